Source: an optimization exercise on an open RTL-to-GDS flow (aim: small area, a short achievable clock period and few clock cycles per item). Production flows keep margins and buffers that such runs may drop. Only simulation tests tie the RTL to the original design; equivalence was not proved. Runs are listed by start time; runs that overlapped did not see each other's results, and the first one shown may already differ from the original design. The series may have gaps, and a smaller design here may also do less where the tests do not look.

==> flow/design.v <==
module matrix_alu (
    input wire clk,
    input wire rst_n,
    input wire [2:0] op_code,
    input wire start,
    input wire [199:0] matrix_a_flat,
    input wire [2:0] m_a,
    input wire [2:0] n_a,
    input wire [199:0] matrix_b_flat,
    input wire [2:0] m_b,
    input wire [2:0] n_b,
    input wire [7:0] scalar,
    output reg [399:0] result_flat,
    output reg [2:0] result_m,
    output reg [2:0] result_n,
    output reg done,
    output reg valid,
    output reg busy
);
localparam OP_TRANSPOSE = 3'd0;
localparam OP_SCALAR    = 3'd1;
localparam OP_ADD       = 3'd2;
localparam OP_MULTIPLY  = 3'd3;
localparam IDLE    = 2'd0;
localparam COMPUTE = 2'd1;
localparam FINISH  = 2'd2;
reg [1:0] state;
reg [2:0] i, j;
reg [3:0] k;                 
reg [15:0] temp_sum;
reg [2:0] m_len, n_len;      
reg [2:0] mb_len;           
reg [2:0] nb_len;            
reg [15:0] mult_result_pipe1;
reg [15:0] sum_pipe2;
reg        valid_pipe1, valid_pipe2;
wire [7:0] a_elem, b_elem;
assign a_elem = matrix_a_flat[((i)*n_len+(j))*8 +: 8];
assign b_elem = matrix_b_flat[((i)*n_len+(j))*8 +: 8];
wire [7:0] a_ik, b_kj;
assign a_ik = (k[2:0] < n_len) ? matrix_a_flat[((i)*n_len+(k[2:0]))*8 +: 8] : 8'd0;
assign b_kj = (k[2:0] < mb_len) ? matrix_b_flat[((k[2:0])*nb_len+(j))*8 +: 8] : 8'd0;
wire [15:0] add_tmp, scalar_tmp, mul_tmp;
assign add_tmp = {8'd0, a_elem} + {8'd0, b_elem};
assign scalar_tmp = a_elem * scalar;
assign mul_tmp = a_ik * b_kj;
always @(posedge clk or negedge rst_n) begin
    if (!rst_n) begin
        state <= IDLE;
        done <= 1'b0;
        busy <= 1'b0;
        valid <= 1'b1;
        i <= 3'd0;
        j <= 3'd0;
        k <= 3'd0;
        temp_sum <= 16'd0;
        mb_len <= 3'd0;
        nb_len <= 3'd0;
        result_flat <= 400'd0;
        result_m <= 3'd0;
        result_n <= 3'd0;
        m_len <= 3'd0;
        n_len <= 3'd0;
        mult_result_pipe1 <= 16'd0;
        sum_pipe2 <= 16'd0;
        valid_pipe1 <= 1'b0;
        valid_pipe2 <= 1'b0;
    end else begin
        case (state)
            IDLE: begin
                done <= 1'b0;
                busy <= 1'b0;
                if (start) begin
                    case (op_code)
                        OP_TRANSPOSE: valid <= m_a >= 3'd1 && n_a >= 3'd1 && m_a <= 3'd5 && n_a <= 3'd5;
                        OP_ADD:       valid <= (m_a == m_b) && (n_a == n_b) && m_a >= 3'd1 && n_a >= 3'd1 && m_a <= 3'd5 && n_a <= 3'd5;
                        OP_SCALAR:    valid <= m_a >= 3'd1 && n_a >= 3'd1 && m_a <= 3'd5 && n_a <= 3'd5;
                        OP_MULTIPLY:  valid <= (n_a == m_b) && m_a >= 3'd1 && n_a >= 3'd1 && m_b >= 3'd1 && n_b >= 3'd1 &&
                                              m_a <= 3'd5 && n_a <= 3'd5 && m_b <= 3'd5 && n_b <= 3'd5;
                        default:      valid <= 1'b0;
                    endcase
                    busy <= 1'b1;
                    state <= COMPUTE;
                    i <= 3'd0;
                    j <= 3'd0;
                    k <= 4'd0;
                    temp_sum <= 16'd0;
                    m_len <= m_a;
                    n_len <= n_a;
                    mb_len <= m_b;
                    nb_len <= n_b;
                end
            end
            COMPUTE: begin
                if (!valid) begin
                    state <= FINISH;
                end else begin
                    case (op_code)
                        OP_TRANSPOSE: begin
                            result_flat[((j)*m_len+(i))*16 +: 16] <= {8'd0, a_elem};
                            if (j == n_len - 1) begin
                                j <= 3'd0;
                                if (i == m_len - 1) begin
                                    result_m <= n_len;
                                    result_n <= m_len;
                                    state <= FINISH;
                                end else begin
                                    i <= i + 1'b1;
                                end
                            end else begin
                                j <= j + 1'b1;
                            end
                        end
                        OP_ADD: begin
                            result_flat[((i)*n_len+(j))*16 +: 16] <= (add_tmp > 16'd255) ? 16'd255 : add_tmp;
                            if (j == n_len - 1) begin
                                j <= 3'd0;
                                if (i == m_len - 1) begin
                                    result_m <= m_len;
                                    result_n <= n_len;
                                    state <= FINISH;
                                end else begin
                                    i <= i + 1'b1;
                                end
                            end else begin
                                j <= j + 1'b1;
                            end
                        end
                        OP_SCALAR: begin
                            result_flat[((i)*n_len+(j))*16 +: 16] <= (scalar_tmp > 16'd255) ? 16'd255 : scalar_tmp;
                            if (j == n_len - 1) begin
                                j <= 3'd0;
                                if (i == m_len - 1) begin
                                    result_m <= m_len;
                                    result_n <= n_len;
                                    state <= FINISH;
                                end else begin
                                    i <= i + 1'b1;
                                end
                            end else begin
                                j <= j + 1'b1;
                            end
                        end
                        OP_MULTIPLY: begin
                            if (k < n_len) begin
                                if (k == 4'd0)
                                    temp_sum <= a_ik * b_kj;           
                                else
                                    temp_sum <= temp_sum + a_ik * b_kj;  
                                k <= k + 1'b1;
                            end else begin
                                result_flat[((i)*nb_len+(j))*16 +: 16] <= temp_sum;
                                k <= 4'd0;
                                temp_sum <= 16'd0;
                                if (j == nb_len - 1) begin
                                    j <= 3'd0;
                                    if (i == m_len - 1) begin
                                        result_m <= m_len;
                                        result_n <= nb_len;
                                        state <= FINISH;
                                    end else begin
                                        i <= i + 1'b1;
                                    end
                                end else begin
                                    j <= j + 1'b1;
                                end
                            end
                        end
                        default: state <= FINISH;
                    endcase
                end
            end
            FINISH: begin
                done <= 1'b1;
                busy <= 1'b0;
                state <= IDLE;
            end
            default: state <= IDLE;
        endcase
    end
end
endmodule
==> flow/run.sh <==
#!/bin/bash
# synth_recipe.tcl (not shown) runs the flow's synth.tcl, then flattens the netlist and writes it again
# the make line also repeats each setting of config.mk as NAME=value (left out here)
make -C /OpenROAD-flow-scripts/flow DESIGN_CONFIG=/design/flow/config.mk WORK_HOME=/design/flow/orfs CLKGATE_MAP_FILE= SYNTH_SCRIPT=/design/flow/synth_recipe.tcl finish
==> flow/config.mk <==
export PLATFORM = sky130hd
export DESIGN_NAME = matrix_alu
export DESIGN_NICKNAME = matrix_alu
export VERILOG_FILES = /design/flow/design.v
export SDC_FILE = /design/flow/constraint.sdc
export NUM_CORES = 4
export LEC_CHECK = 0
export CAP_MARGIN = 20
export CORE_MARGIN = 2
export CORE_UTILIZATION = 40
export PLACE_DENSITY = 0.6
export SLEW_MARGIN = 20
==> flow/constraint.sdc <==
create_clock -name core_clock -period 11.0 [get_ports {clk}]
set_input_delay 2.2000 -clock core_clock [delete_from_list [all_inputs] [get_ports {clk}]]
set_output_delay 2.2000 -clock core_clock [all_outputs]
set_load 0.01 [all_outputs]
==> impl_metrics.toml, run 1 <==
[critical_path]
cp.required_ns = 11.45
cp_slowest_cell = "a222oi_1"
cp_num_buf_inv = 9
path_common_cell = "fa_1"
setup.worst_path.class = "register to register"
worstSetupEndpointType = "register"
worstPathMaxFanout = 14
cpPeakStageDelay_ns = 0.90
path_delay_family = "adder cells"
arrival_ns = 10.82
crit_path_start_kind = "register"

[logic_synthesis]
syn-instance-count = 3917
yosysWarnings = 1
ys_types = 99
synthArstFlopShare_pct = 100
synth_edf_count = 0
synth.net_count = 4583
netlist_area_sq_mm = 0.0369
ys_ff_latch = 449
ys.flop_type = "dfrtp_1"
ys_seq_area_share_pct = 30.5
avgSynthCellArea_sq_um = 9.42

[cts]
root_buffer = "clkbuf_16"
cts_tree = "yes"
cts_resized = 0
clk_path_buf_depth = 3
clk_pin_slew_worst_paths_ns = 0.06
cts_inserted_buffers = 48
clk_latency_ns = 0.63
htreeDepth = 2
cts.sink_count = 449
postCtsSetupBuffers = 0
cts_hold_buffers = 0

[placed_design]
io_buffers = 834
placed_area_sq_mm = 0.0471
dp_hpwl_mm = 145
gp_congestion = 1.05

[die]
start_util_pct = 40.3
fp-row-count = 111
die_height_microns = 308
die_w_microns = 308
die_area_sq_mm = 0.0947
io_pins = 835
core_area_sq_mm = 0.0915

[global_routing]
grt_overflow_total = 0
grt_use_total_pct = 39.2
grt_pass1_wl_mm = 271
grt_max_degree = 147
antenna_found_initial = 17
grt_pass1_vias = 37700

[routing]
vias = 38700
avgRoutedWirePerCell_microns = 32.1
drt_wl_total_mm = 190
vias_per_cell = 6.54
drtIter0Drc = 5205
drc = 0
dr.pass1.iters = 12
ant_nets = 0

[finish]
nets = 5343
fill_cells = 8406
final_common_cell = "clkdlybuf4s50_1"
largest_register = "result_flat"
multi_input_area_sq_mm = 0.0241
layout_common_cells = "clkdlybuf4s50_1 (833), nand2_1 (476), dfrtp_1 (448)"
final-seq-area_sq_mm = 0.0112
top_regs = "result_flat x400, temp_sum x16, k x4"
drive_gt1_share_pct = 13.1
stdcell_area_sq_mm = 0.0488
largest_reg_flops = 400
syn2layout_area_growth_pct = 32.3

[timing]
slew_violations = 0
finalSetupTns_ns = 0
fin_skew_ns = 0.0392
fin_crit_ns = 10.37
relSlewSlack_pct = 7.37
rsz0062_at_grt = "false"
finalHoldViolCount = 0
fmax_ghz = 0.0964
period_share_pct = 94.3
setup_viol = 0
tightest_slew_ns = 1.38

[flow_run]
max-cap-violations = 0

[min_path]
hp-class = "register to register"

[run_status]
status = "complete, no violations"
==> stage by stage <==
stage / std cells / setup WS, ns / utilization, % / hold slack, ns
final: 5916 / 0.630 / 53.3 / 0.479
after CTS: 5899 / 0.803 / 53.3 / 0.485
after global routing: 5915 / 0.174 / 53.3 / 0.500
after global placement: 5810 / 0.801 / 51.4 / 0.462
after floorplan: 3917 / 1.86 / - / 0.440
after detailed placement: 5810 / 0.706 / 51.4 / 0.472
==> routing by layer <==
layer / share of wire (%) / track usage (%) / vias to the layer above
met5: 0.072 / 0.724 / -
met4: 7.5 / 24.3 / 8
met3: 10 / 8.77 / 614
met2: 46 / 62.7 / 2713
met1: 37 / 48.0 / 19000
li1: - / - / 16300
==> tightest hold or removal path: cells and delay by family (launching register included) <==
family	cells	cell delay, ns
AND/OR/NAND/NOR	1	0.05
flip-flops	1	0.34
AO/OA/AOI/OAI	1	0.06
==> cells by family after synthesis <==
kind of cell	count (synthesis)	share of synthesized area, %
flops	449	30.5
simple gates	1219	15.0
buf+inv	469	4.99
fa+ha+maj	240	9.91
mux	258	14.1
compound gates	1205	23.5
xor+xnor	77	2.05
==> path summary, 6_finish.rpt <==
path / slack [ns] / endpoint / from / cells past startpoint
max: 0.63 / result_flat[199] / i[1] / 32
min: 0.48 / result_flat[184] / result_flat[184] / 2
max reg2reg: 0.63 / result_flat[199] / i[1] / 32
min reg2reg: 0.48 / result_flat[184] / result_flat[184] / 2
max in group asynchronous: 7.08 / result_flat[88] / rst_n / 3
min in group asynchronous: 1.62 / result_flat[200] / rst_n / 1
==> Yosys cell counts, drive strengths merged (19+ instances only) <==
| master | count | share of area [%] |
|---|---|---|
| nor2 | 299 | 3.1 |
| dfrtp | 448 | 30 |
| mux2 | 19 | 0.58 |
| a22oi | 48 | 0.98 |
| nor3 | 69 | 0.96 |
| a2bb2oi | 26 | 0.63 |
| or2 | 53 | 0.90 |
| xor2 | 28 | 0.73 |
| and3 | 29 | 0.49 |
| clkbuf | 215 | 2.2 |
| o221ai | 25 | 0.59 |
| nor4 | 20 | 0.38 |
| a222oi | 75 | 2.0 |
| and2 | 94 | 1.6 |
| inv | 183 | 1.9 |
| a211oi | 34 | 0.76 |
| buf | 70 | 0.93 |
| xnor2 | 46 | 1.1 |
| mux4 | 208 | 13 |
| a221o | 21 | 0.57 |
| nand2 | 476 | 4.8 |
| a221oi | 37 | 0.88 |
| o2bb2ai | 25 | 0.59 |
| o22ai | 28 | 0.55 |
| a21o | 37 | 0.75 |
| ha | 153 | 5.2 |
| o21ai | 309 | 4.2 |
| mux2i | 31 | 0.84 |
| nand3 | 100 | 1.4 |
| a31oi | 43 | 0.73 |
| o211ai | 21 | 0.43 |
| a22o | 165 | 3.9 |
| nand2b | 22 | 0.37 |
| a21oi | 170 | 2.3 |
| fa | 87 | 4.7 |
==> layout make-up <==
cell class / instances / share of cell area, %
Multi-Input combinational cell: 2999 / 49.4
Clock buffer: 64 / 2.81
Sequential cell: 449 / 23.0
Inverter: 184 / 1.41
Clock inverter: 25 / 0.579
Antenna cell: 14 / 0.0718
Tap cell: 1186 / 3.04
Timing Repair Buffer: 995 / 19.7
Testbench counts, summed over its fixed seeds: cycles 35,114, ops 2,000.
Power of run 1 is not shown: the default activity estimate is doubtful for this run.
==> inputs of run 2 (changes only) <==
==> flow/design.v (replaced) <==
module matrix_alu (
    input wire clk,
    input wire rst_n,
    input wire [2:0] op_code,
    input wire start,
    input wire [199:0] matrix_a_flat,
    input wire [2:0] m_a,
    input wire [2:0] n_a,
    input wire [199:0] matrix_b_flat,
    input wire [2:0] m_b,
    input wire [2:0] n_b,
    input wire [7:0] scalar,
    output reg [399:0] result_flat,
    output reg [2:0] result_m,
    output reg [2:0] result_n,
    output reg done,
    output reg valid,
    output reg busy
);
localparam OP_TRANSPOSE = 3'd0;
localparam OP_SCALAR    = 3'd1;
localparam OP_ADD       = 3'd2;
localparam OP_MULTIPLY  = 3'd3;
wire a_ok  = m_a >= 3'd1 && m_a <= 3'd5 && n_a >= 3'd1 && n_a <= 3'd5;
wire b_ok  = m_b >= 3'd1 && m_b <= 3'd5 && n_b >= 3'd1 && n_b <= 3'd5;
reg  legal;
always @* begin
    case (op_code)
        OP_TRANSPOSE: legal = a_ok;
        OP_SCALAR:    legal = a_ok;
        OP_ADD:       legal = a_ok && m_a == m_b && n_a == n_b;
        OP_MULTIPLY:  legal = a_ok && b_ok && n_a == m_b;
        default:      legal = 1'b0;
    endcase
end
wire is_tr  = op_code == OP_TRANSPOSE;
wire is_sc  = op_code == OP_SCALAR;
wire is_add = op_code == OP_ADD;
wire is_mul = op_code == OP_MULTIPLY;
reg [2:0] k;
wire last  = (k == n_a - 3'd1);
wire multi = is_mul && legal && n_a != 3'd1;
wire first = !busy;
reg [7:0] ag [0:24];
reg [7:0] bg [0:24];
integer r, c, nn;
always @* begin
    for (r = 0; r < 5; r = r + 1)
        for (c = 0; c < 5; c = c + 1) begin
            ag[r*5+c] = matrix_a_flat[(r*5+c)*8 +: 8];
            bg[r*5+c] = matrix_b_flat[(r*5+c)*8 +: 8];
            for (nn = 1; nn < 5; nn = nn + 1)
                if (c < nn) begin
                    if (n_a == nn) ag[r*5+c] = matrix_a_flat[(r*nn+c)*8 +: 8];
                    if (n_b == nn) bg[r*5+c] = matrix_b_flat[(r*nn+c)*8 +: 8];
                end
        end
end
reg [7:0] va [0:4];
reg [7:0] vb [0:4];
always @* begin
    for (r = 0; r < 5; r = r + 1) begin
        va[r] = ag[r*5+4];
        vb[r] = bg[20+r];
        for (nn = 0; nn < 4; nn = nn + 1)
            if (k == nn) begin
                va[r] = ag[r*5+nn];
                vb[r] = bg[nn*5+r];
            end
    end
end
reg [15:0] acc [0:24];
genvar gr, gc;
generate
for (gr = 0; gr < 5; gr = gr + 1) begin : row
    for (gc = 0; gc < 5; gc = gc + 1) begin : col
        wire [7:0]  x = is_mul ? va[gr] : ag[gr*5+gc];
        wire [7:0]  y = is_mul ? vb[gc] : (is_add ? 8'd1 : scalar);
        wire [15:0] z = is_mul ? (first ? 16'd0 : acc[gr*5+gc]) :
                        (is_add ? {8'd0, bg[gr*5+gc]} : 16'd0);
        wire [15:0] v = x * y + z;
        always @(posedge clk) begin
            if (is_tr)
                acc[gr*5+gc] <= {8'd0, ag[gc*5+gr]};
            else if (!is_mul && v[15:8] != 8'd0)
                acc[gr*5+gc] <= 16'd255;
            else
                acc[gr*5+gc] <= v;
        end
    end
end
endgenerate
always @(posedge clk or negedge rst_n) begin
    if (!rst_n) begin
        busy <= 1'b0;
        done <= 1'b0;
        k    <= 3'd0;
    end else if (busy) begin
        busy <= !last;
        done <= last;
        k    <= last ? 3'd0 : k + 3'd1;
    end else begin
        busy <= start && multi;
        done <= start && !multi;
        k    <= (start && multi) ? 3'd1 : 3'd0;
    end
end
always @(posedge clk) begin
    valid    <= legal;
    result_m <= is_tr ? n_a : m_a;
    result_n <= is_tr ? m_a : (is_mul ? n_b : n_a);
end
integer e;
always @* begin
    for (e = 0; e < 25; e = e + 1) begin
        result_flat[e*16 +: 16] = acc[e];
        for (nn = 1; nn < 5; nn = nn + 1)
            if (e < 5*nn && result_n == nn)
                result_flat[e*16 +: 16] = acc[(e/nn)*5 + e%nn];
    end
end
endmodule
==> run 2 against run 1 <==
Against the previous run: first-iteration DRC count increased to 3.1 times the previous value; wire length grew to 3.6 times the previous value; synthesized area grew to 2.7 times the previous value; global-route usage rose by 13 points; synthesized cell count grew to 3.3 times the previous value; fmax is 0.20% lower; count of clock-buffer cells in the layout is 29 higher; highest routed layer unchanged; final cell count grew to 3.0 times the previous value; largest cell class unchanged; still clean; non-clock buffer count up 570; sequential cell count decreased by 37.
==> impl_metrics.toml, run 2 <==
[routing]
drtIter0Drc = 15900
avgRoutedWirePerCell_microns = 39.3
drc = 0
drt_wl_total_mm = 688
vias = 111000
vias_per_cell = 6.33
ant_nets = 0
dr.pass1.iters = 9

[critical_path]
r2r_cells = 29
path_delay_family = "adder cells"
crit_cells = 27
r2r_setup_slack_ns = 1.49
cp.required_ns = 11.57
cpPeakStageDelay_ns = 0.74
worstSetupEndpointType = "register"
setup.worst_path.class = "input pin to register"
crit_path_start_kind = "input pin"
arrival_ns = 10.96
cp_slowest_cell = "mux2i_2"
worstPathMaxFanout = 43
cp_num_buf_inv = 7

[cts]
cts_tree = "yes"
clk_pin_slew_worst_paths_ns = 0.06
clk_path_buf_depth = 3
htreeDepth = 3
cts_resized = 0
clk_latency_ns = 0.75
root_buffer = "clkbuf_16"
postCtsSetupBuffers = 0
cts.sink_count = 412
cts_inserted_buffers = 68
cts_hold_buffers = 0

[die]
die_area_sq_mm = 0.254
start_util_pct = 40.2
fp-row-count = 183
die_height_microns = 504
io_pins = 835
die_w_microns = 504
core_area_sq_mm = 0.249

[logic_synthesis]
synth_common_cells = "inv_1 (2185), nand2_1 (1657), fa_1 (1250), nor2_1 (1179), ha_1 (885)"
ys_seq_area_share_pct = 8.26
ys_types = 112
ys_ff_latch = 412
avgSynthCellArea_sq_um = 7.73
yosysWarnings = 6
synth.net_count = 15500
synth_edf_count = 0
netlist_area_sq_mm = 0.100
synth.most_common_cell = "inv_1"
syn-instance-count = 13000
post-synth-top-area-cell = "fa_1"
synth_area_leaders = "fa_1 (25%), ha_1 (11%), inv_1 (8.2%), dfxtp_1 (8.1%), nand2_1 (6.2%)"
synth_top_area_share_pct = 25.0
ys.flop_type = "dfxtp_1"
synthArstFlopShare_pct = 1.21

[finish]
largest_reg_flops = 400
fill_cells = 25300
layout_common_cells = "inv_1 (2185), nand2_1 (1655), fa_1 (1250)"
drive_gt1_share_pct = 9.13
nets = 16500
largest_register = "acc"
final_common_cell = "inv_1"
syn2layout_area_growth_pct = 18.8

[global_routing]
grt_pass1_vias = 103000
antenna_found_initial = 247
grt_use_total_pct = 52.4
grt_overflow_total = 0
grt_max_degree = 186
grt_pass1_wl_mm = 907

[timing]
relSlewSlack_pct = 13.0
rsz0062_at_grt = "false"
setup_ws_ns = 0.609
period_share_pct = 94.5
setup_viol = 0
fin_crit_ns = 10.39
tightest_slew_ns = 1.29
fmax_ghz = 0.0962
finalHoldViolCount = 0
fin_skew_ns = 0.0510
slew_violations = 0

[flow_run]
max-cap-violations = 0

[placed_design]
gp_congestion = 1.14
dp_hpwl_mm = 571
place_ws_ns = 0.127
io_buffers = 834

[run_status]
status = "complete, no violations"

[min_path]
hp-class = "register to register"
whs_path_depth = 1
## run 2: through the flow
| stage | std cells | hold slack (ns) | TNS (ns) | util (%) | cell area, sq um |
|---|---|---|---|---|---|
| 4_1_cts | 17300 | 0.601 | 0 | 47.6 | 118000 |
| 3_5_place_dp | 17200 | 0.594 | 0 | 46.6 | 116000 |
| 3_3_place_gp | 17200 | 0.584 | -9.11 | 46.6 | 116000 |
| 6_report | 17500 | 0.613 | 0 | 47.8 | 119000 |
| 2_1_floorplan | 13000 | 0.523 | 0 | - | 100000 |
| 5_1_grt | 17400 | 0.639 | 0 | 47.6 | 119000 |
## run 2: logic make-up after synthesis
group                    count (synthesis)  synth area share, %
buffers and inverters                 2860                 11.2
AND/OR/NAND/NOR                       4129                 18.7
XOR/XNOR                               243                 2.15
multiplexers                           564                 6.00
flip-flops                             412                 8.26
adder cells (fa/ha/maj)               2135                 36.0
AO/OA/AOI/OAI                         2620                 17.6
## run 2: worst reg2reg max path, delay by kind of cell, from the launching register on
family / cells / cell delay, ns
AO/OA/AOI/OAI: 8 / 2.81
adder cells (fa/ha/maj): 7 / 2.45
AND/OR/NAND/NOR: 6 / 2.15
buffers and inverters: 8 / 1.47
flip-flops: 1 / 0.44
## run 2: layout make-up
class / instances / area (sq um) / area share, %
multi-input cells: 9691 / 81200 / 68.2
repair buffers: 1565 / 14200 / 12.0
flip-flops and latches: 412 / 8300 / 6.98
inverters: 2185 / 8200 / 6.89
well taps: 3330 / 4170 / 3.50
clock buffers: 93 / 1960 / 1.65
diodes: 202 / 505 / 0.425
clock inverters: 32 / 419 / 0.352
## run 2: worst paths after layout
kind	endpoint	startpoint
max	acc[16][4]	n_a[1]
min	k[0]	k[0]
min in group asynchronous	k[1]	rst_n
max in group asynchronous	done	rst_n
max reg2reg	acc[19][5]	k[0]
min reg2reg	k[0]	k[0]
## run 2: metal layers
layer / up-vias / track usage [%] / part of all wire [%]
met5: - / 0 / 0.079
met4: 78 / 47.3 / 10
met3: 2502 / 22.5 / 14
met2: 9056 / 70.7 / 39
met1: 54400 / 62.4 / 36
li1: 44800 / - / -
Testbench counts for the RTL of run 2, summed over its fixed seeds: cycles 2,909, ops 2,000.
Power of run 2 is not shown: the default activity estimate is doubtful for this run.
==> inputs of run 3 (changes only) <==
--- a/flow/design.v
+++ b/flow/design.v
@@ -43,49 +43,69 @@
 wire first = !busy;
 reg [7:0] ag [0:24];
-reg [7:0] bg [0:24];
-integer r, c, nn;
+integer r, c, nn, kk, ix;
 always @* begin
     for (r = 0; r < 5; r = r + 1)
         for (c = 0; c < 5; c = c + 1) begin
             ag[r*5+c] = matrix_a_flat[(r*5+c)*8 +: 8];
-            bg[r*5+c] = matrix_b_flat[(r*5+c)*8 +: 8];
             for (nn = 1; nn < 5; nn = nn + 1)
-                if (c < nn) begin
-                    if (n_a == nn) ag[r*5+c] = matrix_a_flat[(r*nn+c)*8 +: 8];
-                    if (n_b == nn) bg[r*5+c] = matrix_b_flat[(r*nn+c)*8 +: 8];
-                end
+                if (c < nn && n_a == nn) ag[r*5+c] = matrix_a_flat[(r*nn+c)*8 +: 8];
         end
 end
-reg [7:0] va [0:4];
-reg [7:0] vb [0:4];
+reg [7:0] va_n [0:4];
+reg [7:0] vb_n [0:4];
+reg [24:0] bsel [0:4];
 always @* begin
     for (r = 0; r < 5; r = r + 1) begin
-        va[r] = ag[r*5+4];
-        vb[r] = bg[20+r];
-        for (nn = 0; nn < 4; nn = nn + 1)
-            if (k == nn) begin
-                va[r] = ag[r*5+nn];
-                vb[r] = bg[nn*5+r];
-            end
-    end
+        va_n[r] = ag[r*5+4];
+        for (kk = 0; kk < 3; kk = kk + 1)
+            if (k == kk) va_n[r] = ag[r*5+kk+1];
+    end
+    for (c = 0; c < 5; c = c + 1) begin
+        bsel[c] = 25'd0;
+        for (nn = 1; nn <= 5; nn = nn + 1)
+            for (kk = 1; kk < 5; kk = kk + 1)
+                if (c < nn && k == kk - 1 && n_b == nn) bsel[c][kk*nn+c] = 1'b1;
+        vb_n[c] = 8'd0;
+        for (ix = 0; ix < 25; ix = ix + 1)
+            vb_n[c] = vb_n[c] | (matrix_b_flat[ix*8 +: 8] & {8{bsel[c][ix]}});
+    end
+end
+reg [7:0] va_q [0:4];
+reg [7:0] vb_q [0:4];
+always @(posedge clk) begin
+    for (r = 0; r < 5; r = r + 1) begin
+        va_q[r] <= va_n[r];
+        vb_q[r] <= vb_n[r];
+    end
+end
+reg [7:0] xa [0:4];
+always @* begin
+    for (r = 0; r < 5; r = r + 1)
+        xa[r] = first ? ag[r*5] : va_q[r];
+end
+reg [7:0] yc [0:4];
+always @* begin
+    for (c = 0; c < 5; c = c + 1)
+        yc[c] = is_mul ? (first ? matrix_b_flat[c*8 +: 8] : vb_q[c]) : (is_sc ? scalar : {7'd0, is_add});
 end
 reg [15:0] acc [0:24];
+wire [15:0] res [0:24];
+reg satm;
 genvar gr, gc;
 generate
 for (gr = 0; gr < 5; gr = gr + 1) begin : row
     for (gc = 0; gc < 5; gc = gc + 1) begin : col
-        wire [7:0]  x = is_mul ? va[gr] : ag[gr*5+gc];
-        wire [7:0]  y = is_mul ? vb[gc] : (is_add ? 8'd1 : scalar);
-        wire [15:0] z = is_mul ? (first ? 16'd0 : acc[gr*5+gc]) :
-                        (is_add ? {8'd0, bg[gr*5+gc]} : 16'd0);
-        wire [15:0] v = x * y + z;
-        always @(posedge clk) begin
-            if (is_tr)
-                acc[gr*5+gc] <= {8'd0, ag[gc*5+gr]};
-            else if (!is_mul && v[15:8] != 8'd0)
-                acc[gr*5+gc] <= 16'd255;
-            else
-                acc[gr*5+gc] <= v;
-        end
+        wire [7:0]  x = is_mul ? xa[gr] : matrix_a_flat[(gr*5+gc)*8 +: 8];
+        wire [15:0] z;
+        assign z[15:8] = acc[gr*5+gc][15:8] & {8{is_mul && !first}};
+        assign z[7:0]  = (acc[gr*5+gc][7:0] & {8{is_mul && !first}}) |
+                         (matrix_b_flat[(gr*5+gc)*8 +: 8] & {8{is_add}}) |
+                         (ag[gc*5+gr] & {8{is_tr}});
+        wire [15:0] v;
+        mac_unit u (.x(x), .y(yc[gc]), .z(z), .v(v));
+        always @(posedge clk)
+            acc[gr*5+gc] <= v;
+        wire ovf = satm && acc[gr*5+gc][15:8] != 8'd0;
+        assign res[gr*5+gc] = {acc[gr*5+gc][15:8] & {8{!satm}}, acc[gr*5+gc][7:0] | {8{ovf}}};
     end
 end
@@ -106,17 +126,201 @@
     end
 end
+reg [2:0] pk;
 always @(posedge clk) begin
     valid    <= legal;
     result_m <= is_tr ? n_a : m_a;
     result_n <= is_tr ? m_a : (is_mul ? n_b : n_a);
+    pk       <= is_tr ? m_a : (is_mul ? n_b : 3'd5);
+    satm     <= is_sc || is_add;
 end
 integer e;
 always @* begin
     for (e = 0; e < 25; e = e + 1) begin
-        result_flat[e*16 +: 16] = acc[e];
+        result_flat[e*16 +: 16] = res[e];
         for (nn = 1; nn < 5; nn = nn + 1)
-            if (e < 5*nn && result_n == nn)
-                result_flat[e*16 +: 16] = acc[(e/nn)*5 + e%nn];
+            if (e < 5*nn && pk == nn)
+                result_flat[e*16 +: 16] = res[(e/nn)*5 + e%nn];
     end
 end
 endmodule
+module mac_unit (input wire [7:0] x, input wire [7:0] y, input wire [15:0] z, output wire [15:0] v);
+wire pp0_0 = x[0] & y[0];
+wire pp0_1 = x[0] & y[1];
+wire pp0_2 = x[0] & y[2];
+wire pp0_3 = x[0] & y[3];
+wire pp0_4 = x[0] & y[4];
+wire pp0_5 = x[0] & y[5];
+wire pp0_6 = x[0] & y[6];
+wire pp0_7 = x[0] & y[7];
+wire pp1_0 = x[1] & y[0];
+wire pp1_1 = x[1] & y[1];
+wire pp1_2 = x[1] & y[2];
+wire pp1_3 = x[1] & y[3];
+wire pp1_4 = x[1] & y[4];
+wire pp1_5 = x[1] & y[5];
+wire pp1_6 = x[1] & y[6];
+wire pp1_7 = x[1] & y[7];
+wire pp2_0 = x[2] & y[0];
+wire pp2_1 = x[2] & y[1];
+wire pp2_2 = x[2] & y[2];
+wire pp2_3 = x[2] & y[3];
+wire pp2_4 = x[2] & y[4];
+wire pp2_5 = x[2] & y[5];
+wire pp2_6 = x[2] & y[6];
+wire pp2_7 = x[2] & y[7];
+wire pp3_0 = x[3] & y[0];
+wire pp3_1 = x[3] & y[1];
+wire pp3_2 = x[3] & y[2];
+wire pp3_3 = x[3] & y[3];
+wire pp3_4 = x[3] & y[4];
+wire pp3_5 = x[3] & y[5];
+wire pp3_6 = x[3] & y[6];
+wire pp3_7 = x[3] & y[7];
+wire pp4_0 = x[4] & y[0];
+wire pp4_1 = x[4] & y[1];
+wire pp4_2 = x[4] & y[2];
+wire pp4_3 = x[4] & y[3];
+wire pp4_4 = x[4] & y[4];
+wire pp4_5 = x[4] & y[5];
+wire pp4_6 = x[4] & y[6];
+wire pp4_7 = x[4] & y[7];
+wire pp5_0 = x[5] & y[0];
+wire pp5_1 = x[5] & y[1];
+wire pp5_2 = x[5] & y[2];
+wire pp5_3 = x[5] & y[3];
+wire pp5_4 = x[5] & y[4];
+wire pp5_5 = x[5] & y[5];
+wire pp5_6 = x[5] & y[6];
+wire pp5_7 = x[5] & y[7];
+wire pp6_0 = x[6] & y[0];
+wire pp6_1 = x[6] & y[1];
+wire pp6_2 = x[6] & y[2];
+wire pp6_3 = x[6] & y[3];
+wire pp6_4 = x[6] & y[4];
+wire pp6_5 = x[6] & y[5];
+wire pp6_6 = x[6] & y[6];
+wire pp6_7 = x[6] & y[7];
+wire pp7_0 = x[7] & y[0];
+wire pp7_1 = x[7] & y[1];
+wire pp7_2 = x[7] & y[2];
+wire pp7_3 = x[7] & y[3];
+wire pp7_4 = x[7] & y[4];
+wire pp7_5 = x[7] & y[5];
+wire pp7_6 = x[7] & y[6];
+wire pp7_7 = x[7] & y[7];
+wire n1 = pp0_5 ^ pp1_4;
+wire n2 = pp0_5 & pp1_4;
+wire n3 = pp0_6 ^ pp1_5 ^ pp2_4;
+wire n4 = (pp0_6 & pp1_5) | (pp0_6 & pp2_4) | (pp1_5 & pp2_4);
+wire n5 = pp3_3 ^ pp4_2;
+wire n6 = pp3_3 & pp4_2;
+wire n7 = pp0_7 ^ pp1_6 ^ pp2_5;
+wire n8 = (pp0_7 & pp1_6) | (pp0_7 & pp2_5) | (pp1_6 & pp2_5);
+wire n9 = pp3_4 ^ pp4_3 ^ pp5_2;
+wire n10 = (pp3_4 & pp4_3) | (pp3_4 & pp5_2) | (pp4_3 & pp5_2);
+wire n11 = pp6_1 ^ pp7_0;
+wire n12 = pp6_1 & pp7_0;
+wire n13 = pp1_7 ^ pp2_6 ^ pp3_5;
+wire n14 = (pp1_7 & pp2_6) | (pp1_7 & pp3_5) | (pp2_6 & pp3_5);
+wire n15 = pp4_4 ^ pp5_3 ^ pp6_2;
+wire n16 = (pp4_4 & pp5_3) | (pp4_4 & pp6_2) | (pp5_3 & pp6_2);
+wire n17 = pp7_1 ^ z[8];
+wire n18 = pp7_1 & z[8];
+wire n19 = pp2_7 ^ pp3_6 ^ pp4_5;
+wire n20 = (pp2_7 & pp3_6) | (pp2_7 & pp4_5) | (pp3_6 & pp4_5);
+wire n21 = pp5_4 ^ pp6_3 ^ pp7_2;
+wire n22 = (pp5_4 & pp6_3) | (pp5_4 & pp7_2) | (pp6_3 & pp7_2);
+wire n23 = pp3_7 ^ pp4_6 ^ pp5_5;
+wire n24 = (pp3_7 & pp4_6) | (pp3_7 & pp5_5) | (pp4_6 & pp5_5);
+wire n25 = pp0_3 ^ pp1_2;
+wire n26 = pp0_3 & pp1_2;
+wire n27 = pp0_4 ^ pp1_3 ^ pp2_2;
+wire n28 = (pp0_4 & pp1_3) | (pp0_4 & pp2_2) | (pp1_3 & pp2_2);
+wire n29 = pp3_1 ^ pp4_0;
+wire n30 = pp3_1 & pp4_0;
+wire n31 = pp2_3 ^ pp3_2 ^ pp4_1;
+wire n32 = (pp2_3 & pp3_2) | (pp2_3 & pp4_1) | (pp3_2 & pp4_1);
+wire n33 = pp5_0 ^ z[5] ^ n1;
+wire n34 = (pp5_0 & z[5]) | (pp5_0 & n1) | (z[5] & n1);
+wire n35 = pp5_1 ^ pp6_0 ^ z[6];
+wire n36 = (pp5_1 & pp6_0) | (pp5_1 & z[6]) | (pp6_0 & z[6]);
+wire n37 = n3 ^ n5 ^ n2;
+wire n38 = (n3 & n5) | (n3 & n2) | (n5 & n2);
+wire n39 = z[7] ^ n7 ^ n9;
+wire n40 = (z[7] & n7) | (z[7] & n9) | (n7 & n9);
+wire n41 = n11 ^ n4 ^ n6;
+wire n42 = (n11 & n4) | (n11 & n6) | (n4 & n6);
+wire n43 = n13 ^ n15 ^ n17;
+wire n44 = (n13 & n15) | (n13 & n17) | (n15 & n17);
+wire n45 = n8 ^ n10 ^ n12;
+wire n46 = (n8 & n10) | (n8 & n12) | (n10 & n12);
+wire n47 = z[9] ^ n19 ^ n21;
+wire n48 = (z[9] & n19) | (z[9] & n21) | (n19 & n21);
+wire n49 = n14 ^ n16 ^ n18;
+wire n50 = (n14 & n16) | (n14 & n18) | (n16 & n18);
+wire n51 = pp6_4 ^ pp7_3 ^ z[10];
+wire n52 = (pp6_4 & pp7_3) | (pp6_4 & z[10]) | (pp7_3 & z[10]);
+wire n53 = n23 ^ n20 ^ n22;
+wire n54 = (n23 & n20) | (n23 & n22) | (n20 & n22);
+wire n55 = pp4_7 ^ pp5_6 ^ pp6_5;
+wire n56 = (pp4_7 & pp5_6) | (pp4_7 & pp6_5) | (pp5_6 & pp6_5);
+wire n57 = pp7_4 ^ z[11] ^ n24;
+wire n58 = (pp7_4 & z[11]) | (pp7_4 & n24) | (z[11] & n24);
+wire n59 = pp5_7 ^ pp6_6 ^ pp7_5;
+wire n60 = (pp5_7 & pp6_6) | (pp5_7 & pp7_5) | (pp6_6 & pp7_5);
+wire n61 = pp0_2 ^ pp1_1;
+wire n62 = pp0_2 & pp1_1;
+wire n63 = pp2_1 ^ pp3_0 ^ z[3];
+wire n64 = (pp2_1 & pp3_0) | (pp2_1 & z[3]) | (pp3_0 & z[3]);
+wire n65 = z[4] ^ n27 ^ n29;
+wire n66 = (z[4] & n27) | (z[4] & n29) | (n27 & n29);
+wire n67 = n31 ^ n33 ^ n28;
+wire n68 = (n31 & n33) | (n31 & n28) | (n33 & n28);
+wire n69 = n35 ^ n37 ^ n32;
+wire n70 = (n35 & n37) | (n35 & n32) | (n37 & n32);
+wire n71 = n39 ^ n41 ^ n36;
+wire n72 = (n39 & n41) | (n39 & n36) | (n41 & n36);
+wire n73 = n43 ^ n45 ^ n40;
+wire n74 = (n43 & n45) | (n43 & n40) | (n45 & n40);
+wire n75 = n47 ^ n49 ^ n44;
+wire n76 = (n47 & n49) | (n47 & n44) | (n49 & n44);
+wire n77 = n51 ^ n53 ^ n48;
+wire n78 = (n51 & n53) | (n51 & n48) | (n53 & n48);
+wire n79 = n55 ^ n57 ^ n52;
+wire n80 = (n55 & n57) | (n55 & n52) | (n57 & n52);
+wire n81 = z[12] ^ n59 ^ n56;
+wire n82 = (z[12] & n59) | (z[12] & n56) | (n59 & n56);
+wire n83 = pp6_7 ^ pp7_6 ^ z[13];
+wire n84 = (pp6_7 & pp7_6) | (pp6_7 & z[13]) | (pp7_6 & z[13]);
+wire n85 = pp0_1 ^ pp1_0;
+wire n86 = pp0_1 & pp1_0;
+wire n87 = pp2_0 ^ z[2] ^ n61;
+wire n88 = (pp2_0 & z[2]) | (pp2_0 & n61) | (z[2] & n61);
+wire n89 = n25 ^ n63 ^ n62;
+wire n90 = (n25 & n63) | (n25 & n62) | (n63 & n62);
+wire n91 = n26 ^ n65 ^ n64;
+wire n92 = (n26 & n65) | (n26 & n64) | (n65 & n64);
+wire n93 = n30 ^ n67 ^ n66;
+wire n94 = (n30 & n67) | (n30 & n66) | (n67 & n66);
+wire n95 = n34 ^ n69 ^ n68;
+wire n96 = (n34 & n69) | (n34 & n68) | (n69 & n68);
+wire n97 = n38 ^ n71 ^ n70;
+wire n98 = (n38 & n71) | (n38 & n70) | (n71 & n70);
+wire n99 = n42 ^ n73 ^ n72;
+wire n100 = (n42 & n73) | (n42 & n72) | (n73 & n72);
+wire n101 = n46 ^ n75 ^ n74;
+wire n102 = (n46 & n75) | (n46 & n74) | (n75 & n74);
+wire n103 = n50 ^ n77 ^ n76;
+wire n104 = (n50 & n77) | (n50 & n76) | (n77 & n76);
+wire n105 = n54 ^ n79 ^ n78;
+wire n106 = (n54 & n79) | (n54 & n78) | (n79 & n78);
+wire n107 = n58 ^ n81 ^ n80;
+wire n108 = (n58 & n81) | (n58 & n80) | (n81 & n80);
+wire n109 = n60 ^ n83 ^ n82;
+wire n110 = (n60 & n83) | (n60 & n82) | (n83 & n82);
+wire n111 = pp7_7 ^ z[14] ^ n84;
+wire n112 = (pp7_7 & z[14]) | (pp7_7 & n84) | (z[14] & n84);
+wire [15:0] ra = {z[15], n111, n109, n107, n105, n103, n101, n99, n97, n95, n93, n91, n89, n87, z[1], pp0_0};
+wire [15:0] rb = {n112, n110, n108, n106, n104, n102, n100, n98, n96, n94, n92, n90, n88, n86, n85, z[0]};
+assign v = ra + rb;
+endmodule
==> run 3 against run 2 <==
Against the previous run: now fails the layout checks on capacitance limit; sequential cell count grew 84; worst hold slack gained 0.028 ns; core utilization grew 0.080 points; largest cell class unchanged; clock skew shrank 0.0056 ns; critical path depth shrank 2; first-iteration DRC count grew 12%; via count shrank 8.2%; setup slack gained 0.33 ns; synthesized cell count shrank 15%; final cell count shrank 15%; die area shrank 12%.
==> impl_metrics.toml, run 3 <==
[finish]
largest_reg_flops = 400
final_common_cell = "inv_1"
drive_gt1_share_pct = 8.09
top_regs = "acc x400, va_q x40, vb_q x40"
syn2layout_area_growth_pct = 19.3
layout_common_cells = "inv_1 (1428), nor2_1 (1408), nand2_1 (1292)"
largest_register = "acc"
fill_cells = 21800
nets = 14100

[logic_synthesis]
synth_edf_count = 0
yosysWarnings = 19
synth.most_common_cell = "inv_1"
synth_top_area_share_pct = 27.9
syn-instance-count = 11000
ys_ff_latch = 496
ys.flop_type = "dfxtp_1"
synth_common_cells = "inv_1 (1429), nor2_1 (1427), nand2_1 (1297), fa_1 (1225), ha_1 (585)"
avgSynthCellArea_sq_um = 7.96
ys_types = 88
netlist_area_sq_mm = 0.0879
synth.net_count = 13300
synth_area_leaders = "fa_1 (28%), dfxtp_1 (11%), ha_1 (8.3%), inv_1 (6.1%), nor2_1 (6.1%)"
synthArstFlopShare_pct = 1.01
post-synth-top-area-cell = "fa_1"
ys_seq_area_share_pct = 11.3

[placed_design]
io_buffers = 834
gp_congestion = 1.16
place_ws_ns = 0.728
dp_hpwl_mm = 510

[cts]
htreeDepth = 3
cts_tree = "yes"
postCtsSetupBuffers = 0
cts_hold_buffers = 0
root_buffer = "clkbuf_16"
clk_pin_slew_worst_paths_ns = 0.05
cts_inserted_buffers = 81
clk_path_buf_depth = 3
cts.sink_count = 496
cts_resized = 0
clk_latency_ns = 0.79

[die]
fp-row-count = 172
die_w_microns = 473
die_area_sq_mm = 0.224
die_height_microns = 473
core_area_sq_mm = 0.219
io_pins = 835
start_util_pct = 40.1

[timing]
setup_ws_ns = 0.937
finalSetupTns_ns = 0
setup_viol = 0
period_share_pct = 91.5
fin_crit_ns = 10.06
slew_violations = 12
fin_skew_ns = 0.0454
rsz0062_at_grt = "false"
fmax_ghz = 0.0994
finalHoldViolCount = 0
tightest_slew_ns = 1.56
relSlewSlack_pct = -4.66

[critical_path]
cp_num_buf_inv = 6
cp_slowest_cell = "o211ai_2"
path_common_cell = "fa_1"
r2r-start = "busy"
worstPathMaxFanout = 34
cp.required_ns = 11.66
path_delay_family = "compound AO/OA/AOI/OAI gates"
setup.worst_path.start = "n_a[0]"
setup.worst_path.class = "input pin to register"
cpPeakStageDelay_ns = 0.96
worstSetupEndpointType = "register"
arrival_ns = 10.72
r2r_setup_slack_ns = 3.49
crit_path_start_kind = "input pin"

[routing]
vias_per_cell = 6.79
dr.pass1.iters = 14
drc = 0
ant_nets = 0
drt_wl_total_mm = 640
dr_wl_met2_mm = 245
routed.top_layer = "met5"
drtIter0Drc = 17800
vias = 102000
wl_met3_mm = 101
wl_met1_mm = 214
avgRoutedWirePerCell_microns = 42.8

[run_status]
status = "finished with violations"
violations = "capacitance limit"

[global_routing]
grt_overflow_total = 0
antenna_found_initial = 175
grt_max_degree = 124
grt_use_total_pct = 56.0
grt_pass1_wl_mm = 847
grt_pass1_vias = 96000

[flow_run]
max-cap-violations = 1

[min_path]
hp-class = "register to register"
min_from = "acc[24][0]"
run 3: cell count changes after synthesis, moves of 84 or more:
cell      change
inv_1       -756
nand2_1     -360
ha_1        -300
mux2i_1     -284
and2_1      -249
nor2_1      +248
a222oi_1    +150
a21oi_1     -135
o21ai_0     -107
nand2b_1     -87
dfxtp_1      +84
xnor2_1      +84
run 3: area by class of cell:
type / count / area [sq um] / area share [%]
antenna: 195 / 488 / 0.465
clock buffer: 106 / 2270 / 2.17
clock inverter: 40 / 500 / 0.477
inverter: 1430 / 5370 / 5.12
multi-input combinational: 8531 / 70700 / 67.4
sequential: 496 / 9980 / 9.51
tap: 2871 / 3590 / 3.42
timing repair buffer: 1299 / 12000 / 11.5
run 3: stage by stage:
| step | cells | hold slack [ns] | instance area (sq um) | utilization, % |
|---|---|---|---|---|
| final | 15000 | 0.641 | 105000 | 47.9 |
| after global routing | 14800 | 0.691 | 105000 | 47.7 |
| after CTS | 14800 | 0.644 | 104000 | 47.6 |
| after detailed placement | 14600 | 0.628 | 101000 | 46.3 |
| after global placement | 14600 | 0.612 | 101000 | 46.3 |
| after floorplan | 11000 | 0.532 | 87900 | - |
run 3: metal layers:
layer	up-vias	global-route usage [%]
li1	39000	-
met1	49900	62.1
met2	9691	74.4
met3	3025	29.1
met4	78	56.2
met5	-	2.38
run 3: kinds of logic (layout without fill, tap and decap cells):
logic type,count (synthesis),after routing,synth area share (%)
buf+inv,2018,2875,8.84
flops,496,496,11.3
other cells,0,195,0
xor+xnor,333,333,3.32
simple gates,3766,3766,18.9
mux,190,190,2.24
fa+ha+maj,1810,1810,36.2
compound gates,2432,2432,19.2
run 3: final timing paths:
kind / end / cells past startpoint
worst max-delay path: acc[19][15] / 25
worst min-delay path: acc[24][0] / 3
worst max register to register: acc[17][15] / 18
worst min register to register: acc[24][0] / 3
max in group asynchronous: busy / 1
min in group asynchronous: k[2] / 1
run 3: worst reg2reg max path, cell delays in order, from the launching register on:
cell and delay [ns]:
dfrtp_4 0.93, buf_4 0.71, mux2i_1 0.46, a21o_1 0.89, buf_4 0.54, nor2_1 0.18
fa_1 0.55, inv_1 0.05, fa_1 0.53, inv_1 0.05, fa_1 0.46, fa_1 0.41
ha_1 0.39, a21o_1 0.22, a21o_1 0.19, a211oi_1 0.24, o21ai_0 0.22, and4_1 0.26
nor3_1 0.16
Testbench counts for the RTL of run 3, summed over its fixed seeds: cycles 2,909, ops 2,000.
Power of run 3 is not shown: the default activity estimate is doubtful for this run.
==> inputs of run 4 (changes only) <==
==> flow/design.v (replaced) <==
module matrix_alu (
    input wire clk,
    input wire rst_n,
    input wire [2:0] op_code,
    input wire start,
    input wire [199:0] matrix_a_flat,
    input wire [2:0] m_a,
    input wire [2:0] n_a,
    input wire [199:0] matrix_b_flat,
    input wire [2:0] m_b,
    input wire [2:0] n_b,
    input wire [7:0] scalar,
    output reg [399:0] result_flat,
    output reg [2:0] result_m,
    output reg [2:0] result_n,
    output reg done,
    output reg valid,
    output reg busy
);
localparam OP_TRANSPOSE = 3'd0;
localparam OP_SCALAR    = 3'd1;
localparam OP_ADD       = 3'd2;
localparam OP_MULTIPLY  = 3'd3;
wire a_ok  = m_a >= 3'd1 && m_a <= 3'd5 && n_a >= 3'd1 && n_a <= 3'd5;
wire b_ok  = m_b >= 3'd1 && m_b <= 3'd5 && n_b >= 3'd1 && n_b <= 3'd5;
reg  legal;
always @* begin
    case (op_code)
        OP_TRANSPOSE: legal = a_ok;
        OP_SCALAR:    legal = a_ok;
        OP_ADD:       legal = a_ok && m_a == m_b && n_a == n_b;
        OP_MULTIPLY:  legal = a_ok && b_ok && n_a == m_b;
        default:      legal = 1'b0;
    endcase
end
wire is_tr  = op_code == OP_TRANSPOSE;
wire is_sc  = op_code == OP_SCALAR;
wire is_add = op_code == OP_ADD;
wire is_mul = op_code == OP_MULTIPLY;
reg [2:0] k;
wire last  = (k == n_a - 3'd1);
wire multi = is_mul && legal && n_a != 3'd1;
wire first = !busy;
reg [7:0] ag [0:24];
reg [5:1] na_is;
integer r, c, nn, kk, ix;
always @* begin
    for (nn = 1; nn <= 5; nn = nn + 1)
        na_is[nn] = n_a == nn;
    for (r = 0; r < 5; r = r + 1)
        for (c = 0; c < 5; c = c + 1) begin
            ag[r*5+c] = 8'd0;
            for (nn = 1; nn <= 5; nn = nn + 1)
                if (c < nn)
                    ag[r*5+c] = ag[r*5+c] | (matrix_a_flat[(r*nn+c)*8 +: 8] & {8{na_is[nn]}});
        end
end
reg [7:0] va_n [0:4];
reg [7:0] vb_n [0:4];
reg [24:0] bsel [0:4];
always @* begin
    for (r = 0; r < 5; r = r + 1) begin
        va_n[r] = ag[r*5+4];
        for (kk = 0; kk < 3; kk = kk + 1)
            if (k == kk) va_n[r] = ag[r*5+kk+1];
    end
    for (c = 0; c < 5; c = c + 1) begin
        bsel[c] = 25'd0;
        for (nn = 1; nn <= 5; nn = nn + 1)
            for (kk = 1; kk < 5; kk = kk + 1)
                if (c < nn && k == kk - 1 && n_b == nn) bsel[c][kk*nn+c] = 1'b1;
        vb_n[c] = 8'd0;
        for (ix = 0; ix < 25; ix = ix + 1)
            vb_n[c] = vb_n[c] | (matrix_b_flat[ix*8 +: 8] & {8{bsel[c][ix]}});
    end
end
reg [7:0] va_q [0:4];
reg [7:0] vb_q [0:4];
always @(posedge clk) begin
    for (r = 0; r < 5; r = r + 1) begin
        va_q[r] <= va_n[r];
        vb_q[r] <= vb_n[r];
    end
end
reg [7:0] xa [0:4];
always @* begin
    for (r = 0; r < 5; r = r + 1)
        xa[r] = first ? ag[r*5] : va_q[r];
end
reg [7:0] yc [0:4];
always @* begin
    for (c = 0; c < 5; c = c + 1)
        yc[c] = is_mul ? (first ? matrix_b_flat[c*8 +: 8] : vb_q[c]) : (is_sc ? scalar : {7'd0, is_add});
end
reg [15:0] acc [0:24];
reg satm;
genvar gr, gc;
generate
for (gr = 0; gr < 5; gr = gr + 1) begin : row
    for (gc = 0; gc < 5; gc = gc + 1) begin : col
        wire [7:0]  x = is_mul ? xa[gr] : matrix_a_flat[(gr*5+gc)*8 +: 8];
        wire [15:0] z;
        assign z[15:8] = acc[gr*5+gc][15:8] & {8{is_mul && !first}};
        assign z[7:0]  = (acc[gr*5+gc][7:0] & {8{is_mul && !first}}) |
                         (matrix_b_flat[(gr*5+gc)*8 +: 8] & {8{is_add}}) |
                         (ag[gc*5+gr] & {8{is_tr}});
        wire [15:0] v;
        mac_unit u (.x(x), .y(yc[gc]), .z(z), .v(v));
        always @(posedge clk)
            acc[gr*5+gc] <= v;
    end
end
endgenerate
always @(posedge clk or negedge rst_n) begin
    if (!rst_n) begin
        busy <= 1'b0;
        done <= 1'b0;
        k    <= 3'd0;
    end else if (busy) begin
        busy <= !last;
        done <= last;
        k    <= last ? 3'd0 : k + 3'd1;
    end else begin
        busy <= start && multi;
        done <= start && !multi;
        k    <= (start && multi) ? 3'd1 : 3'd0;
    end
end
reg [5:1] ps;    
always @(posedge clk) begin
    valid    <= legal;
    result_m <= is_tr ? n_a : m_a;
    result_n <= is_tr ? m_a : (is_mul ? n_b : n_a);
    for (nn = 1; nn <= 5; nn = nn + 1)
        ps[nn] <= (is_tr && m_a == nn) || (is_mul && n_b == nn);
    satm     <= is_sc || is_add;
end
integer e;
reg [7:0] lo, hi;
always @* begin
    for (e = 0; e < 25; e = e + 1) begin
        lo = {8{satm && acc[e][15:8] != 8'd0}};
        hi = 8'd0;
        for (nn = 1; nn <= 5; nn = nn + 1)
            if (e < 5*nn) begin
                lo = lo | (acc[(e/nn)*5 + e%nn][7:0]  & {8{ps[nn] || (nn == 5 && satm)}});
                hi = hi | (acc[(e/nn)*5 + e%nn][15:8] & {8{ps[nn]}});
            end
        result_flat[e*16 +: 16] = {hi, lo};
    end
end
endmodule
module mac_unit (input wire [7:0] x, input wire [7:0] y, input wire [15:0] z, output wire [15:0] v);
wire pp0_0 = x[0] & y[0];
wire pp0_1 = x[0] & y[1];
wire pp0_2 = x[0] & y[2];
wire pp0_3 = x[0] & y[3];
wire pp0_4 = x[0] & y[4];
wire pp0_5 = x[0] & y[5];
wire pp0_6 = x[0] & y[6];
wire pp0_7 = x[0] & y[7];
wire pp1_0 = x[1] & y[0];
wire pp1_1 = x[1] & y[1];
wire pp1_2 = x[1] & y[2];
wire pp1_3 = x[1] & y[3];
wire pp1_4 = x[1] & y[4];
wire pp1_5 = x[1] & y[5];
wire pp1_6 = x[1] & y[6];
wire pp1_7 = x[1] & y[7];
wire pp2_0 = x[2] & y[0];
wire pp2_1 = x[2] & y[1];
wire pp2_2 = x[2] & y[2];
wire pp2_3 = x[2] & y[3];
wire pp2_4 = x[2] & y[4];
wire pp2_5 = x[2] & y[5];
wire pp2_6 = x[2] & y[6];
wire pp2_7 = x[2] & y[7];
wire pp3_0 = x[3] & y[0];
wire pp3_1 = x[3] & y[1];
wire pp3_2 = x[3] & y[2];
wire pp3_3 = x[3] & y[3];
wire pp3_4 = x[3] & y[4];
wire pp3_5 = x[3] & y[5];
wire pp3_6 = x[3] & y[6];
wire pp3_7 = x[3] & y[7];
wire pp4_0 = x[4] & y[0];
wire pp4_1 = x[4] & y[1];
wire pp4_2 = x[4] & y[2];
wire pp4_3 = x[4] & y[3];
wire pp4_4 = x[4] & y[4];
wire pp4_5 = x[4] & y[5];
wire pp4_6 = x[4] & y[6];
wire pp4_7 = x[4] & y[7];
wire pp5_0 = x[5] & y[0];
wire pp5_1 = x[5] & y[1];
wire pp5_2 = x[5] & y[2];
wire pp5_3 = x[5] & y[3];
wire pp5_4 = x[5] & y[4];
wire pp5_5 = x[5] & y[5];
wire pp5_6 = x[5] & y[6];
wire pp5_7 = x[5] & y[7];
wire pp6_0 = x[6] & y[0];
wire pp6_1 = x[6] & y[1];
wire pp6_2 = x[6] & y[2];
wire pp6_3 = x[6] & y[3];
wire pp6_4 = x[6] & y[4];
wire pp6_5 = x[6] & y[5];
wire pp6_6 = x[6] & y[6];
wire pp6_7 = x[6] & y[7];
wire pp7_0 = x[7] & y[0];
wire pp7_1 = x[7] & y[1];
wire pp7_2 = x[7] & y[2];
wire pp7_3 = x[7] & y[3];
wire pp7_4 = x[7] & y[4];
wire pp7_5 = x[7] & y[5];
wire pp7_6 = x[7] & y[6];
wire pp7_7 = x[7] & y[7];
wire n1, n2;
mac_ha hn1 (.a(pp0_5), .b(pp1_4), .s(n1), .co(n2));
wire n3, n4;
mac_fa fn3 (.a(pp0_6), .b(pp1_5), .c(pp2_4), .s(n3), .co(n4));
wire n5, n6;
mac_ha hn5 (.a(pp3_3), .b(pp4_2), .s(n5), .co(n6));
wire n7, n8;
mac_fa fn7 (.a(pp0_7), .b(pp1_6), .c(pp2_5), .s(n7), .co(n8));
wire n9, n10;
mac_fa fn9 (.a(pp3_4), .b(pp4_3), .c(pp5_2), .s(n9), .co(n10));
wire n11, n12;
mac_ha hn11 (.a(pp6_1), .b(pp7_0), .s(n11), .co(n12));
wire n13, n14;
mac_fa fn13 (.a(pp1_7), .b(pp2_6), .c(pp3_5), .s(n13), .co(n14));
wire n15, n16;
mac_fa fn15 (.a(pp4_4), .b(pp5_3), .c(pp6_2), .s(n15), .co(n16));
wire n17, n18;
mac_ha hn17 (.a(pp7_1), .b(z[8]), .s(n17), .co(n18));
wire n19, n20;
mac_fa fn19 (.a(pp2_7), .b(pp3_6), .c(pp4_5), .s(n19), .co(n20));
wire n21, n22;
mac_fa fn21 (.a(pp5_4), .b(pp6_3), .c(pp7_2), .s(n21), .co(n22));
wire n23, n24;
mac_fa fn23 (.a(pp3_7), .b(pp4_6), .c(pp5_5), .s(n23), .co(n24));
wire n25, n26;
mac_ha hn25 (.a(pp0_3), .b(pp1_2), .s(n25), .co(n26));
wire n27, n28;
mac_fa fn27 (.a(pp0_4), .b(pp1_3), .c(pp2_2), .s(n27), .co(n28));
wire n29, n30;
mac_ha hn29 (.a(pp3_1), .b(pp4_0), .s(n29), .co(n30));
wire n31, n32;
mac_fa fn31 (.a(pp2_3), .b(pp3_2), .c(pp4_1), .s(n31), .co(n32));
wire n33, n34;
mac_fa fn33 (.a(pp5_0), .b(z[5]), .c(n1), .s(n33), .co(n34));
wire n35, n36;
mac_fa fn35 (.a(pp5_1), .b(pp6_0), .c(z[6]), .s(n35), .co(n36));
wire n37, n38;
mac_fa fn37 (.a(n3), .b(n5), .c(n2), .s(n37), .co(n38));
wire n39, n40;
mac_fa fn39 (.a(z[7]), .b(n7), .c(n9), .s(n39), .co(n40));
wire n41, n42;
mac_fa fn41 (.a(n11), .b(n4), .c(n6), .s(n41), .co(n42));
wire n43, n44;
mac_fa fn43 (.a(n13), .b(n15), .c(n17), .s(n43), .co(n44));
wire n45, n46;
mac_fa fn45 (.a(n8), .b(n10), .c(n12), .s(n45), .co(n46));
wire n47, n48;
mac_fa fn47 (.a(z[9]), .b(n19), .c(n21), .s(n47), .co(n48));
wire n49, n50;
mac_fa fn49 (.a(n14), .b(n16), .c(n18), .s(n49), .co(n50));
wire n51, n52;
mac_fa fn51 (.a(pp6_4), .b(pp7_3), .c(z[10]), .s(n51), .co(n52));
wire n53, n54;
mac_fa fn53 (.a(n23), .b(n20), .c(n22), .s(n53), .co(n54));
wire n55, n56;
mac_fa fn55 (.a(pp4_7), .b(pp5_6), .c(pp6_5), .s(n55), .co(n56));
wire n57, n58;
mac_fa fn57 (.a(pp7_4), .b(z[11]), .c(n24), .s(n57), .co(n58));
wire n59, n60;
mac_fa fn59 (.a(pp5_7), .b(pp6_6), .c(pp7_5), .s(n59), .co(n60));
wire n61, n62;
mac_ha hn61 (.a(pp0_2), .b(pp1_1), .s(n61), .co(n62));
wire n63, n64;
mac_fa fn63 (.a(pp2_1), .b(pp3_0), .c(z[3]), .s(n63), .co(n64));
wire n65, n66;
mac_fa fn65 (.a(z[4]), .b(n27), .c(n29), .s(n65), .co(n66));
wire n67, n68;
mac_fa fn67 (.a(n31), .b(n33), .c(n28), .s(n67), .co(n68));
wire n69, n70;
mac_fa fn69 (.a(n35), .b(n37), .c(n32), .s(n69), .co(n70));
wire n71, n72;
mac_fa fn71 (.a(n39), .b(n41), .c(n36), .s(n71), .co(n72));
wire n73, n74;
mac_fa fn73 (.a(n43), .b(n45), .c(n40), .s(n73), .co(n74));
wire n75, n76;
mac_fa fn75 (.a(n47), .b(n49), .c(n44), .s(n75), .co(n76));
wire n77, n78;
mac_fa fn77 (.a(n51), .b(n53), .c(n48), .s(n77), .co(n78));
wire n79, n80;
mac_fa fn79 (.a(n55), .b(n57), .c(n52), .s(n79), .co(n80));
wire n81, n82;
mac_fa fn81 (.a(z[12]), .b(n59), .c(n56), .s(n81), .co(n82));
wire n83, n84;
mac_fa fn83 (.a(pp6_7), .b(pp7_6), .c(z[13]), .s(n83), .co(n84));
wire n85, n86;
mac_ha hn85 (.a(pp0_1), .b(pp1_0), .s(n85), .co(n86));
wire n87, n88;
mac_fa fn87 (.a(pp2_0), .b(z[2]), .c(n61), .s(n87), .co(n88));
wire n89, n90;
mac_fa fn89 (.a(n25), .b(n63), .c(n62), .s(n89), .co(n90));
wire n91, n92;
mac_fa fn91 (.a(n26), .b(n65), .c(n64), .s(n91), .co(n92));
wire n93, n94;
mac_fa fn93 (.a(n30), .b(n67), .c(n66), .s(n93), .co(n94));
wire n95, n96;
mac_fa fn95 (.a(n34), .b(n69), .c(n68), .s(n95), .co(n96));
wire n97, n98;
mac_fa fn97 (.a(n38), .b(n71), .c(n70), .s(n97), .co(n98));
wire n99, n100;
mac_fa fn99 (.a(n42), .b(n73), .c(n72), .s(n99), .co(n100));
wire n101, n102;
mac_fa fn101 (.a(n46), .b(n75), .c(n74), .s(n101), .co(n102));
wire n103, n104;
mac_fa fn103 (.a(n50), .b(n77), .c(n76), .s(n103), .co(n104));
wire n105, n106;
mac_fa fn105 (.a(n54), .b(n79), .c(n78), .s(n105), .co(n106));
wire n107, n108;
mac_fa fn107 (.a(n58), .b(n81), .c(n80), .s(n107), .co(n108));
wire n109, n110;
mac_fa fn109 (.a(n60), .b(n83), .c(n82), .s(n109), .co(n110));
wire n111, n112;
mac_fa fn111 (.a(pp7_7), .b(z[14]), .c(n84), .s(n111), .co(n112));
wire [15:0] ra = {z[15], n111, n109, n107, n105, n103, n101, n99, n97, n95, n93, n91, n89, n87, z[1], pp0_0};
wire [15:0] rb = {n112, n110, n108, n106, n104, n102, n100, n98, n96, n94, n92, n90, n88, n86, n85, z[0]};
wire [15:0] p0 = ra ^ rb;
wire [15:0] g0 = ra & rb;
wire gg1 = g0[1] | (p0[1] & g0[0]);
wire pp_1 = p0[1] & p0[0];
wire gg2 = g0[3] | (p0[3] & g0[2]);
wire pp_2 = p0[3] & p0[2];
wire gg3 = g0[5] | (p0[5] & g0[4]);
wire pp_3 = p0[5] & p0[4];
wire gg4 = g0[7] | (p0[7] & g0[6]);
wire pp_4 = p0[7] & p0[6];
wire gg5 = g0[9] | (p0[9] & g0[8]);
wire pp_5 = p0[9] & p0[8];
wire gg6 = g0[11] | (p0[11] & g0[10]);
wire pp_6 = p0[11] & p0[10];
wire gg7 = g0[13] | (p0[13] & g0[12]);
wire pp_7 = p0[13] & p0[12];
wire gg8 = g0[15] | (p0[15] & g0[14]);
wire pp_8 = p0[15] & p0[14];
wire gg9 = gg2 | (pp_2 & gg1);
wire pp_9 = pp_2 & pp_1;
wire gg10 = gg4 | (pp_4 & gg3);
wire pp_10 = pp_4 & pp_3;
wire gg11 = gg6 | (pp_6 & gg5);
wire pp_11 = pp_6 & pp_5;
wire gg12 = gg8 | (pp_8 & gg7);
wire pp_12 = pp_8 & pp_7;
wire gg13 = gg10 | (pp_10 & gg9);
wire pp_13 = pp_10 & pp_9;
wire gg14 = gg12 | (pp_12 & gg11);
wire pp_14 = pp_12 & pp_11;
wire gg15 = gg14 | (pp_14 & gg13);
wire pp_15 = pp_14 & pp_13;
wire gg16 = gg11 | (pp_11 & gg13);
wire pp_16 = pp_11 & pp_13;
wire gg17 = gg3 | (pp_3 & gg9);
wire pp_17 = pp_3 & pp_9;
wire gg18 = gg5 | (pp_5 & gg13);
wire pp_18 = pp_5 & pp_13;
wire gg19 = gg7 | (pp_7 & gg16);
wire pp_19 = pp_7 & pp_16;
wire gg20 = g0[2] | (p0[2] & gg1);
wire pp_20 = p0[2] & pp_1;
wire gg21 = g0[4] | (p0[4] & gg9);
wire pp_21 = p0[4] & pp_9;
wire gg22 = g0[6] | (p0[6] & gg17);
wire pp_22 = p0[6] & pp_17;
wire gg23 = g0[8] | (p0[8] & gg13);
wire pp_23 = p0[8] & pp_13;
wire gg24 = g0[10] | (p0[10] & gg18);
wire pp_24 = p0[10] & pp_18;
wire gg25 = g0[12] | (p0[12] & gg16);
wire pp_25 = p0[12] & pp_16;
wire gg26 = g0[14] | (p0[14] & gg19);
wire pp_26 = p0[14] & pp_19;
assign v = p0 ^ {gg26, gg19, gg25, gg16, gg24, gg18, gg23, gg13, gg22, gg17, gg21, gg9, gg20, gg1, g0[0], 1'b0};
endmodule
module mac_fa (input wire a, input wire b, input wire c, output wire s, output wire co);
assign s = a ^ b ^ c;
assign co = (a & b) | (a & c) | (b & c);
endmodule
module mac_ha (input wire a, input wire b, output wire s, output wire co);
assign s = a ^ b;
assign co = a & b;
endmodule
==> flow/flow/run.sh (new file) <==
#!/bin/bash
# The standard layout (standard.sh, all ORFS steps unchanged), except
# that buffer_ports buffers every input and output port with buf_1, the
# smallest buffer, instead of the delay buffer it picks on its own.
set -euo pipefail
export BUFFER_PORTS_ARGS="-buffer_cell sky130_fd_sc_hd__buf_1"
bash standard.sh > standard.log 2>&1
==> flow/standard.sh (new file) <==
#!/bin/bash
# synth_recipe.tcl (not shown) runs the flow's synth.tcl, then flattens the netlist and writes it again
# the make line also repeats each setting of config.mk as NAME=value (left out here)
make -C /OpenROAD-flow-scripts/flow DESIGN_CONFIG=/design/flow/config.mk WORK_HOME=/design/flow/orfs CLKGATE_MAP_FILE= SYNTH_SCRIPT=/design/flow/synth_recipe.tcl "${@:-finish}"
--- a/flow/config.mk
+++ b/flow/config.mk
@@ -6,7 +6,9 @@
 export NUM_CORES = 4
 export LEC_CHECK = 0
-export CAP_MARGIN = 20
+export CAP_MARGIN = 30
 export CORE_MARGIN = 2
 export CORE_UTILIZATION = 40
 export PLACE_DENSITY = 0.6
-export SLEW_MARGIN = 20
+export SETUP_SLACK_MARGIN = 4
+export SLEW_MARGIN = 30
+export SYNTH_HIERARCHICAL = 1
removed: flow/run.sh
==> run 4 against run 3 <==
Against the previous run: now clean on timing, DRC and antenna; count of clock-buffer cells in the layout rose by 9; non-clock buffer count rose by 246; core utilization rose by 2.0 points; die area fell by 7.8%; setup slack improved by 2.0 ns; synthesized area fell by 7.8%; global-route usage rose by 1.2 points; worst hold slack improved by 0.024 ns; final cell count fell by 17%; critical endpoint is now acc[20][15]; largest cell class unchanged.
==> impl_metrics.toml, run 4 <==
[cts]
clk_path_buf_depth = 3
clk_latency_ns = 0.78
cts_tree = "yes"
htreeDepth = 3
cts.sink_count = 498
cts_hold_buffers = 0
cts_inserted_buffers = 80
root_buffer = "clkbuf_16"
clk_pin_slew_worst_paths_ns = 0.06

[routing]
drt_wl_total_mm = 598
dr.pass1.iters = 17
wl_met3_mm = 80.5
avgRoutedWirePerCell_microns = 48.2
ant_nets = 0
vias_per_cell = 7.13
wl_met1_mm = 197
drc = 0
vias = 88500
drtIter0Drc = 15700
routed.top_layer = "met5"
dr_wl_met2_mm = 238

[finish]
top_regs = "acc x400, va_q x40, vb_q x40"
fill_cells = 19000
final_common_cell = "and2_1"
syn2layout_area_growth_pct = 24.1
nets = 11800
largest_register = "acc"
layout_common_cells = "and2_1 (1546), fa_1 (1241), buf_1 (813)"
drive_gt1_share_pct = 18.8
largest_reg_flops = 400

[critical_path]
crit_path_start_kind = "input pin"
worstSetupEndpointType = "register"
worstPathMaxFanout = 8
cp.required_ns = 11.67
arrival_ns = 8.71
setup.worst_path.class = "input pin to register"
r2r_cells = 16

[timing]
tightest_slew_ns = 1.37
fin_skew_ns = 0.0454
relSlewSlack_pct = 8.58
rsz0062_at_grt = "true"
period_share_pct = 73.1
slew_violations = 0
finalSetupTns_ns = 0
fin_crit_ns = 8.04
fmax_ghz = 0.124
setup_viol = 0
finalHoldViolCount = 0

[logic_synthesis]
synth_common_cells = "and2_1 (1645), fa_1 (1400), ha_1 (535), nand2_1 (508), dfxtp_1 (493)"
ys_ff_latch = 498
ys.flop_type = "dfxtp_1"
synth_top_area_share_pct = 34.6
synth.most_common_cell = "and2_1"
synthArstFlopShare_pct = 1.00
ys_types = 72
synth.net_count = 10600
netlist_area_sq_mm = 0.0810
avgSynthCellArea_sq_um = 9.82
synth_area_leaders = "fa_1 (35%), and2_1 (13%), dfxtp_1 (12%), ha_1 (8.3%), a22oi_1 (3.6%)"
post-synth-top-area-cell = "fa_1"
syn-instance-count = 8253
ys_seq_area_share_pct = 12.3
synth_edf_count = 0
yosysWarnings = 25

[die]
fp-row-count = 165
start_util_pct = 40.2
core_area_sq_mm = 0.202
io_pins = 835
die_w_microns = 454
die_height_microns = 454
die_area_sq_mm = 0.206

[flow_run]
max-cap-violations = 0

[global_routing]
grt_pass1_wl_mm = 784
grt_use_total_pct = 57.2
grt_pass1_vias = 84600
grt_overflow_total = 0
grt_max_degree = 132
antenna_found_initial = 161

[min_path]
hp-class = "register to register"
whs_path_depth = 3

[placed_design]
io_buffers = 834
dp_hpwl_mm = 459
gp_congestion = 1.11

[run_status]
status = "complete, no violations"
run 4: logic make-up after synthesis:
| logic type | after synthesis | synth area share [%] |
|---|---|---|
| simple gates | 2793 | 19.6 |
| compound gates | 1987 | 18.5 |
| fa+ha+maj | 1935 | 42.8 |
| buf+inv | 753 | 3.57 |
| flops | 498 | 12.3 |
| xor+xnor | 212 | 2.29 |
| mux | 75 | 0.942 |
run 4: path summary, 6_finish.rpt:
kind / from / slack, ns / end
min: acc[19][0] / 0.66 / acc[19][0]
min in group asynchronous: rst_n / 1.33 / done
min reg2reg: acc[19][0] / 0.66 / acc[19][0]
max: n_a[1] / 2.96 / acc[20][15]
max in group asynchronous: rst_n / 9.32 / busy
max reg2reg: busy / 3.63 / acc[23][15]
run 4: layout make-up:
cell class	instances	area (sq um)	area share [%]
Inverter	346	1320	1.31
Clock buffer	115	2340	2.33
Sequential cell	498	10000	9.97
Multi-Input combinational cell	7006	72900	72.5
Tap cell	2672	3340	3.33
Timing Repair Buffer	1545	9740	9.69
Clock inverter	25	329	0.327
Antenna cell	207	518	0.515
run 4: critical path: stages:
cell        delay, ns
buf_12           0.09
clkinvlp_4       0.12
ha_4             0.24
buf_16           0.17
a222oi_1         1.15
a21o_1           0.24
o21ai_1          0.06
buf_4            0.22
o21a_4           0.24
and2_4           0.19
fa_1             0.55
fa_1             0.45
fa_1             0.54
fa_1             0.47
ha_4             0.29
a21oi_4          0.12
o211ai_1         0.25
a31o_1           0.32
o31a_1           0.28
fa_2             0.34
xnor2_1          0.12
run 4: what timing repair did:
action | 4_1_cts | 5_1_grt
pin swaps | 287 | 462
cloned | 10 | 1
buffers inserted | 229 | 124
endpoints found under the setup margin | 267 | 228
gates resized for setup | 495 | 374
run 4: Yosys stat by module, one instance, submodules excluded:
| module | times used | area [sq um] | flip-flops and latches |
|---|---|---|---|
| matrix_alu | 1 | 30000 | 498 |
| mac_unit | 25 | 981 | 0 |
| mac_fa | 1200 | 20.0 | 0 |
| mac_ha | 200 | 12.5 | 0 |
run 4: metrics by stage:
stage | utilization [%] | worst slack (ns) | hold slack, ns | area (sq um) | cells
4_1_cts | 48.2 | 3.38 | 0.631 | 97300 | 12100
2_1_floorplan | - | 3.67 | 0.532 | 82500 | 8253
6_report | 49.8 | 2.96 | 0.664 | 101000 | 12400
3_5_place_dp | 44.9 | 1.40 | 0.616 | 90500 | 11700
5_1_grt | 49.7 | 3.19 | 0.667 | 100000 | 12300
3_3_place_gp | 44.8 | 1.46 | 0.599 | 90300 | 11700
run 4: metal layers:
| layer | GRT usage [%] | up-vias |
|---|---|---|
| met1 | 60.6 | 45000 |
| met4 | 61.9 | 52 |
| met5 | 5.43 | - |
| li1 | - | 31900 |
| met2 | 77.2 | 8399 |
| met3 | 29.6 | 3137 |
Testbench counts for the RTL of run 4, summed over its fixed seeds: cycles 2,909, ops 2,000.
Power of run 4 is not shown: the default activity estimate is doubtful for this run.
==> inputs of run 5 (changes only) <==
--- a/flow/design.v
+++ b/flow/design.v
@@ -39,13 +39,18 @@
 wire is_mul = op_code == OP_MULTIPLY;
 reg [2:0] k;
-wire last  = (k == n_a - 3'd1);
+reg [2:0] k1;    
+wire last  = (k1 == n_a);
 wire multi = is_mul && legal && n_a != 3'd1;
 wire first = !busy;
 reg [7:0] ag [0:24];
-reg [5:1] na_is;
+wire [5:1] na_is [0:4];
+genvar gd;
+generate
+for (gd = 0; gd < 5; gd = gd + 1) begin : nadec
+    dim_dec d (.n(n_a), .is(na_is[gd]));
+end
+endgenerate
 integer r, c, nn, kk, ix;
 always @* begin
-    for (nn = 1; nn <= 5; nn = nn + 1)
-        na_is[nn] = n_a == nn;
     for (r = 0; r < 5; r = r + 1)
         for (c = 0; c < 5; c = c + 1) begin
@@ -53,5 +58,5 @@
             for (nn = 1; nn <= 5; nn = nn + 1)
                 if (c < nn)
-                    ag[r*5+c] = ag[r*5+c] | (matrix_a_flat[(r*nn+c)*8 +: 8] & {8{na_is[nn]}});
+                    ag[r*5+c] = ag[r*5+c] | (matrix_a_flat[(r*nn+c)*8 +: 8] & {8{na_is[r][nn]}});
         end
 end
@@ -106,5 +111,5 @@
                          (ag[gc*5+gr] & {8{is_tr}});
         wire [15:0] v;
-        mac_unit u (.x(x), .y(yc[gc]), .z(z), .v(v));
+        mac_unit u (.xn(~x), .yn(~yc[gc]), .z(z), .v(v));
         always @(posedge clk)
             acc[gr*5+gc] <= v;
@@ -117,12 +122,15 @@
         done <= 1'b0;
         k    <= 3'd0;
+        k1   <= 3'd1;
     end else if (busy) begin
         busy <= !last;
         done <= last;
-        k    <= last ? 3'd0 : k + 3'd1;
+        k    <= last ? 3'd0 : k1;
+        k1   <= last ? 3'd1 : k1 + 3'd1;
     end else begin
         busy <= start && multi;
         done <= start && !multi;
         k    <= (start && multi) ? 3'd1 : 3'd0;
+        k1   <= (start && multi) ? 3'd2 : 3'd1;
     end
 end
@@ -151,69 +159,76 @@
 end
 endmodule
-module mac_unit (input wire [7:0] x, input wire [7:0] y, input wire [15:0] z, output wire [15:0] v);
-wire pp0_0 = x[0] & y[0];
-wire pp0_1 = x[0] & y[1];
-wire pp0_2 = x[0] & y[2];
-wire pp0_3 = x[0] & y[3];
-wire pp0_4 = x[0] & y[4];
-wire pp0_5 = x[0] & y[5];
-wire pp0_6 = x[0] & y[6];
-wire pp0_7 = x[0] & y[7];
-wire pp1_0 = x[1] & y[0];
-wire pp1_1 = x[1] & y[1];
-wire pp1_2 = x[1] & y[2];
-wire pp1_3 = x[1] & y[3];
-wire pp1_4 = x[1] & y[4];
-wire pp1_5 = x[1] & y[5];
-wire pp1_6 = x[1] & y[6];
-wire pp1_7 = x[1] & y[7];
-wire pp2_0 = x[2] & y[0];
-wire pp2_1 = x[2] & y[1];
-wire pp2_2 = x[2] & y[2];
-wire pp2_3 = x[2] & y[3];
-wire pp2_4 = x[2] & y[4];
-wire pp2_5 = x[2] & y[5];
-wire pp2_6 = x[2] & y[6];
-wire pp2_7 = x[2] & y[7];
-wire pp3_0 = x[3] & y[0];
-wire pp3_1 = x[3] & y[1];
-wire pp3_2 = x[3] & y[2];
-wire pp3_3 = x[3] & y[3];
-wire pp3_4 = x[3] & y[4];
-wire pp3_5 = x[3] & y[5];
-wire pp3_6 = x[3] & y[6];
-wire pp3_7 = x[3] & y[7];
-wire pp4_0 = x[4] & y[0];
-wire pp4_1 = x[4] & y[1];
-wire pp4_2 = x[4] & y[2];
-wire pp4_3 = x[4] & y[3];
-wire pp4_4 = x[4] & y[4];
-wire pp4_5 = x[4] & y[5];
-wire pp4_6 = x[4] & y[6];
-wire pp4_7 = x[4] & y[7];
-wire pp5_0 = x[5] & y[0];
-wire pp5_1 = x[5] & y[1];
-wire pp5_2 = x[5] & y[2];
-wire pp5_3 = x[5] & y[3];
-wire pp5_4 = x[5] & y[4];
-wire pp5_5 = x[5] & y[5];
-wire pp5_6 = x[5] & y[6];
-wire pp5_7 = x[5] & y[7];
-wire pp6_0 = x[6] & y[0];
-wire pp6_1 = x[6] & y[1];
-wire pp6_2 = x[6] & y[2];
-wire pp6_3 = x[6] & y[3];
-wire pp6_4 = x[6] & y[4];
-wire pp6_5 = x[6] & y[5];
-wire pp6_6 = x[6] & y[6];
-wire pp6_7 = x[6] & y[7];
-wire pp7_0 = x[7] & y[0];
-wire pp7_1 = x[7] & y[1];
-wire pp7_2 = x[7] & y[2];
-wire pp7_3 = x[7] & y[3];
-wire pp7_4 = x[7] & y[4];
-wire pp7_5 = x[7] & y[5];
-wire pp7_6 = x[7] & y[6];
-wire pp7_7 = x[7] & y[7];
+module dim_dec (input wire [2:0] n, output wire [5:1] is);
+assign is[1] = n == 3'd1;
+assign is[2] = n == 3'd2;
+assign is[3] = n == 3'd3;
+assign is[4] = n == 3'd4;
+assign is[5] = n == 3'd5;
+endmodule
+module mac_unit (input wire [7:0] xn, input wire [7:0] yn, input wire [15:0] z, output wire [15:0] v);
+wire pp0_0 = ~(xn[0] | yn[0]);
+wire pp0_1 = ~(xn[0] | yn[1]);
+wire pp0_2 = ~(xn[0] | yn[2]);
+wire pp0_3 = ~(xn[0] | yn[3]);
+wire pp0_4 = ~(xn[0] | yn[4]);
+wire pp0_5 = ~(xn[0] | yn[5]);
+wire pp0_6 = ~(xn[0] | yn[6]);
+wire pp0_7 = ~(xn[0] | yn[7]);
+wire pp1_0 = ~(xn[1] | yn[0]);
+wire pp1_1 = ~(xn[1] | yn[1]);
+wire pp1_2 = ~(xn[1] | yn[2]);
+wire pp1_3 = ~(xn[1] | yn[3]);
+wire pp1_4 = ~(xn[1] | yn[4]);
+wire pp1_5 = ~(xn[1] | yn[5]);
+wire pp1_6 = ~(xn[1] | yn[6]);
+wire pp1_7 = ~(xn[1] | yn[7]);
+wire pp2_0 = ~(xn[2] | yn[0]);
+wire pp2_1 = ~(xn[2] | yn[1]);
+wire pp2_2 = ~(xn[2] | yn[2]);
+wire pp2_3 = ~(xn[2] | yn[3]);
+wire pp2_4 = ~(xn[2] | yn[4]);
+wire pp2_5 = ~(xn[2] | yn[5]);
+wire pp2_6 = ~(xn[2] | yn[6]);
+wire pp2_7 = ~(xn[2] | yn[7]);
+wire pp3_0 = ~(xn[3] | yn[0]);
+wire pp3_1 = ~(xn[3] | yn[1]);
+wire pp3_2 = ~(xn[3] | yn[2]);
+wire pp3_3 = ~(xn[3] | yn[3]);
+wire pp3_4 = ~(xn[3] | yn[4]);
+wire pp3_5 = ~(xn[3] | yn[5]);
+wire pp3_6 = ~(xn[3] | yn[6]);
+wire pp3_7 = ~(xn[3] | yn[7]);
+wire pp4_0 = ~(xn[4] | yn[0]);
+wire pp4_1 = ~(xn[4] | yn[1]);
+wire pp4_2 = ~(xn[4] | yn[2]);
+wire pp4_3 = ~(xn[4] | yn[3]);
+wire pp4_4 = ~(xn[4] | yn[4]);
+wire pp4_5 = ~(xn[4] | yn[5]);
+wire pp4_6 = ~(xn[4] | yn[6]);
+wire pp4_7 = ~(xn[4] | yn[7]);
+wire pp5_0 = ~(xn[5] | yn[0]);
+wire pp5_1 = ~(xn[5] | yn[1]);
+wire pp5_2 = ~(xn[5] | yn[2]);
+wire pp5_3 = ~(xn[5] | yn[3]);
+wire pp5_4 = ~(xn[5] | yn[4]);
+wire pp5_5 = ~(xn[5] | yn[5]);
+wire pp5_6 = ~(xn[5] | yn[6]);
+wire pp5_7 = ~(xn[5] | yn[7]);
+wire pp6_0 = ~(xn[6] | yn[0]);
+wire pp6_1 = ~(xn[6] | yn[1]);
+wire pp6_2 = ~(xn[6] | yn[2]);
+wire pp6_3 = ~(xn[6] | yn[3]);
+wire pp6_4 = ~(xn[6] | yn[4]);
+wire pp6_5 = ~(xn[6] | yn[5]);
+wire pp6_6 = ~(xn[6] | yn[6]);
+wire pp6_7 = ~(xn[6] | yn[7]);
+wire pp7_0 = ~(xn[7] | yn[0]);
+wire pp7_1 = ~(xn[7] | yn[1]);
+wire pp7_2 = ~(xn[7] | yn[2]);
+wire pp7_3 = ~(xn[7] | yn[3]);
+wire pp7_4 = ~(xn[7] | yn[4]);
+wire pp7_5 = ~(xn[7] | yn[5]);
+wire pp7_6 = ~(xn[7] | yn[6]);
+wire pp7_7 = ~(xn[7] | yn[7]);
 wire n1, n2;
 mac_ha hn1 (.a(pp0_5), .b(pp1_4), .s(n1), .co(n2));
==> run 5 against run 4 <==
Against the previous run: sequential share of layout area about the same; sequential cell count up 3; count of clock-buffer cells in the layout down 2; highest routed layer unchanged; core utilization up 2.3 points; setup slack better by 0.41 ns; global-route usage down 4.0 points.
==> impl_metrics.toml, run 5 <==
[critical_path]
cpPeakStageDelay_ns = 0.88
worstPathMaxFanout = 5
path_delay_family = "buffers and inverters"
setup.worst_path.start = "n_a[0]"
reg2reg_to = "acc[1][15]"
r2r_cells = 17
setup.worst_path.class = "input pin to register"
worstSetupEndpointType = "register"
arrival_ns = 8.28
cp_num_buf_inv = 18
r2r-start = "busy"
crit_cells = 29
path_common_cell = "buf_4"
cp.required_ns = 11.65
crit_path_start_kind = "input pin"
r2r_setup_slack_ns = 3.91
cp_slowest_cell = "a222oi_1"

[routing]
dr.pass1.iters = 22
vias_per_cell = 6.97
drtIter0Drc = 15900
avgRoutedWirePerCell_microns = 42.9
ant_nets = 0
drc = 0
vias = 88800
drt_wl_total_mm = 546

[logic_synthesis]
ys_types = 71
synth.most_common_cell = "nor2_1"
synthArstFlopShare_pct = 1.60
synth_top_area_share_pct = 35.9
post-synth-top-area-cell = "fa_1"
synth_edf_count = 0
ys_ff_latch = 501
syn-instance-count = 8624
ys.flop_type = "dfxtp_1"
synth_common_cells = "nor2_1 (1705), fa_1 (1400), clkbuf_1 (739), nand2_1 (539), ha_1 (526)"
yosysWarnings = 25
synth.net_count = 11000
netlist_area_sq_mm = 0.0782
avgSynthCellArea_sq_um = 9.06
ys_seq_area_share_pct = 12.9
synth_area_leaders = "fa_1 (36%), dfxtp_1 (13%), ha_1 (8.4%), nor2_1 (8.2%), a222oi_1 (3.8%)"

[global_routing]
grt_max_degree = 165
top_usage_layer = "met2"
grt_pass1_wl_mm = 716
grt_pass1_vias = 83400
grt_util_met3_pct = 28.5
use_met2_pct = 69.6
grt_overflow_total = 0
antenna_found_initial = 140
grt_use_met1_pct = 58.2
grt_use_total_pct = 53.2

[cts]
clk_latency_ns = 0.82
htreeDepth = 3
cts_inserted_buffers = 78
clk_path_buf_depth = 3
clk_pin_slew_worst_paths_ns = 0.06
cts.sink_count = 501
cts_tree = "yes"
root_buffer = "clkbuf_16"

[die]
die_w_microns = 446
start_util_pct = 40.2
fp-row-count = 162
die_area_sq_mm = 0.199
io_pins = 835
die_height_microns = 446
core_area_sq_mm = 0.195

[timing]
fin_crit_ns = 7.62
period_share_pct = 69.3
finalSetupTns_ns = 0
fin_skew_ns = 0.0686
tightest_slew_ns = 1.35
rsz0062_at_grt = "true"
finalHoldViolCount = 0
setup_viol = 0
fmax_ghz = 0.131
slew_violations = 0
relSlewSlack_pct = 10.3

[placed_design]
io_buffers = 834
gp_congestion = 1.11
dp_hpwl_mm = 404

[min_path]
whs_path_depth = 1
min_from = "k1[0]"
holdPathEnd = "k1[0]"
hp-class = "register to register"

[finish]
drive_gt1_share_pct = 24.2
largest_reg_flops = 400
layout_common_cells = "nor2_1 (1503), fa_1 (1225), buf_4 (902)"
nets = 12300
largest_register = "acc"
final_common_cell = "nor2_1"
top_regs = "acc x400, va_q x40, vb_q x40"
syn2layout_area_growth_pct = 29.9

[run_status]
status = "complete, no violations"

[flow_run]
max-cap-violations = 0
-- run 5: worst reg2reg max path: cells and delay by family, from the launching register on --
| kind | cells | cell delay [ns] |
|---|---|---|
| AOI/OAI and AO/OA | 5 | 1.23 |
| buffers and inverters | 3 | 1.66 |
| and+or+nand+nor | 1 | 0.13 |
| adders and majority gates | 6 | 2.71 |
| xor gates and xnor gates | 1 | 0.14 |
| muxes | 1 | 0.50 |
| DFF | 1 | 0.59 |
-- run 5: layout make-up --
type | instances | area (sq um)
fill | 18200 | 93100
multi-input combinational | 6976 | 69300
timing repair buffer | 2046 | 14500
sequential | 501 | 10100
tap | 2542 | 3180
clock buffer | 113 | 2340
inverter | 357 | 1340
antenna | 175 | 438
clock inverter | 26 | 282
-- run 5: how the worst max path moves through the flow --
| stage | end | slack (ns) |
|---|---|---|
| CTS | acc[4][15] | 3.66 |
| global route | acc[1][15] | 3.43 |
| global placement | acc[16][15] | 1.36 |
| detailed placement | acc[4][15] | 1.68 |
| finish | acc[2][13] | 3.38 |
| floorplan | acc[0][15] | 3.65 |
-- run 5: modules after synthesis (local to each module, per instance) --
module,area [sq um],times used,flops+latches,cells inside
dim_dec,42.5,5,0,5
mac_fa,20.0,1200,0,1
mac_ha,12.5,200,0,1
mac_unit,881,25,0,143
matrix_alu,29400,1,501,3624
-- run 5: timing repair --
action,in CTS,in global routing
hold buffers,0,0
setup endpoints to repair,254,193
cloned,24,2
setup buffers,564,245
pin swaps,321,557
resized for setup,720,529
-- run 5: metal layers --
layer	routed length, microns	vias up	part of all wire (%)
li1	-	32900	-
met1	178000	44300	33
met2	212000	8527	39
met3	82100	2968	15
met4	73100	64	13
met5	1130	-	0.21
-- run 5: logic make-up after synthesis --
logic type / share of synthesized area, %
flops: 12.9
fa+ha+maj: 44.3
simple gates: 16.0
xor+xnor: 2.40
buf+inv: 5.64
mux: 1.14
compound gates: 17.6
-- run 5: per-stage QoR --
| step | utilization, % | cells | area [sq um] | hold slack (ns) | setup slack [ns] |
|---|---|---|---|---|---|
| floorplan | - | 8624 | 80300 | 0.516 | 3.65 |
| global placement | 44.2 | 11600 | 86100 | 0.533 | 1.36 |
| detailed placement | 44.3 | 11600 | 86200 | 0.559 | 1.68 |
| CTS | 49.7 | 12300 | 96700 | 0.571 | 3.66 |
| global route | 52.0 | 12600 | 101000 | 0.587 | 3.43 |
| finish | 52.2 | 12700 | 102000 | 0.574 | 3.38 |
Testbench counts for the RTL of run 5, summed over its fixed seeds: cycles 2,909, ops 2,000.
Power of run 5 is not shown: the default activity estimate is doubtful for this run.

static timing again, ports no longer ideal:
No port has a modelled driver above. Below, the same layouts with a new extraction and two added sets of constraints. Step 1 sets driving cells, clkbuf_16 on the clock port and buf_2 on the other inputs (assumed; they add their load-dependent delay and slew). Step 2 moves the port delays by t, midway between the first and last clock arrival at a register: inputs arrive t later, outputs are due t later. That takes back most of the time a late clock gives input paths. a / b / c = no drivers / after step 1 / after step 2; a / b = the first two.
| run | shift t [ns] | setup slack, ns | worst setup path at the end |
|---|---|---|---|
| run 1 | 0.679 | 0.630 / 0.630 / 0.573 | input to register |
| run 2 | 0.832 | 0.609 / 0.695 / -0.136 | input to register |
| run 3 | 0.874 | 0.937 / 1.019 / 0.145 | input to register |
| run 4 | 0.865 | 2.963 / 2.993 / 2.129 | input to register |
| run 5 | 0.891 | 3.375 / 3.207 / 2.317 | input to register |
Met with ideal ports but missed after step 2: setup timing in run 2. For run 5, which loses most, drivers alone change the setup slack by -0.168 ns; drivers and shift together by -1.058 ns.
